Context: an optimization exercise on an open-source flow, tuned for small area, a short achievable clock period and few clock cycles. The choices shown serve that exercise and are no tape-out recipe. RTL that was checked went through simulation tests only; none was proved equivalent to the original. Runs are listed by start time; runs that overlapped did not see each other's results, and the first one shown may already differ from the original design. Some runs may be left out. An edit can pass the tests and still lose a function that they never use. The RTL of run 1 was laid out without a check of its function.

$ cat flow/config.mk
export PLATFORM = sky130hd
export DESIGN_NAME = riscv_trainy_soc
export DESIGN_NICKNAME = riscv_trainy_soc
export VERILOG_FILES = /design/flow/design.v
export SDC_FILE = /design/flow/constraint.sdc
export NUM_CORES = 4
export LEC_CHECK = 0
export CAP_MARGIN = 20
export CORE_MARGIN = 2
export CORE_UTILIZATION = 40
export SLEW_MARGIN = 20
$ cat flow/constraint.sdc
create_clock -name core_clock -period 14.0 [get_ports {clock}]
set_input_delay 2.8000 -clock core_clock [delete_from_list [all_inputs] [get_ports {clock}]]
set_output_delay 2.8000 -clock core_clock [all_outputs]
set_load 0.01 [all_outputs]
$ cat flow/design.v
module riscv_trainy_soc
(
	input         clock,
	input         reset,
	output [31:0] mem_read_address,
	output        mem_read,
	input  [31:0] mem_read_data,
	input         mem_read_ready,
	output [31:0] mem_write_address,
	output        mem_write,
	output [31:0] mem_write_data
);
function [31:0] rev32(input [31:0] v);
	integer k;
	for (k = 0; k < 32; k = k + 1) rev32[k] = v[31 - k];
endfunction
reg [31:2] fpc;        
reg [31:2] ipc;        
reg        inflight;   
reg        xv;         
reg [31:0] ir;
reg [31:2] xpc;
reg        m_req;      
reg        m_resp;     
reg        m_load;     
reg [31:2] m_addr;
reg [1:0]  m_off;
reg [2:0]  m_f3;
reg [3:0]  m_rd;
reg        w_valid;
reg [31:0] w_data;
reg [31:0] rf [1:15];
reg        md_busy, md_done;
reg [1:0]  md_ph;      
reg [5:0]  md_cnt;
reg [32:0] hi;
reg [31:0] lo;
reg        md_swap, md_neg;
wire [6:0] op  = ir[6:0];
wire [2:0] f3  = ir[14:12];
wire [3:0] rd  = ir[10:7];
wire [3:0] rs1 = ir[18:15];
wire [3:0] rs2 = ir[23:20];
wire is_load  = op[6:2] == 5'b00000;
wire is_store = op[6:2] == 5'b01000;
wire is_op    = op[6:2] == 5'b01100;
wire is_opimm = op[6:2] == 5'b00100;
wire is_lui   = op[6:2] == 5'b01101;
wire is_auipc = op[6:2] == 5'b00101;
wire is_br    = op[6:2] == 5'b11000;
wire is_jal   = op[6:2] == 5'b11011;
wire is_jalr  = op[6:2] == 5'b11001;
wire is_md    = is_op & ir[25];
wire [31:0] imm_i = {{20{ir[31]}}, ir[31:20]};
wire [31:0] imm_s = {{20{ir[31]}}, ir[31:25], ir[11:7]};
wire [31:0] imm_b = {{20{ir[31]}}, ir[7], ir[30:25], ir[11:8], 1'b0};
wire [31:0] imm_u = {ir[31:12], 12'b0};
wire [31:0] imm_j = {{12{ir[31]}}, ir[19:12], ir[20], ir[30:21], 1'b0};
wire [31:0] rs1v = (rs1 == 4'd0) ? 32'd0 : rf[rs1];
wire [31:0] rs2v = (rs2 == 4'd0) ? 32'd0 : rf[rs2];
wire use_rs2 = is_op | is_br;
wire [31:0] opb = use_rs2 ? rs2v : (is_store ? imm_s : imm_i);
wire sub = is_br | ((is_op | is_opimm) & (f3 == 3'd2 || f3 == 3'd3)) | (is_op & f3 == 3'd0 & ir[30]);
wire [32:0] sum = {1'b0, rs1v} + {1'b0, opb ^ {32{sub}}} + {32'd0, sub};
wire ltu = !sum[32];
wire lt  = (rs1v[31] ^ opb[31]) ? rs1v[31] : sum[31];
wire sh_left = !f3[2];
wire [31:0] sh_in = sh_left ? rev32(rs1v) : rs1v;
wire sh_fill = ir[30] & rs1v[31] & !sh_left;
wire [32:0] sh_wide = $signed({sh_fill, sh_in}) >>> opb[4:0];
wire [31:0] sh_res = sh_left ? rev32(sh_wide[31:0]) : sh_wide[31:0];
reg [31:0] alu;
always @(*) begin
	case (f3)
	3'd0: alu = sum[31:0];
	3'd1: alu = sh_res;
	3'd2: alu = {31'd0, lt};
	3'd3: alu = {31'd0, ltu};
	3'd4: alu = rs1v ^ opb;
	3'd5: alu = sh_res;
	3'd6: alu = rs1v | opb;
	default: alu = rs1v & opb;
	endcase
end
wire eq = rs1v == rs2v;
wire br_taken = (f3[2] ? (f3[1] ? ltu : lt) : eq) ^ f3[0];
wire [31:0] pcimm = {xpc, 2'b00} + (is_br ? imm_b : is_jal ? imm_j : imm_u);
wire [31:2] pc4 = xpc + 30'd1;
wire jump = is_jal | is_jalr | (is_br & br_taken);
wire [31:2] target = is_jalr ? sum[31:2] : pcimm[31:2];
wire x_wr = (is_lui | is_auipc | is_jal | is_jalr | is_op | is_opimm) & (rd != 4'd0);
wire uses_rs1 = !(is_lui | is_auipc | is_jal);
wire uses_rs2 = is_op | is_br | is_store;
wire m_busy = m_req | m_resp;
wire load_pend = m_busy & m_load;
wire hazard = load_pend & ((uses_rs1 & rs1 == m_rd) | (uses_rs2 & rs2 == m_rd) |
                           ((x_wr | is_load) & rd == m_rd));
wire stall = hazard | ((is_load | is_store) & m_busy) | (m_resp & m_load) | (is_md & !md_done);
wire x_done = xv & !stall;
wire md_mul = !f3[2];
wire a_sgn = md_mul ? (f3 != 3'd3) : !f3[0];
wire b_sgn = md_mul ? (f3[1] == 1'b0) : !f3[0];
wire a_neg = a_sgn & rs1v[31];
wire b_neg = b_sgn & rs2v[31];
wire md_sel_hi = md_mul ? (f3[1:0] != 2'd0) : f3[1];
wire a_small = a_neg ? (&rs1v[31:16]) : ~|rs1v[31:16];
wire b_small = b_neg ? (&rs2v[31:16]) : ~|rs2v[31:16];
wire swap_now = !b_small & a_small;
wire [31:0] mx_now = swap_now ? rs1v : rs2v;
wire mx_neg_now = swap_now ? a_neg : b_neg;
wire [31:0] ysrc = md_swap ? rs2v : rs1v;
wire ysgn = md_swap ? b_sgn : a_sgn;
wire [33:0] y34 = {{2{ysgn & ysrc[31]}}, ysrc};
wire [33:0] nb34 = b_neg ? {{2{rs2v[31]}}, rs2v} : ~{2'b00, rs2v};
wire nb_cin = !b_neg;
wire md_start = xv & is_md & !md_busy & !md_done & !hazard;
reg [33:0] add_a, add_b;
reg        add_c;
always @(*) begin
	add_a = 34'd0; add_b = 34'd0; add_c = 1'b0;
	if (!md_busy) begin
		if (md_mul) begin
			add_a = {2'b00, mx_neg_now ? ~mx_now : mx_now}; add_c = mx_neg_now;
		end else begin
			add_a = {{2{a_neg}}, rs1v};
			add_b = (a_neg == b_neg) ? ~{{2{b_neg}}, rs2v} : {{2{b_neg}}, rs2v};
			add_c = (a_neg == b_neg);
		end
	end else if (md_ph == 2'd0) begin
		add_a = {2'b00, ~lo}; add_c = 1'b1;
	end else if (md_ph == 2'd1) begin
		if (md_mul) begin
			add_a = {hi[32], hi}; add_b = lo[0] ? y34 : 34'd0;
		end else begin
			add_a = {1'b0, hi[31:0], lo[31]}; add_b = nb34; add_c = nb_cin;
		end
	end else begin
		if (md_sel_hi) begin
			add_a = {1'b0, ~hi}; add_c = md_mul ? (lo == 32'd0) : 1'b1;
		end else begin
			add_a = {2'b00, ~lo}; add_c = 1'b1;
		end
	end
end
wire [33:0] md_sum = add_a + add_b + {33'd0, add_c};
wire [36:0] skip_t = {1'b0, hi[31:0], lo[31:28]} + {{3{nb34[33]}}, nb34} + {36'd0, nb_cin};
wire div_skip4 = skip_t[36] && md_cnt[5:2] != 4'd0;
wire quick_lt = a_neg ? (!md_sum[33] && md_sum != 34'd0) : md_sum[33];
wire a_zero = rs1v == 32'd0;
wire b_zero = rs2v == 32'd0;
wire mul_skip8 = lo[7:0] == 8'd0 && md_cnt[5:3] != 3'd0;
wire mul_skip4 = lo[3:0] == 4'd0 && md_cnt[5:2] != 4'd0;
wire [5:0] cnt_next = md_mul ? (mul_skip8 ? md_cnt - 6'd8 : mul_skip4 ? md_cnt - 6'd4 : md_cnt - 6'd1)
                             : (div_skip4 ? md_cnt - 6'd4 : md_cnt - 6'd1);
always @(posedge clock or posedge reset) begin
	if (reset) begin
		md_busy <= 1'b0;
		md_done <= 1'b0;
		md_ph <= 2'd0;
	end else if (md_start) begin
		if (md_mul ? (a_zero | b_zero) : (b_zero | quick_lt)) begin
			md_done <= 1'b1;
		end else begin
			md_busy <= 1'b1;
			md_ph <= (!md_mul & a_neg) ? 2'd0 : 2'd1;
		end
	end else if (md_busy) begin
		if (md_ph == 2'd0) md_ph <= 2'd1;
		else if (md_ph == 2'd1) begin
			if (cnt_next == 6'd0) begin
				if (md_neg) md_ph <= 2'd2;
				else begin md_busy <= 1'b0; md_done <= 1'b1; end
			end
		end else begin
			md_busy <= 1'b0; md_done <= 1'b1;
		end
	end else if (md_done & x_done) begin
		md_done <= 1'b0;
	end
end
always @(posedge clock) begin
	if (md_start) begin
		md_cnt <= 6'd32;
		md_swap <= swap_now;
		if (md_mul) begin
			hi <= 33'd0;
			lo <= (a_zero | b_zero) ? 32'd0 : md_sum[31:0];
			md_neg <= mx_neg_now;
		end else begin
			hi <= {1'b0, rs1v};
			lo <= b_zero ? 32'hffffffff : quick_lt ? 32'd0 : rs1v;
			if (!b_zero & !quick_lt) hi <= 33'd0;
			md_neg <= f3[1] ? a_neg : (a_neg ^ b_neg);
		end
	end else if (md_busy) begin
		if (md_ph == 2'd0) begin
			lo <= md_sum[31:0];
		end else if (md_ph == 2'd1) begin
			md_cnt <= cnt_next;
			if (md_mul) begin
				if (mul_skip8) begin
					hi <= {{8{hi[32]}}, hi[32:8]};
					lo <= {hi[7:0], lo[31:8]};
				end else if (mul_skip4) begin
					hi <= {{4{hi[32]}}, hi[32:4]};
					lo <= {hi[3:0], lo[31:4]};
				end else begin
					hi <= md_sum[33:1];
					lo <= {md_sum[0], lo[31:1]};
				end
			end else begin
				if (div_skip4) begin
					hi <= {1'b0, hi[27:0], lo[31:28]};
					lo <= {lo[27:0], 4'd0};
				end else if (!md_sum[33]) begin
					hi <= {1'b0, md_sum[31:0]};
					lo <= {lo[30:0], 1'b1};
				end else begin
					hi <= {hi[31:0], lo[31]};
					lo <= {lo[30:0], 1'b0};
				end
			end
		end else begin
			if (md_sel_hi) hi <= {1'b0, md_sum[31:0]};
			else lo <= md_sum[31:0];
		end
	end
end
wire [31:0] md_res = md_sel_hi ? hi[31:0] : lo;
wire redirect = x_done & jump;
wire ir_free = !xv | x_done;
wire accept = inflight & ir_free & !redirect;
wire rewind = inflight & !redirect & (!ir_free | !mem_read_ready);
wire issue = !m_req;
assign mem_read = 1'b1;
assign mem_read_address = {m_req ? m_addr : fpc, 2'b00};
always @(posedge clock or posedge reset) begin
	if (reset) begin
		fpc <= 30'd0;
		inflight <= 1'b0;
		xv <= 1'b0;
	end else begin
		if (redirect) begin
			fpc <= target;
			inflight <= 1'b0;
		end else if (rewind) begin
			fpc <= ipc;
			inflight <= 1'b0;
		end else if (issue) begin
			fpc <= fpc + 30'd1;
			inflight <= 1'b1;
		end else begin
			inflight <= 1'b0;
		end
		xv <= (xv & !x_done) | (accept & mem_read_ready);
	end
end
always @(posedge clock) begin
	if (issue) ipc <= fpc;
	if (accept) begin
		ir <= mem_read_data;
		xpc <= ipc;
	end
end
wire do_load = x_done & is_load & (rd != 4'd0);
wire do_sub  = x_done & is_store & !f3[1];
wire do_sw   = x_done & is_store & f3[1];
wire [31:0] st_data = f3[1] ? rs2v : f3[0] ? {2{rs2v[15:0]}} : {4{rs2v[7:0]}};
wire [3:0] st_mask = m_f3[0] ? (m_off[1] ? 4'b1100 : 4'b0011) : (4'b0001 << m_off);
wire [31:0] wmask = {{8{st_mask[3]}}, {8{st_mask[2]}}, {8{st_mask[1]}}, {8{st_mask[0]}}};
always @(posedge clock or posedge reset) begin
	if (reset) begin
		m_req <= 1'b0;
		m_resp <= 1'b0;
		w_valid <= 1'b0;
	end else begin
		m_req <= do_load | do_sub | (m_resp & !mem_read_ready);
		m_resp <= m_req;
		w_valid <= do_sw | (m_resp & !m_load & mem_read_ready);
	end
end
always @(posedge clock) begin
	if (do_load | do_sub | do_sw) begin
		m_addr <= sum[31:2];
		m_off <= sum[1:0];
		m_f3 <= f3;
		m_rd <= rd;
		m_load <= is_load;
	end
	if (do_sub | do_sw) w_data <= st_data;
	else if (m_resp & !m_load) w_data <= (mem_read_data & ~wmask) | (w_data & wmask);
end
assign mem_write = w_valid;
assign mem_write_address = {m_addr, 2'b00};
assign mem_write_data = w_data;
wire [31:0] ld_sh = mem_read_data >> {m_off, 3'b000};
wire [31:0] ld_val = m_f3[1] ? mem_read_data :
                     m_f3[0] ? {{16{!m_f3[2] & ld_sh[15]}}, ld_sh[15:0]} :
                               {{24{!m_f3[2] & ld_sh[7]}}, ld_sh[7:0]};
wire [31:0] xres = is_lui ? imm_u : is_auipc ? pcimm : (is_jal | is_jalr) ? {pc4, 2'b00} :
                   is_md ? md_res : alu;
wire wr_ld = m_resp & m_load;
wire [3:0] wr_idx = wr_ld ? m_rd : rd;
wire [31:0] wr_val = wr_ld ? ld_val : xres;
wire wr_en = wr_ld | (x_done & x_wr);
always @(posedge clock) begin
	if (wr_en) rf[wr_idx] <= wr_val;
end
endmodule
$ cat flow/run.sh
#!/bin/bash
# synth_recipe.tcl (not shown) runs the flow's synth.tcl, then flattens the netlist and writes it again
# the make line also repeats each setting of config.mk as NAME=value (left out here)
make -C /OpenROAD-flow-scripts/flow DESIGN_CONFIG=/design/flow/config.mk WORK_HOME=/design/flow/orfs CLKGATE_MAP_FILE= SYNTH_SCRIPT=/design/flow/synth_recipe.tcl finish
==> run notes, run 1 <==
- Vias in the first global route: slightly above 50000
- Number of port buffers: 127
- DR WL/cell: 36.9 um
- Pre-antenna DRT Iters: 7
- Hold endpoint: xpc[20]
- Count of cell types in the netlist: 101
- Worst skew pair latency: 0.76 ns
- Max Freq: 87.2 MHz
- Longest Clk Path Bufs: 3
- Cell count after synthesis: a little under 6000
- Fin. max-slew vios: 0
- Fin crit share: 81.9%
- Sink Count: roughly 760
- RSZ-0062 raised after global routing: false
- Asr flop ratio synth: 5.12%
- Max Cap Viol: 0
- Sequential share of the synthesized area: 39.2%
- Worst stage delay on the critical path: 0.93 ns
- Post-synth design cell area: ~57000 um^2
- Clock root buffer: clkbuf_16
- Synth top area share: a little under two fifths
- Cell at the slowest stage of the critical path: o21ai_2
- Fill cell count: around 14000
- Remaining global-route overflow: 0
- First-pass GRT wire length: roughly 400000 um
- Area grow syn2layout: 11.6%
- # hold bufs at CTS: 0
- Die H: about 380 um
- Worst setup path category: reg -> reg
- Routability congestion estimate: around 1.1
- Hold Violations, Final: 0
- R2R setup slack: 2.53 ns
- CTS tree: done
- # IOs: 133
- Most instantiated cells after synthesis: edfxtp_1 (709), nor2_1 (524), a21oi_1 (517)
- Total die area: 147000 um^2
- HP Class: reg -> reg
- Min-delay src: ipc[20]
- R2r endpoint: md_ph[0]
- Hpwl dp: 208000 um
- GRT Util Overall: 38.1%
- Routed Antenna Nets: 0
- Placement Cell Area: between 60000 and 70000 um^2
- Starting Density: 40.2%
- CP Buf/Inv Count: 5
- Rel. slew slack: under 10%
- Synthesized flop and latch total: 762
- Yosys top cell by area: edfxtp_1
- Post-CTS Setup Repair Bufs: 0
- Delay-heaviest family, CP: compound AO/OA/AOI/OAI gates
- Die width: 383 um
- Final WL: ~290000 um
- Number of synthesized flops with an enable pin: 709
- Most common cell in the netlist: edfxtp_1
- Startpoint Class: flip-flop
- Final setup fails: 0
- Num CTS Buffers: 85
- Most used DFF post-synth: edfxtp_1
- Reg2Reg Depth: 30
- Largest cells by area after synthesis: edfxtp_1 (37%), mux4_2 (7.1%), mux2i_1 (5.9%)
- Critical path arrival: 12.05 ns
- DRT iter0 DRCs: 8730
- Largest net degree at the start of global routing: 140
- Setup TNS: 0 ns
- Hold Slack: about 0.45 ns
- Crit path time final: 11.47 ns
- Vias per cell: 6.97
- Row cnt: 139
- Drt drc: 0
- Status: finished clean
- Post-cts gate resize count: 0
- Worst Tran Pin Value: approximately 1.4 ns
- CP Data Required Time: approximately 15 ns
- Clk_skew: approximately 0.066 ns
- Fin area: between 60000 and 70000 um^2
- Synth Area per Inst: 9.87 um^2
- NumNets Final: roughly 6100
- Initial antenna violation count: 19
- Core area: 143000 um^2
- CP max FO: 60
- Ratio of cells with drive above 1 in the final layout: around an eighth
- Clk slew on worst S/H paths: 0.06 ns
- Worst setup EP type: flip-flop
- Vias: 54400
- Ys Warns: 1
- Hold path depth: 0
- Max H-tree Level: 3
[cell usage in the layout (no fill, tap or decap), types with 84 or more instances in the layout]
cell	instances
a211oi_1	159
a21oi_1	512
a221oi_1	84
buf_4	220
clkbuf_16	85
clkdlybuf4s50_1	127
edfxtp_1	709
ha_1	193
inv_1	119
mux2i_1	339
mux4_2	180
nand2_1	472
nand3_1	119
nor2_1	502
nor3_1	103
o21ai_0	320
o22ai_1	91
xnor2_1	168
xor2_1	98
[metal layers]
metal / track usage (%) / share of wire, % / vias up
met5: 0 / 0.052 / -
met4: 24.1 / 7.9 / 8
met3: 10.6 / 12 / 981
met2: 55.6 / 42 / 4022
met1: 49.7 / 38 / 26900
li1: - / - / 22500
[metrics by stage]
stage,util [%],instances,setup slack (ns)
2_1_floorplan,-,5828,5.97
3_3_place_gp,42.8,7637,3.38
3_5_place_dp,42.8,7637,3.18
5_1_grt,44.8,7798,2.35
4_1_cts,44.8,7796,3.07
6_report,44.8,7804,2.53
[worst register-to-register path, delay by kind of cell (launching register included)]
| family | cells | cell delay (ns) |
|---|---|---|
| AOI/OAI and AO/OA | 13 | 4.13 |
| and+or+nand+nor | 9 | 3.87 |
| buffers and inverters | 5 | 1.50 |
| adders and majority gates | 2 | 0.74 |
| DFF | 1 | 0.72 |
| xor gates and xnor gates | 1 | 0.33 |
[worst max-delay path by stage]
stage / slack, ns / to / cells after the start / from
floorplan: 5.97 / lo[27] / 32 / flip-flop
global placement: 3.38 / lo[15] / 31 / flip-flop
detailed placement: 3.18 / md_ph[0] / 30 / flip-flop
CTS: 3.07 / md_ph[0] / 30 / flip-flop
global route: 2.35 / lo[7] / 31 / flip-flop
finish: 2.53 / md_ph[0] / 30 / flip-flop
[layout make-up]
class | count | area, um^2 | share of cell area (%)
antenna | 6 | 15.0 | 0.0234
clock buffer | 112 | 2260 | 3.52
clock inverter | 47 | 609 | 0.950
inverter | 132 | 498 | 0.776
multi-input combinational | 4488 | 32800 | 51.1
sequential | 762 | 22600 | 35.2
tap | 1903 | 2380 | 3.71
timing repair buffer | 354 | 3050 | 4.75
[state kept, by name (all words and copies together), names as in the netlist, 6 cells and up, named ones only]
signal,count
ipc,30
xpc,30
ir,30
lo,32
hi,33
fpc,30
m_addr,30
rf,480
md_cnt,6
[cell families (layout without fill, tap and decap cells)]
kind of cell	after synthesis	count (layout)	share of synthesized area, %
AO/OA/AOI/OAI	1833	1833	21.0
XOR/XNOR	267	267	4.08
adder cells (fa/ha/maj)	197	197	4.34
buffers and inverters	578	645	4.29
flip-flops	762	762	39.2
multiplexers	583	583	14.2
other	2	11	0.0131
AND/OR/NAND/NOR	1603	1603	12.9
Power of run 1 is not shown: default switching activity piles up to over one toggle a cycle in this logic, so the estimate is an artifact.
==> inputs of run 2 (changes only) <==
==> flow/design.v (replaced) <==
module riscv_trainy_soc
(
	input         clock,
	input         reset,
	output [31:0] mem_read_address,
	output        mem_read,
	input  [31:0] mem_read_data,
	input         mem_read_ready,
	output [31:0] mem_write_address,
	output        mem_write,
	output [31:0] mem_write_data
);
function [31:0] rev32(input [31:0] v);
	integer k;
	for (k = 0; k < 32; k = k + 1) rev32[k] = v[31 - k];
endfunction
reg [31:2] fpc;        
reg        inflight;   
reg        rv;         
reg [31:0] ir;
reg [31:2] rpc;
reg        xv;         
reg [31:0] xa, xb;     
reg [31:0] xc;         
reg [3:0]  x_rd;
reg [2:0]  x_f3;
reg        x_wr, x_load, x_store, x_br, x_jalr, x_md, x_link, x_sub, x_arith, x_pred;
reg        m_req;      
reg        m_resp;     
reg        m_load;     
reg [31:2] m_addr;
reg [1:0]  m_off;
reg [2:0]  m_f3;
reg [3:0]  m_rd;
reg        w_valid;
reg [31:0] w_data;
reg        md_busy, md_done;
reg [1:0]  md_ph;      
reg [5:0]  md_cnt;
reg [32:0] hi;
reg [31:0] lo;
reg        md_swap, md_neg;
reg        md_mulr, md_bneg, md_selhi, md_ysgn;   
reg [31:0] rf [1:15];
wire [32:0] sum = {1'b0, xa} + {1'b0, xb ^ {32{x_sub}}} + {32'd0, x_sub};
wire ltu = !sum[32];
wire lt  = (xa[31] ^ xb[31]) ? xa[31] : sum[31];
wire sh_left = !x_f3[2];
wire [31:0] sh_in = sh_left ? rev32(xa) : xa;
wire sh_fill = x_arith & xa[31] & !sh_left;
wire [32:0] sh_wide = $signed({sh_fill, sh_in}) >>> xb[4:0];
wire [31:0] sh_res = sh_left ? rev32(sh_wide[31:0]) : sh_wide[31:0];
reg [31:0] alu;
always @(*) begin
	case (x_f3)
	3'd0: alu = sum[31:0];
	3'd1: alu = sh_res;
	3'd2: alu = {31'd0, lt};
	3'd3: alu = {31'd0, ltu};
	3'd4: alu = xa ^ xb;
	3'd5: alu = sh_res;
	3'd6: alu = xa | xb;
	default: alu = xa & xb;
	endcase
end
wire eq = xa == xb;
wire taken = (x_f3[2] ? (x_f3[1] ? ltu : lt) : eq) ^ x_f3[0];
wire x_jump = x_jalr | (x_br & (taken ^ x_pred));
wire [31:2] x_target = x_jalr ? sum[31:2] : xc[31:2];
wire md_mul = !x_f3[2];
wire a_sgn = md_mul ? (x_f3 != 3'd3) : !x_f3[0];
wire b_sgn = md_mul ? (x_f3[1] == 1'b0) : !x_f3[0];
wire a_neg = a_sgn & xa[31];
wire b_neg = b_sgn & xb[31];
wire md_sel_hi = md_mul ? (x_f3[1:0] != 2'd0) : x_f3[1];
wire a_small = a_neg ? (&xa[31:16]) : ~|xa[31:16];
wire b_small = b_neg ? (&xb[31:16]) : ~|xb[31:16];
wire swap_now = !b_small & a_small;
wire [31:0] mx_now = swap_now ? xa : xb;
wire mx_neg_now = swap_now ? a_neg : b_neg;
wire [31:0] ysrc = md_swap ? xb : xa;
wire [33:0] y34 = {{2{md_ysgn & ysrc[31]}}, ysrc};
wire [33:0] nb34 = md_bneg ? {{2{xb[31]}}, xb} : ~{2'b00, xb};
wire nb_cin = !md_bneg;
wire md_start = xv & x_md & !md_busy & !md_done;
reg [33:0] add_a, add_b;
reg        add_c;
always @(*) begin
	add_a = 34'd0; add_b = 34'd0; add_c = 1'b0;
	if (md_ph == 2'd0) begin
		add_a = {2'b00, ~lo}; add_c = 1'b1;
	end else if (md_ph == 2'd1) begin
		if (md_mulr) begin
			add_a = {hi[32], hi}; add_b = lo[0] ? y34 : 34'd0;
		end else begin
			add_a = {1'b0, hi[31:0], lo[31]}; add_b = nb34; add_c = nb_cin;
		end
	end else begin
		if (md_selhi) begin
			add_a = {1'b0, ~hi}; add_c = md_mulr ? (lo == 32'd0) : 1'b1;
		end else begin
			add_a = {2'b00, ~lo}; add_c = 1'b1;
		end
	end
end
wire [33:0] md_sum = add_a + add_b + {33'd0, add_c};
wire [36:0] skip_t = {1'b0, hi[31:0], lo[31:28]} + {{3{nb34[33]}}, nb34} + {36'd0, nb_cin};
wire div_skip4 = skip_t[36] && md_cnt[5:2] != 4'd0;
wire [31:0] a1 = a_neg ? ~xa : xa;
wire [31:0] b1 = b_neg ? ~xb : xb;
wire lt1 = a1 < b1;
wire a_is_not_b = (xa ^ xb) == 32'hffffffff;
wire ab_sum0 = (xa ^ xb) == {xa[30:0] | xb[30:0], 1'b0};
wire quick_lt = (a_neg == b_neg) ? lt1 : a_neg ? (lt1 & !ab_sum0) : (lt1 | a_is_not_b);
wire a_zero = xa == 32'd0;
wire b_zero = xb == 32'd0;
wire mul_skip8 = lo[7:0] == 8'd0 && md_cnt[5:3] != 3'd0;
wire mul_skip4 = lo[3:0] == 4'd0 && md_cnt[5:2] != 4'd0;
wire [5:0] cnt_next = md_mulr ? (mul_skip8 ? md_cnt - 6'd8 : mul_skip4 ? md_cnt - 6'd4 : md_cnt - 6'd1)
                             : (div_skip4 ? md_cnt - 6'd4 : md_cnt - 6'd1);
wire [31:0] md_res = md_selhi ? hi[31:0] : lo;
wire [31:0] x_res = x_link ? xc : x_md ? md_res : alu;
wire m_busy = m_req | m_resp;
wire x_stall = ((x_load | x_store) & m_busy) | (m_resp & m_load) | (x_md & !md_done);
wire x_done = xv & !x_stall;
wire x_redirect = x_done & x_jump;
wire x_free = !xv | x_done;
always @(posedge clock or posedge reset) begin
	if (reset) begin
		md_busy <= 1'b0;
		md_done <= 1'b0;
		md_ph <= 2'd0;
	end else if (md_start) begin
		if (md_mul ? (a_zero | b_zero) : (b_zero | quick_lt)) begin
			md_done <= 1'b1;
		end else begin
			md_busy <= 1'b1;
			md_ph <= (md_mul ? mx_neg_now : a_neg) ? 2'd0 : 2'd1;
		end
	end else if (md_busy) begin
		if (md_ph == 2'd0) md_ph <= 2'd1;
		else if (md_ph == 2'd1) begin
			if (cnt_next == 6'd0) begin
				if (md_neg) md_ph <= 2'd2;
				else begin md_busy <= 1'b0; md_done <= 1'b1; end
			end
		end else begin
			md_busy <= 1'b0; md_done <= 1'b1;
		end
	end else if (md_done & x_done) begin
		md_done <= 1'b0;
	end
end
always @(posedge clock) begin
	if (md_start) begin
		md_cnt <= 6'd32;
		md_swap <= swap_now;
		md_mulr <= md_mul;
		md_bneg <= b_neg;
		md_selhi <= md_sel_hi;
		md_ysgn <= swap_now ? b_sgn : a_sgn;
		if (md_mul) begin
			hi <= 33'd0;
			lo <= (a_zero | b_zero) ? 32'd0 : mx_now;
			md_neg <= mx_neg_now;
		end else begin
			hi <= (b_zero | quick_lt) ? {1'b0, xa} : 33'd0;
			lo <= b_zero ? 32'hffffffff : quick_lt ? 32'd0 : xa;
			md_neg <= x_f3[1] ? a_neg : (a_neg ^ b_neg);
		end
	end else if (md_busy) begin
		if (md_ph == 2'd0) begin
			lo <= md_sum[31:0];
		end else if (md_ph == 2'd1) begin
			md_cnt <= cnt_next;
			if (md_mulr) begin
				if (mul_skip8) begin
					hi <= {{8{hi[32]}}, hi[32:8]};
					lo <= {hi[7:0], lo[31:8]};
				end else if (mul_skip4) begin
					hi <= {{4{hi[32]}}, hi[32:4]};
					lo <= {hi[3:0], lo[31:4]};
				end else begin
					hi <= md_sum[33:1];
					lo <= {md_sum[0], lo[31:1]};
				end
			end else begin
				if (div_skip4) begin
					hi <= {1'b0, hi[27:0], lo[31:28]};
					lo <= {lo[27:0], 4'd0};
				end else if (!md_sum[33]) begin
					hi <= {1'b0, md_sum[31:0]};
					lo <= {lo[30:0], 1'b1};
				end else begin
					hi <= {hi[31:0], lo[31]};
					lo <= {lo[30:0], 1'b0};
				end
			end
		end else begin
			if (md_selhi) hi <= {1'b0, md_sum[31:0]};
			else lo <= md_sum[31:0];
		end
	end
end
wire [6:0] op  = ir[6:0];
wire [2:0] f3  = ir[14:12];
wire [3:0] rd  = ir[10:7];
wire [3:0] rs1 = ir[18:15];
wire [3:0] rs2 = ir[23:20];
wire is_load  = op[6:2] == 5'b00000;
wire is_store = op[6:2] == 5'b01000;
wire is_op    = op[6:2] == 5'b01100;
wire is_opimm = op[6:2] == 5'b00100;
wire is_lui   = op[6:2] == 5'b01101;
wire is_auipc = op[6:2] == 5'b00101;
wire is_br    = op[6:2] == 5'b11000;
wire is_jal   = op[6:2] == 5'b11011;
wire is_jalr  = op[6:2] == 5'b11001;
wire [31:0] imm_i = {{20{ir[31]}}, ir[31:20]};
wire [31:0] imm_s = {{20{ir[31]}}, ir[31:25], ir[11:7]};
wire [31:0] imm_b = {{20{ir[31]}}, ir[7], ir[30:25], ir[11:8], 1'b0};
wire [31:0] imm_u = {ir[31:12], 12'b0};
wire [31:0] imm_j = {{12{ir[31]}}, ir[19:12], ir[20], ir[30:21], 1'b0};
wire rd_nz = rd != 4'd0;
wire r_wr = (is_lui | is_auipc | is_jal | is_jalr | is_op | is_opimm) & rd_nz;
wire r_ld = is_load & rd_nz;
wire r_uses_rs1 = !(is_lui | is_auipc | is_jal);
wire r_uses_rs2 = is_op | is_br | is_store;
wire [31:0] rf1 = (rs1 == 4'd0) ? 32'd0 : rf[rs1];
wire [31:0] rf2 = (rs2 == 4'd0) ? 32'd0 : rf[rs2];
wire r_pred = is_jal | (is_br & ir[31]);
wire [31:2] r_tgt = rpc + (is_jal ? imm_j[31:2] : imm_b[31:2]);
wire [31:2] r_pc4 = rpc + 30'd1;
wire x_fwd = xv & x_wr;
wire byp1 = x_fwd & (x_rd == rs1);
wire byp2 = x_fwd & (x_rd == rs2);
wire [31:0] a_pre = is_lui ? 32'd0 : is_auipc ? {rpc, 2'b00} : rf1;
wire [31:0] b_pre = (is_op | is_br) ? rf2 : is_store ? imm_s : (is_lui | is_auipc) ? imm_u : imm_i;
wire [31:0] c_pre = is_store ? rf2 : (is_br & !r_pred) ? {r_tgt, 2'b00} : {r_pc4, 2'b00};
wire sel_a = byp1 & r_uses_rs1 & !is_lui & !is_auipc;
wire sel_b = byp2 & (is_op | is_br);
wire sel_c = byp2 & is_store;
wire load_x = xv & x_load;
wire load_m = m_busy & m_load;
wire hz_x = load_x & ((r_uses_rs1 & rs1 == x_rd) | (r_uses_rs2 & rs2 == x_rd) | ((r_wr | r_ld) & rd == x_rd));
wire hz_m = load_m & ((r_uses_rs1 & rs1 == m_rd) | (r_uses_rs2 & rs2 == m_rd) | ((r_wr | r_ld) & rd == m_rd));
wire r_go = rv & !hz_x & !hz_m & x_free & !x_redirect;
wire r_redirect = r_go & r_pred;
wire r_free = !rv | r_go;
always @(posedge clock) begin
	if (r_go) begin
		xa <= sel_a ? x_res : a_pre;
		xb <= sel_b ? x_res : b_pre;
		xc <= sel_c ? x_res : c_pre;
		x_rd <= rd;
		x_f3 <= (is_lui | is_auipc) ? 3'd0 : f3;
		x_wr <= r_wr;
		x_load <= r_ld;
		x_store <= is_store;
		x_br <= is_br;
		x_jalr <= is_jalr;
		x_md <= is_op & ir[25];
		x_link <= is_jal | is_jalr;
		x_sub <= is_br | ((is_op | is_opimm) & (f3 == 3'd2 || f3 == 3'd3)) | (is_op & f3 == 3'd0 & ir[30]);
		x_arith <= ir[30];
		x_pred <= r_pred;
	end
end
wire squash = x_redirect | r_redirect;
wire accept = inflight & r_free;
wire rewind = inflight & !squash & (!r_free | !mem_read_ready);
wire issue = !m_req;
wire [31:2] fpc_m1 = fpc - 30'd1;
assign mem_read = 1'b1;
assign mem_read_address = {m_req ? m_addr : fpc, 2'b00};
always @(posedge clock or posedge reset) begin
	if (reset) begin
		fpc <= 30'd0;
		inflight <= 1'b0;
		rv <= 1'b0;
		xv <= 1'b0;
	end else begin
		if (x_redirect) begin
			fpc <= x_target;
			inflight <= 1'b0;
		end else if (r_redirect) begin
			fpc <= r_tgt;
			inflight <= 1'b0;
		end else if (rewind) begin
			fpc <= fpc_m1;
			inflight <= 1'b0;
		end else if (issue) begin
			fpc <= fpc + 30'd1;
			inflight <= 1'b1;
		end else begin
			inflight <= 1'b0;
		end
		rv <= (rv & !r_go & !x_redirect) | (accept & !squash & mem_read_ready);
		xv <= (xv & !x_done) | r_go;
	end
end
always @(posedge clock) begin
	if (accept) begin
		ir <= mem_read_data;
		rpc <= fpc_m1;
	end
end
wire do_load = x_done & x_load;
wire do_sub  = x_done & x_store & !x_f3[1];
wire do_sw   = x_done & x_store & x_f3[1];
wire [31:0] st_data = x_f3[1] ? xc : x_f3[0] ? {2{xc[15:0]}} : {4{xc[7:0]}};
wire [3:0] st_mask = m_f3[0] ? (m_off[1] ? 4'b1100 : 4'b0011) : (4'b0001 << m_off);
wire [31:0] wmask = {{8{st_mask[3]}}, {8{st_mask[2]}}, {8{st_mask[1]}}, {8{st_mask[0]}}};
always @(posedge clock or posedge reset) begin
	if (reset) begin
		m_req <= 1'b0;
		m_resp <= 1'b0;
		w_valid <= 1'b0;
	end else begin
		m_req <= do_load | do_sub | (m_resp & !mem_read_ready);
		m_resp <= m_req;
		w_valid <= do_sw | (m_resp & !m_load & mem_read_ready);
	end
end
always @(posedge clock) begin
	if (do_load | do_sub | do_sw) begin
		m_addr <= sum[31:2];
		m_off <= sum[1:0];
		m_f3 <= x_f3;
		m_rd <= x_rd;
		m_load <= x_load;
	end
	if (do_sub | do_sw) w_data <= st_data;
	else if (m_resp & !m_load) w_data <= (mem_read_data & ~wmask) | (w_data & wmask);
end
assign mem_write = w_valid;
assign mem_write_address = {m_addr, 2'b00};
assign mem_write_data = w_data;
wire [31:0] ld_sh = mem_read_data >> {m_off, 3'b000};
wire [31:0] ld_val = m_f3[1] ? mem_read_data :
                     m_f3[0] ? {{16{!m_f3[2] & ld_sh[15]}}, ld_sh[15:0]} :
                               {{24{!m_f3[2] & ld_sh[7]}}, ld_sh[7:0]};
wire wr_ld = m_resp & m_load;
wire [3:0] wr_idx = wr_ld ? m_rd : x_rd;
wire [31:0] wr_val = wr_ld ? ld_val : x_res;
wire wr_en = wr_ld | (x_done & x_wr);
always @(posedge clock) begin
	if (wr_en) rf[wr_idx] <= wr_val;
end
endmodule
--- a/flow/config.mk
+++ b/flow/config.mk
@@ -7,5 +7,6 @@
 export LEC_CHECK = 0
 export CAP_MARGIN = 20
 export CORE_MARGIN = 2
-export CORE_UTILIZATION = 40
+export CORE_UTILIZATION = 55
+export SETUP_SLACK_MARGIN = 5
 export SLEW_MARGIN = 20
==> run notes, run 2 <==
- Most common cell after layout, fill and taps aside: edfxtp_1 (unchanged)
- Count of cell types in the netlist: 110 (was 101)
- Reg2reg start: md_mulr
- Initial antenna violation count: 24 (was 19)
- Reg2Reg Depth: 20 (was 30)
- Clk_skew: 0.0526 ns (was 0.0659 ns)
- Worst skew pair latency: 0.75 ns (was 0.76 ns)
- R2r endpoint: hi[27] (was md_ph[0])
- Critical path arrival: 7.55 ns (was 12.05 ns)
- Min-delay src: md_cnt[0] (was ipc[20])
- Max Cap Viol: 0 (unchanged)
- Row cnt: 122 (was 139)
- Longest Clk Path Bufs: 3 (unchanged)
- Fill cell count: 9068 (was 13600)
- Area grow syn2layout: 10.1% (was 11.6%)
- Vias in the first global route: 49800 (was 50800)
- Most frequent cells in the layout: edfxtp_1 (796), nand2_1 (515), a21oi_1 (450) (was edfxtp_1 (709), a21oi_1 (512), nor2_1 (502))
- Number of synthesized flops with an enable pin: 796 (was 709)
- Remaining global-route overflow: 0 (unchanged)
- Yosys top cell by area: edfxtp_1 (unchanged)
- Drt drc: 0 (unchanged)
- DRT iter0 DRCs: 9972 (was 8730)
- Startpoint Class: flip-flop (unchanged)
- R2R setup slack: 7.06 ns (was 2.53 ns)
- Asr flop ratio synth: 4.71% (was 5.12%)
- Die width: 337 um (was 383 um)
- Fin. max-slew vios: 0 (unchanged)
- NumNets Final: 6067 (was 6055)
- Area occupied by multi-input gates: 33500 um^2 (was 32800 um^2)
- Cell count after synthesis: 5883 (was 5825)
- Starting Density: 55.4% (was 40.2%)
- RSZ-0062 raised after global routing: false (unchanged)
- Setup TNS: 0 ns (unchanged)
- Worst Tran Pin Value: 1.33 ns (was 1.35 ns)
- Worst setup EP type: flip-flop (unchanged)
- Fin crit share: 49.5% (was 81.9%)
- Max Freq: 144 MHz (was 87.2 MHz)
- Clock root buffer: clkbuf_16 (unchanged)
- Pre-antenna DRT Iters: 13 (was 7)
- Number of port buffers: 127 (unchanged)
- Rel. slew slack: 11.2% (was 9.26%)
- Die H: 337 um (was 383 um)
- Sink Count: 850 (was 762)
- Vias per cell: 7.46 (was 6.97)
- Final WL: 279000 um (was 288000 um)
- Hold endpoint: md_cnt[0] (was xpc[20])
- Ratio of cells with drive above 1 in the final layout: 14.5% (was 12.3%)
- Hold path depth: 1 (was 0)
- Crit path time final: 6.94 ns (was 11.47 ns)
- Routed Antenna Nets: 0 (unchanged)
- GRT Util Overall: 48.3% (was 38.1%)
- Most instantiated cells after synthesis: edfxtp_1 (796), nand2_1 (518), nor2_1 (462) (was edfxtp_1 (709), nor2_1 (524), a21oi_1 (517))
- Total die area: 114000 um^2 (was 147000 um^2)
- HP Class: reg -> reg (unchanged)
- Largest net degree at the start of global routing: 148 (was 140)
- Num CTS Buffers: 94 (was 85)
- Status: finished clean (unchanged)
- # hold bufs at CTS: 0 (unchanged)
- Synthesized flop and latch total: 850 (was 762)
- CP Data Required Time: 14.62 ns (was 14.58 ns)
- Post-synth design cell area: 61100 um^2 (was 57500 um^2)
- CTS tree: done (unchanged)
- Post-cts gate resize count: 0 (unchanged)
- First-pass GRT wire length: 385000 um (was 398000 um)
- # IOs: 133 (unchanged)
- Routability congestion estimate: 1.07 (was 1.09)
- Sequential share of the synthesized area: 41.2% (was 39.2%)
- Most common cell in the netlist: edfxtp_1 (unchanged)
- Hold Violations, Final: 0 (unchanged)
- Hpwl dp: 194000 um (was 208000 um)
- Sequential Area: 25200 um^2 (was 22600 um^2)
- Clk slew on worst S/H paths: 0.07 ns (was 0.06 ns)
- Core area: 110000 um^2 (was 143000 um^2)
- Post-CTS Setup Repair Bufs: 0 (unchanged)
- CP max FO: 147 (was 60)
- Most used DFF post-synth: edfxtp_1 (unchanged)
- Worst setup path category: reg -> reg (unchanged)
- Register bank with the most flops: rf (unchanged)
- Synth top area share: 39.1% (was 37.0%)
- Fin area: 67300 um^2 (was 64200 um^2)
- Ys Warns: 1 (unchanged)
- Max reg flops: 480 (unchanged)
- Vias: 55000 (was 54400)
- Final setup fails: 0 (unchanged)
- Placement Cell Area: 64000 um^2 (was 61300 um^2)
- Max H-tree Level: 3 (unchanged)
- Largest cells by area after synthesis: edfxtp_1 (39%), mux4_2 (9.9%), ha_1 (4.7%) (was edfxtp_1 (37%), mux4_2 (7.1%), mux2i_1 (5.9%))
- Largest regs: rf (480), hi (33) (was rf (480), hi (33), lo (32))
- Final core occ: 61.0% (was 44.8%)
- Synth Area per Inst: 10.4 um^2 (was 9.87 um^2)
- DR WL/cell: 37.9 um (was 36.9 um)
[run 2: how the worst max path moves through the flow]
stage	cells after the start	startpoint	endpoint	slack, ns
detailed placement	20	md_mulr	hi[27]	7.31
finish	20	md_mulr	hi[27]	7.06
CTS	20	md_mulr	hi[27]	7.32
global placement	20	md_mulr	hi[27]	7.38
floorplan	16	xb[3]	ir[10]	5.85
global route	20	md_mulr	hi[27]	6.88
[run 2: per-layer routing]
| layer | track usage (%) | wire length [um] |
|---|---|---|
| met5 | 0 | 199 |
| met4 | 26.9 | 20300 |
| met3 | 19.2 | 44400 |
| met2 | 67.6 | 113000 |
| met1 | 63.6 | 101000 |
[run 2: worst max-delay path, cell delays in order (launching register included)]
cell      delay [ns]
edfxtp_1        0.38
buf_12          0.56
inv_1           0.66
nor3b_2         0.31
buf_4           0.36
a221o_1         0.21
nand2_1         0.07
fa_1            0.52
nor2b_1         0.15
o21a_1          0.17
o21ai_0         0.13
a21o_1          0.22
o21ai_1         0.29
a31oi_1         0.33
a211oi_1        0.47
o22ai_2         0.21
xnor2_2         0.59
buf_4           0.39
nand2_1         0.26
a221oi_1        0.36
a221o_1         0.16
[run 2: area by class of cell]
class,instances,share of cell area (%)
multi-input cells,4365,49.8
flip-flops and latches,850,37.5
repair buffers,336,4.29
clock buffers,126,3.82
well taps,1488,2.77
clock inverters,45,0.930
inverters,151,0.844
diodes,10,0.0372
[run 2: stage by stage]
stage / hold slack (ns) / cells / worst slack (ns)
after global placement: 0.479 / 7174 / 7.38
after global routing: 0.524 / 7362 / 6.88
final: 0.499 / 7371 / 7.06
after detailed placement: 0.492 / 7179 / 7.31
after CTS: 0.500 / 7350 / 7.32
after floorplan: 0.394 / 5886 / 5.85
[run 2: kinds of logic (layout without fill, tap and decap cells)]
logic type | count (synthesis) | in the layout | share of synthesized area, %
other | 2 | 15 | 0.0123
flip-flops | 850 | 850 | 41.2
AND/OR/NAND/NOR | 1508 | 1508 | 11.1
multiplexers | 659 | 659 | 16.5
adder cells (fa/ha/maj) | 234 | 234 | 4.84
XOR/XNOR | 346 | 346 | 4.96
AO/OA/AOI/OAI | 1613 | 1613 | 16.9
buffers and inverters | 671 | 658 | 4.34
Testbench counts for the RTL of run 2, summed over its fixed seeds: cycles 213,654.
Power of run 2 is left out for the same reason.
==> inputs of run 3 (changes only) <==
--- a/flow/design.v
+++ b/flow/design.v
@@ -19,12 +19,15 @@
 reg        rv;         
 reg [31:0] ir;
 reg [31:2] rpc;
+reg [15:1] r_s1, r_s2;  
 reg        xv;         
 reg [31:0] xa, xb;     
 reg [31:0] xc;         
 reg [3:0]  x_rd;
 reg [2:0]  x_f3;
 reg        x_wr, x_load, x_store, x_br, x_jalr, x_md, x_link, x_sub, x_arith, x_pred;
+reg        x_mdmul, x_asgn, x_bsgn, x_mdhi;   
+reg        x_shl;      
 reg        m_req;      
 reg        m_resp;     
 reg        m_load;     
@@ -41,11 +44,12 @@
 reg [31:0] lo;
 reg        md_swap, md_neg;
 reg        md_mulr, md_bneg, md_selhi, md_ysgn;   
+reg        md_sp, md_spa, md_sp1;   
 reg [31:0] rf [1:15];
 wire [32:0] sum = {1'b0, xa} + {1'b0, xb ^ {32{x_sub}}} + {32'd0, x_sub};
 wire ltu = !sum[32];
 wire lt  = (xa[31] ^ xb[31]) ? xa[31] : sum[31];
-wire sh_left = !x_f3[2];
+wire sh_left = x_shl;
 wire [31:0] sh_in = sh_left ? rev32(xa) : xa;
 wire sh_fill = x_arith & xa[31] & !sh_left;
 wire [32:0] sh_wide = $signed({sh_fill, sh_in}) >>> xb[4:0];
@@ -67,12 +71,12 @@
 wire taken = (x_f3[2] ? (x_f3[1] ? ltu : lt) : eq) ^ x_f3[0];
 wire x_jump = x_jalr | (x_br & (taken ^ x_pred));
 wire [31:2] x_target = x_jalr ? sum[31:2] : xc[31:2];
-wire md_mul = !x_f3[2];
-wire a_sgn = md_mul ? (x_f3 != 3'd3) : !x_f3[0];
-wire b_sgn = md_mul ? (x_f3[1] == 1'b0) : !x_f3[0];
+wire md_mul = x_mdmul;
+wire a_sgn = x_asgn;
+wire b_sgn = x_bsgn;
 wire a_neg = a_sgn & xa[31];
 wire b_neg = b_sgn & xb[31];
-wire md_sel_hi = md_mul ? (x_f3[1:0] != 2'd0) : x_f3[1];
+wire md_sel_hi = x_mdhi;
 wire a_small = a_neg ? (&xa[31:16]) : ~|xa[31:16];
 wire b_small = b_neg ? (&xb[31:16]) : ~|xb[31:16];
 wire swap_now = !b_small & a_small;
@@ -83,29 +87,15 @@
 wire [33:0] nb34 = md_bneg ? {{2{xb[31]}}, xb} : ~{2'b00, xb};
 wire nb_cin = !md_bneg;
 wire md_start = xv & x_md & !md_busy & !md_done;
-reg [33:0] add_a, add_b;
-reg        add_c;
-always @(*) begin
-	add_a = 34'd0; add_b = 34'd0; add_c = 1'b0;
-	if (md_ph == 2'd0) begin
-		add_a = {2'b00, ~lo}; add_c = 1'b1;
-	end else if (md_ph == 2'd1) begin
-		if (md_mulr) begin
-			add_a = {hi[32], hi}; add_b = lo[0] ? y34 : 34'd0;
-		end else begin
-			add_a = {1'b0, hi[31:0], lo[31]}; add_b = nb34; add_c = nb_cin;
-		end
-	end else begin
-		if (md_selhi) begin
-			add_a = {1'b0, ~hi}; add_c = md_mulr ? (lo == 32'd0) : 1'b1;
-		end else begin
-			add_a = {2'b00, ~lo}; add_c = 1'b1;
-		end
-	end
-end
-wire [33:0] md_sum = add_a + add_b + {33'd0, add_c};
+wire [33:0] mul_sum = {hi[32], hi} + (lo[0] ? y34 : 34'd0);
+wire [33:0] div_t = {1'b0, hi[31:0], lo[31]} + nb34 + {33'd0, nb_cin};
+wire div_ge = !div_t[33];
 wire [36:0] skip_t = {1'b0, hi[31:0], lo[31:28]} + {{3{nb34[33]}}, nb34} + {36'd0, nb_cin};
 wire div_skip4 = skip_t[36] && md_cnt[5:2] != 4'd0;
+wire neg_hi = md_ph[1] & md_selhi;
+wire [31:0] neg_in = neg_hi ? hi[31:0] : lo;
+wire neg_c = !(neg_hi & md_mulr) | (lo == 32'd0);
+wire [31:0] neg_out = ~neg_in + {31'd0, neg_c};
 wire [31:0] a1 = a_neg ? ~xa : xa;
 wire [31:0] b1 = b_neg ? ~xb : xb;
 wire lt1 = a1 < b1;
@@ -117,8 +107,12 @@
 wire mul_skip8 = lo[7:0] == 8'd0 && md_cnt[5:3] != 3'd0;
 wire mul_skip4 = lo[3:0] == 4'd0 && md_cnt[5:2] != 4'd0;
 wire [5:0] cnt_next = md_mulr ? (mul_skip8 ? md_cnt - 6'd8 : mul_skip4 ? md_cnt - 6'd4 : md_cnt - 6'd1)
-                             : (div_skip4 ? md_cnt - 6'd4 : md_cnt - 6'd1);
-wire [31:0] md_res = md_selhi ? hi[31:0] : lo;
+                              : (div_skip4 ? md_cnt - 6'd4 : md_cnt - 6'd1);
+wire [32:0] hi_mul = mul_skip8 ? {{8{hi[32]}}, hi[32:8]} : mul_skip4 ? {{4{hi[32]}}, hi[32:4]} : mul_sum[33:1];
+wire [31:0] lo_mul = mul_skip8 ? {hi[7:0], lo[31:8]} : mul_skip4 ? {hi[3:0], lo[31:4]} : {mul_sum[0], lo[31:1]};
+wire [32:0] hi_div = div_skip4 ? {1'b0, hi[27:0], lo[31:28]} : div_ge ? {1'b0, div_t[31:0]} : {hi[31:0], lo[31]};
+wire [31:0] lo_div = div_skip4 ? {lo[27:0], 4'd0} : {lo[30:0], div_ge};
+wire [31:0] md_res = md_sp ? (md_spa ? xa : {32{md_sp1}}) : md_selhi ? hi[31:0] : lo;
 wire [31:0] x_res = x_link ? xc : x_md ? md_res : alu;
 wire m_busy = m_req | m_resp;
 wire x_stall = ((x_load | x_store) & m_busy) | (m_resp & m_load) | (x_md & !md_done);
@@ -159,46 +153,20 @@
 		md_bneg <= b_neg;
 		md_selhi <= md_sel_hi;
 		md_ysgn <= swap_now ? b_sgn : a_sgn;
-		if (md_mul) begin
-			hi <= 33'd0;
-			lo <= (a_zero | b_zero) ? 32'd0 : mx_now;
-			md_neg <= mx_neg_now;
-		end else begin
-			hi <= (b_zero | quick_lt) ? {1'b0, xa} : 33'd0;
-			lo <= b_zero ? 32'hffffffff : quick_lt ? 32'd0 : xa;
-			md_neg <= x_f3[1] ? a_neg : (a_neg ^ b_neg);
-		end
+		md_sp <= md_mul ? (a_zero | b_zero) : (b_zero | quick_lt);
+		md_spa <= !md_mul & md_sel_hi;
+		md_sp1 <= !md_mul & !md_sel_hi & b_zero;
+		hi <= 33'd0;
+		lo <= md_mul ? mx_now : xa;
+		md_neg <= md_mul ? mx_neg_now : md_sel_hi ? a_neg : (a_neg ^ b_neg);
 	end else if (md_busy) begin
-		if (md_ph == 2'd0) begin
-			lo <= md_sum[31:0];
-		end else if (md_ph == 2'd1) begin
+		if (md_ph == 2'd1) begin
 			md_cnt <= cnt_next;
-			if (md_mulr) begin
-				if (mul_skip8) begin
-					hi <= {{8{hi[32]}}, hi[32:8]};
-					lo <= {hi[7:0], lo[31:8]};
-				end else if (mul_skip4) begin
-					hi <= {{4{hi[32]}}, hi[32:4]};
-					lo <= {hi[3:0], lo[31:4]};
-				end else begin
-					hi <= md_sum[33:1];
-					lo <= {md_sum[0], lo[31:1]};
-				end
-			end else begin
-				if (div_skip4) begin
-					hi <= {1'b0, hi[27:0], lo[31:28]};
-					lo <= {lo[27:0], 4'd0};
-				end else if (!md_sum[33]) begin
-					hi <= {1'b0, md_sum[31:0]};
-					lo <= {lo[30:0], 1'b1};
-				end else begin
-					hi <= {hi[31:0], lo[31]};
-					lo <= {lo[30:0], 1'b0};
-				end
-			end
+			hi <= md_mulr ? hi_mul : hi_div;
+			lo <= md_mulr ? lo_mul : lo_div;
 		end else begin
-			if (md_selhi) hi <= {1'b0, md_sum[31:0]};
-			else lo <= md_sum[31:0];
+			if (neg_hi) hi <= {1'b0, neg_out};
+			else lo <= neg_out;
 		end
 	end
 end
@@ -226,8 +194,16 @@
 wire r_ld = is_load & rd_nz;
 wire r_uses_rs1 = !(is_lui | is_auipc | is_jal);
 wire r_uses_rs2 = is_op | is_br | is_store;
-wire [31:0] rf1 = (rs1 == 4'd0) ? 32'd0 : rf[rs1];
-wire [31:0] rf2 = (rs2 == 4'd0) ? 32'd0 : rf[rs2];
+reg [31:0] rf1, rf2;
+integer ri;
+always @(*) begin
+	rf1 = 32'd0;
+	rf2 = 32'd0;
+	for (ri = 1; ri < 16; ri = ri + 1) begin
+		rf1 = rf1 | (rf[ri] & {32{r_s1[ri]}});
+		rf2 = rf2 | (rf[ri] & {32{r_s2[ri]}});
+	end
+end
 wire r_pred = is_jal | (is_br & ir[31]);
 wire [31:2] r_tgt = rpc + (is_jal ? imm_j[31:2] : imm_b[31:2]);
 wire [31:2] r_pc4 = rpc + 30'd1;
@@ -244,11 +220,12 @@
 wire load_m = m_busy & m_load;
 wire hz_x = load_x & ((r_uses_rs1 & rs1 == x_rd) | (r_uses_rs2 & rs2 == x_rd) | ((r_wr | r_ld) & rd == x_rd));
 wire hz_m = load_m & ((r_uses_rs1 & rs1 == m_rd) | (r_uses_rs2 & rs2 == m_rd) | ((r_wr | r_ld) & rd == m_rd));
-wire r_go = rv & !hz_x & !hz_m & x_free & !x_redirect;
+wire r_adv = rv & !hz_x & !hz_m & x_free;
+wire r_go = r_adv & !x_redirect;
 wire r_redirect = r_go & r_pred;
-wire r_free = !rv | r_go;
+wire r_free = !rv | r_adv;    
 always @(posedge clock) begin
-	if (r_go) begin
+	if (r_adv) begin
 		xa <= sel_a ? x_res : a_pre;
 		xb <= sel_b ? x_res : b_pre;
 		xc <= sel_c ? x_res : c_pre;
@@ -264,13 +241,20 @@
 		x_sub <= is_br | ((is_op | is_opimm) & (f3 == 3'd2 || f3 == 3'd3)) | (is_op & f3 == 3'd0 & ir[30]);
 		x_arith <= ir[30];
 		x_pred <= r_pred;
+		x_mdmul <= !f3[2];
+		x_shl <= !f3[2];
+		x_asgn <= !f3[2] ? (f3 != 3'd3) : !f3[0];
+		x_bsgn <= !f3[2] ? !f3[1] : !f3[0];
+		x_mdhi <= !f3[2] ? (f3[1:0] != 2'd0) : f3[1];
 	end
 end
-wire squash = x_redirect | r_redirect;
-wire accept = inflight & r_free;
-wire rewind = inflight & !squash & (!r_free | !mem_read_ready);
 wire issue = !m_req;
 wire [31:2] fpc_m1 = fpc - 30'd1;
+wire accept = inflight & r_free;
+wire squash = x_redirect | r_redirect;
+wire rewind = inflight & !squash & (!r_free | !mem_read_ready);
+wire [15:0] i_s1 = 16'd1 << mem_read_data[18:15];
+wire [15:0] i_s2 = 16'd1 << mem_read_data[23:20];
 assign mem_read = 1'b1;
 assign mem_read_address = {m_req ? m_addr : fpc, 2'b00};
 always @(posedge clock or posedge reset) begin
@@ -295,7 +279,7 @@
 		end else begin
 			inflight <= 1'b0;
 		end
-		rv <= (rv & !r_go & !x_redirect) | (accept & !squash & mem_read_ready);
+		rv <= (rv & !r_adv & !x_redirect) | (accept & !squash & mem_read_ready);
 		xv <= (xv & !x_done) | r_go;
 	end
 end
@@ -303,6 +287,8 @@
 	if (accept) begin
 		ir <= mem_read_data;
 		rpc <= fpc_m1;
+		r_s1 <= i_s1[15:1];
+		r_s2 <= i_s2[15:1];
 	end
 end
 wire do_load = x_done & x_load;
==> run notes, run 3 <==
- Status: finished clean (unchanged)
- Clock root buffer: clkbuf_16 (unchanged)
- First-pass GRT wire length: 398000 um (was 385000 um)
- Synth top area share: 39.1% (about the same)
- Die width: 338 um (was 337 um)
- Clk slew on worst S/H paths: 0.07 ns (about the same)
- Asr flop ratio synth: 4.55% (was 4.71%)
- Die H: 338 um (was 337 um)
- # IOs: 133 (unchanged)
- Routability congestion estimate: 1.04 (was 1.07)
- Vias: 58800 (was 55000)
- Max Freq: 155 MHz (was 144 MHz)
- Hold path depth: 2 (was 1)
- Largest regs: rf (480), hi (33) (unchanged)
- Area occupied by multi-input gates: 33100 um^2 (was 33500 um^2)
- R2R setup slack: 7.54 ns (was 7.06 ns)
- Drt drc: 0 (unchanged)
- CP Data Required Time: 14.65 ns (was 14.62 ns)
- Finished Layout Cells: 7799 (was 7371)
- Register bank with the most flops: rf (unchanged)
- Longest Clk Path Bufs: 3 (unchanged)
- Worst Tran Pin Value: 1.41 ns (was 1.33 ns)
- Max Cap Viol: 0 (unchanged)
- Fill cell count: 9505 (was 9068)
- Hold Violations, Final: 0 (unchanged)
- Fin. max-slew vios: 0 (unchanged)
- GRT Util Overall: 48.0% (was 48.3%)
- DRT iter0 DRCs: 10900 (was 9972)
- Routed Antenna Nets: 0 (unchanged)
- Pre-antenna DRT Iters: 14 (was 13)
- Most common cell in the netlist: edfxtp_1 (unchanged)
- RSZ-0062 raised after global routing: false (unchanged)
- Critical path arrival: 7.11 ns (was 7.55 ns)
- Vias per cell: 7.54 (was 7.46)
- Placed Cells incl. Taps: 7608 (was 7179)
- Cell count after synthesis: 6359 (was 5883)
- Final setup fails: 0 (unchanged)
- Synthesized flop and latch total: 879 (was 850)
- # hold bufs at CTS: 0 (unchanged)
- HP Class: reg -> reg (unchanged)
- Max reg flops: 480 (unchanged)
- Most used DFF post-synth: edfxtp_1 (unchanged)
- CP max FO: 36 (was 147)
- Hpwl dp: 191000 um (was 194000 um)
- Fin crit share: 46.1% (was 49.5%)
- Sequential Area: 25800 um^2 (was 25200 um^2)
- Number of synthesized flops with an enable pin: 800 (was 796)
- NumNets Final: 6523 (was 6067)
- Synth Area per Inst: 9.66 um^2 (was 10.4 um^2)
- Most common cell after layout, fill and taps aside: edfxtp_1 (unchanged)
- Yosys top cell by area: edfxtp_1 (unchanged)
- Count of cell types in the netlist: 104 (was 110)
- Clk_skew: 0.0848 ns (was 0.0526 ns)
- Number of port buffers: 127 (unchanged)
- Post-CTS Setup Repair Bufs: 0 (unchanged)
- Reg2Reg Depth: 14 (was 20)
- Core area: 111000 um^2 (was 110000 um^2)
- Ratio of cells with drive above 1 in the final layout: 8.81% (was 14.5%)
- Post-cts gate resize count: 0 (unchanged)
- Max H-tree Level: 3 (unchanged)
- Worst setup EP type: flip-flop (unchanged)
- Rel. slew slack: 4.89% (was 11.2%)
- Sink Count: 879 (was 850)
- Final WL: 286000 um (was 279000 um)
- Most instantiated cells after synthesis: edfxtp_1 (800), nand2_1 (512), a21oi_1 (477) (was edfxtp_1 (796), nand2_1 (518), nor2_1 (462))
- Worst skew pair latency: 0.74 ns (was 0.75 ns)
- Total die area: 114000 um^2 (about the same)
- Sequential share of the synthesized area: 42.0% (was 41.2%)
- Num CTS Buffers: 95 (was 94)
- Hold Slack: 0.465 ns (was 0.499 ns)
- Post-synth design cell area: 61500 um^2 (was 61100 um^2)
- CTS tree: done (unchanged)
- Worst setup path category: reg -> reg (unchanged)
- Initial antenna violation count: 22 (was 24)
- DR WL/cell: 36.6 um (was 37.9 um)
- Remaining global-route overflow: 0 (unchanged)
- Ys Warns: 1 (unchanged)
- Most frequent cells in the layout: edfxtp_1 (800), nand2_1 (509), a21oi_1 (466) (was edfxtp_1 (796), nand2_1 (515), a21oi_1 (450))
- Setup TNS: 0 ns (unchanged)
- Vias in the first global route: 54300 (was 49800)
- Crit path time final: 6.46 ns (was 6.94 ns)
- Largest cells by area after synthesis: edfxtp_1 (39%), ha_1 (5.4%), a21oi_1 (3.9%) (was edfxtp_1 (39%), mux4_2 (9.9%), ha_1 (4.7%))
- Row cnt: 122 (unchanged)
- Largest net degree at the start of global routing: 80 (was 148)
- Startpoint Class: flip-flop (unchanged)
- Starting Density: 55.5% (was 55.4%)
- Area grow syn2layout: 9.75% (was 10.1%)
==> run 3: layer usage <==
| metal | share of wire [%] | GRT usage, % |
|---|---|---|
| met1 | 34 | 59.3 |
| met2 | 42 | 70.0 |
| met3 | 15 | 16.2 |
| met4 | 9.1 | 34.5 |
| met5 | 0.074 | 0 |
==> run 3: area by class of cell <==
type | instances | area share [%]
inverter | 167 | 0.933
timing repair buffer | 325 | 4.09
sequential | 879 | 38.3
multi-input combinational | 4752 | 49.1
clock buffer | 117 | 3.66
clock inverter | 59 | 1.11
antenna | 12 | 0.0445
tap | 1488 | 2.76
==> run 3: cell families after synthesis <==
group / synth area share [%]
compound gates: 22.6
simple gates: 13.6
flops: 42.0
buf+inv: 4.55
xor+xnor: 5.48
mux: 6.21
fa+ha+maj: 5.51
other cells: 0.0122
==> run 3: worst max-delay path, cell delays in order (launching register included) <==
cell	delay, ns
edfxtp_1	1.00
ha_1	0.47
inv_1	0.21
ha_1	0.33
a2111oi_0	0.40
o21bai_1	0.15
a21oi_1	0.25
nor3b_1	0.43
mux2i_4	0.69
buf_4	0.65
a221o_1	0.29
o211ai_1	0.11
nor4_1	0.92
o21ai_0	0.25
o2bb2ai_1	0.18
==> run 3: final timing paths <==
kind,from,endpoint
min in group asynchronous,reset,md_done
hold / removal,md_cnt[1],md_cnt[1]
setup reg to reg,md_bneg,md_done
hold reg to reg,md_cnt[1],md_cnt[1]
max in group asynchronous,reset,m_req
setup / recovery,md_bneg,md_done
==> run 3: stage by stage <==
| stage | area (um^2) | util, % | setup slack [ns] |
|---|---|---|---|
| 3_3_place_gp | 64100 | 57.8 | 7.82 |
| 5_1_grt | 67400 | 60.8 | 7.36 |
| 6_report | 67400 | 60.9 | 7.54 |
| 3_5_place_dp | 64100 | 57.9 | 7.81 |
| 4_1_cts | 67400 | 60.8 | 7.73 |
| 2_1_floorplan | 61500 | - | 8.68 |
Testbench counts for the RTL of run 3, summed over its fixed seeds: cycles 213,654.
Power of run 3 is not shown: the default activity estimate is doubtful for this run.
==> inputs of run 4 (changes only) <==
--- a/flow/design.v
+++ b/flow/design.v
@@ -40,9 +40,9 @@
 reg        md_busy, md_done;
 reg [1:0]  md_ph;      
 reg [5:0]  md_cnt;
-reg [32:0] hi;
+reg [33:0] hi;
 reg [31:0] lo;
-reg        md_swap, md_neg;
+reg        md_swap, md_neg, md_prev;
 reg        md_mulr, md_bneg, md_selhi, md_ysgn;   
 reg        md_sp, md_spa, md_sp1;   
 reg [31:0] rf [1:15];
@@ -77,17 +77,23 @@
 wire a_neg = a_sgn & xa[31];
 wire b_neg = b_sgn & xb[31];
 wire md_sel_hi = x_mdhi;
-wire a_small = a_neg ? (&xa[31:16]) : ~|xa[31:16];
-wire b_small = b_neg ? (&xb[31:16]) : ~|xb[31:16];
+wire a_small = a_sgn ? (&xa[31:15] | ~|xa[31:15]) : ~|xa[31:16];
+wire b_small = b_sgn ? (&xb[31:15] | ~|xb[31:15]) : ~|xb[31:16];
 wire swap_now = !b_small & a_small;
 wire [31:0] mx_now = swap_now ? xa : xb;
-wire mx_neg_now = swap_now ? a_neg : b_neg;
+wire mx_uns_top = !(swap_now ? a_sgn : b_sgn) & mx_now[31];
 wire [31:0] ysrc = md_swap ? xb : xa;
-wire [33:0] y34 = {{2{md_ysgn & ysrc[31]}}, ysrc};
+wire [35:0] y36 = {{4{md_ysgn & ysrc[31]}}, ysrc};
 wire [33:0] nb34 = md_bneg ? {{2{xb[31]}}, xb} : ~{2'b00, xb};
 wire nb_cin = !md_bneg;
 wire md_start = xv & x_md & !md_busy & !md_done;
-wire [33:0] mul_sum = {hi[32], hi} + (lo[0] ? y34 : 34'd0);
+wire bz = (lo[1:0] == {2{md_prev}}) & (lo[0] == md_prev);
+wire b2 = (lo[1] != lo[0]) & (lo[0] == md_prev);
+wire bn = lo[1] & !(lo[0] & md_prev);
+wire [35:0] bmul = b2 ? {y36[34:0], 1'b0} : y36;
+wire [35:0] m_add = md_ph[1] ? y36 : bz ? 36'd0 : bn ? ~bmul : bmul;
+wire m_cin = !md_ph[1] & !bz & bn;
+wire [35:0] mul_sum = {{2{hi[33]}}, hi} + m_add + {35'd0, m_cin};
 wire [33:0] div_t = {1'b0, hi[31:0], lo[31]} + nb34 + {33'd0, nb_cin};
 wire div_ge = !div_t[33];
 wire [36:0] skip_t = {1'b0, hi[31:0], lo[31:28]} + {{3{nb34[33]}}, nb34} + {36'd0, nb_cin};
@@ -104,18 +110,21 @@
 wire quick_lt = (a_neg == b_neg) ? lt1 : a_neg ? (lt1 & !ab_sum0) : (lt1 | a_is_not_b);
 wire a_zero = xa == 32'd0;
 wire b_zero = xb == 32'd0;
-wire mul_skip8 = lo[7:0] == 8'd0 && md_cnt[5:3] != 3'd0;
-wire mul_skip4 = lo[3:0] == 4'd0 && md_cnt[5:2] != 4'd0;
-wire [5:0] cnt_next = md_mulr ? (mul_skip8 ? md_cnt - 6'd8 : mul_skip4 ? md_cnt - 6'd4 : md_cnt - 6'd1)
+wire mul_skip8 = lo[7:0] == {8{md_prev}} && md_cnt[5:3] != 3'd0;
+wire mul_skip4 = lo[3:0] == {4{md_prev}} && md_cnt[5:2] != 4'd0;
+wire md_last = md_mulr ? (mul_skip8 ? md_cnt == 6'd8 : mul_skip4 ? md_cnt == 6'd4 : md_cnt == 6'd2)
+                       : (div_skip4 ? md_cnt == 6'd4 : md_cnt == 6'd1);
+wire [5:0] cnt_next = md_mulr ? (mul_skip8 ? md_cnt - 6'd8 : mul_skip4 ? md_cnt - 6'd4 : md_cnt - 6'd2)
                               : (div_skip4 ? md_cnt - 6'd4 : md_cnt - 6'd1);
-wire [32:0] hi_mul = mul_skip8 ? {{8{hi[32]}}, hi[32:8]} : mul_skip4 ? {{4{hi[32]}}, hi[32:4]} : mul_sum[33:1];
-wire [31:0] lo_mul = mul_skip8 ? {hi[7:0], lo[31:8]} : mul_skip4 ? {hi[3:0], lo[31:4]} : {mul_sum[0], lo[31:1]};
-wire [32:0] hi_div = div_skip4 ? {1'b0, hi[27:0], lo[31:28]} : div_ge ? {1'b0, div_t[31:0]} : {hi[31:0], lo[31]};
+wire [33:0] hi_mul = mul_skip8 ? {{8{hi[33]}}, hi[33:8]} : mul_skip4 ? {{4{hi[33]}}, hi[33:4]} : mul_sum[35:2];
+wire [31:0] lo_mul = mul_skip8 ? {hi[7:0], lo[31:8]} : mul_skip4 ? {hi[3:0], lo[31:4]} : {mul_sum[1:0], lo[31:2]};
+wire prev_mul = (mul_skip8 | mul_skip4) ? md_prev : lo[1];
+wire [33:0] hi_div = div_skip4 ? {2'b00, hi[27:0], lo[31:28]} : div_ge ? {2'b00, div_t[31:0]} : {1'b0, hi[31:0], lo[31]};
 wire [31:0] lo_div = div_skip4 ? {lo[27:0], 4'd0} : {lo[30:0], div_ge};
 wire [31:0] md_res = md_sp ? (md_spa ? xa : {32{md_sp1}}) : md_selhi ? hi[31:0] : lo;
 wire [31:0] x_res = x_link ? xc : x_md ? md_res : alu;
 wire m_busy = m_req | m_resp;
-wire x_stall = ((x_load | x_store) & m_busy) | (m_resp & m_load) | (x_md & !md_done);
+wire x_stall = ((x_load | x_store) & m_busy) | (m_resp & m_load & x_wr) | (x_md & !md_done);
 wire x_done = xv & !x_stall;
 wire x_redirect = x_done & x_jump;
 wire x_free = !xv | x_done;
@@ -129,12 +138,12 @@
 			md_done <= 1'b1;
 		end else begin
 			md_busy <= 1'b1;
-			md_ph <= (md_mul ? mx_neg_now : a_neg) ? 2'd0 : 2'd1;
+			md_ph <= (!md_mul & a_neg) ? 2'd0 : 2'd1;
 		end
 	end else if (md_busy) begin
 		if (md_ph == 2'd0) md_ph <= 2'd1;
 		else if (md_ph == 2'd1) begin
-			if (cnt_next == 6'd0) begin
+			if (md_last) begin
 				if (md_neg) md_ph <= 2'd2;
 				else begin md_busy <= 1'b0; md_done <= 1'b1; end
 			end
@@ -156,16 +165,20 @@
 		md_sp <= md_mul ? (a_zero | b_zero) : (b_zero | quick_lt);
 		md_spa <= !md_mul & md_sel_hi;
 		md_sp1 <= !md_mul & !md_sel_hi & b_zero;
-		hi <= 33'd0;
+		hi <= 34'd0;
 		lo <= md_mul ? mx_now : xa;
-		md_neg <= md_mul ? mx_neg_now : md_sel_hi ? a_neg : (a_neg ^ b_neg);
+		md_prev <= 1'b0;
+		md_neg <= md_mul ? mx_uns_top : md_sel_hi ? a_neg : (a_neg ^ b_neg);
 	end else if (md_busy) begin
 		if (md_ph == 2'd1) begin
 			md_cnt <= cnt_next;
 			hi <= md_mulr ? hi_mul : hi_div;
 			lo <= md_mulr ? lo_mul : lo_div;
+			md_prev <= prev_mul;
+		end else if (md_ph[1] & md_mulr) begin
+			hi <= mul_sum[33:0];
 		end else begin
-			if (neg_hi) hi <= {1'b0, neg_out};
+			if (neg_hi) hi <= {2'b00, neg_out};
 			else lo <= neg_out;
 		end
 	end
--- a/flow/config.mk
+++ b/flow/config.mk
@@ -7,6 +7,6 @@
 export LEC_CHECK = 0
 export CAP_MARGIN = 20
 export CORE_MARGIN = 2
-export CORE_UTILIZATION = 55
+export CORE_UTILIZATION = 50
 export SETUP_SLACK_MARGIN = 5
 export SLEW_MARGIN = 20
==> run notes, run 4 <==
- Status: finished clean (unchanged)
- Drt drc: 0 (unchanged)
- Setup TNS: 0 ns (unchanged)
- Critical path arrival: 6.77 ns (was 7.11 ns)
- Yosys top cell by area: edfxtp_1 (unchanged)
- RSZ-0062 raised after global routing: false (unchanged)
- # IOs: 133 (unchanged)
- Hpwl dp: 216000 um (was 191000 um)
- Most used DFF post-synth: edfxtp_1 (unchanged)
- Crit path time final: 6.38 ns (was 6.46 ns)
- R2R setup slack: 7.62 ns (was 7.54 ns)
- Number of port buffers: 127 (unchanged)
- Pre-antenna DRT Iters: 13 (was 14)
- Register bank with the most flops: rf (unchanged)
- Worst-case setup slack after placement: 7.68 ns (was 7.81 ns)
- Core area: 126000 um^2 (was 111000 um^2)
- Worst Tran Pin Value: 1.37 ns (was 1.41 ns)
- Cell Chain, Critical Path: buf_4 -> buf_4 -> mux2_2 -> fa_1 -> a211oi_1 -> o211ai_1 -> a21oi_1 -> o21ai_1 -> and4_1 -> o21ai_0 -> a41oi_1 -> o311ai_1 -> o21ai_2 -> o21ai_1 (was ha_1 -> inv_1 -> ha_1 -> a2111oi_0 -> o21bai_1 -> a21oi_1 -> nor3b_1 -> mux2i_4 -> buf_4 -> a221o_1 -> o211ai_1 -> nor4_1 -> o21ai_0 -> o2bb2ai_1)
- Max reg flops: 480 (unchanged)
- Vias per cell: 7.43 (was 7.54)
- Post-cts gate resize count: 0 (unchanged)
- Fin. max-slew vios: 0 (unchanged)
- DR WL/cell: 37.8 um (was 36.6 um)
- Clock root buffer: clkbuf_16 (unchanged)
- Routability congestion estimate: 1.05 (was 1.04)
- Reg2reg start: xb[0] (was md_bneg)
- Max Cap Viol: 0 (unchanged)
- R2r endpoint: rf[8][0] (was md_done)
- Clk_skew: 0.111 ns (was 0.0848 ns)
- Fin crit share: 45.6% (was 46.1%)
- Worst setup path category: reg -> reg (unchanged)
- Rel. slew slack: 8.90% (was 4.89%)
- Row cnt: 130 (was 122)
- Max Freq: 157 MHz (was 155 MHz)
- # hold bufs at CTS: 0 (unchanged)
- End of the critical path: rf[8][0] (was md_done)
- Vias: 62400 (was 58800)
- Clk slew on worst S/H paths: 0.07 ns (about the same)
- Routed Antenna Nets: 0 (unchanged)
- Largest net degree at the start of global routing: 81 (was 80)
- Worst stage delay on the critical path: 1.07 ns (was 1.00 ns)
- Die H: 361 um (was 338 um)
- Most common cell in the netlist: edfxtp_1 (unchanged)
- Cell count after synthesis: 6798 (was 6359)
- Asr flop ratio synth: 4.54% (was 4.55%)
- Remaining global-route overflow: 0 (unchanged)
- Crit. Startpoint: xb[0] (was md_bneg)
- Reg2Reg Depth: 14 (unchanged)
- Post-synth design cell area: 63700 um^2 (was 61500 um^2)
- Most common cell after layout, fill and taps aside: edfxtp_1 (unchanged)
- Final core occ: 55.5% (was 60.9%)
- Synthesized flop and latch total: 881 (was 879)
- First-pass GRT wire length: 440000 um (was 398000 um)
- Hold Violations, Final: 0 (unchanged)
- Largest cells by area after synthesis: edfxtp_1 (38%), ha_1 (5.4%), a21oi_1 (4.7%) (was edfxtp_1 (39%), ha_1 (5.4%), a21oi_1 (3.9%))
- Total die area: 130000 um^2 (was 114000 um^2)
- Die width: 361 um (was 338 um)
- Worst Slack Setup Final: 7.62 ns (was 7.54 ns)
- Final WL: 318000 um (was 286000 um)
- Sequential share of the synthesized area: 40.6% (was 42.0%)
- CP Data Required Time: 14.39 ns (was 14.65 ns)
- Area grow syn2layout: 9.84% (was 9.75%)
- Initial antenna violation count: 16 (was 22)
- Starting Density: 50.5% (was 55.5%)
- GRT Util Overall: 47.2% (was 48.0%)
- Number of synthesized flops with an enable pin: 800 (unchanged)
- Most instantiated cells after synthesis: edfxtp_1 (800), a21oi_1 (599), nand2_1 (594) (was edfxtp_1 (800), nand2_1 (512), a21oi_1 (477))
- Vias in the first global route: 57700 (was 54300)
- Worst setup EP type: flip-flop (unchanged)
- Sink Count: 881 (was 879)
- Largest regs: rf (480), hi (34) (was rf (480), hi (33))
- Longest Clk Path Bufs: 3 (unchanged)
- Ratio of cells with drive above 1 in the final layout: 8.69% (was 8.81%)
- Worst skew pair latency: 0.78 ns (was 0.74 ns)
- DRT iter0 DRCs: 12500 (was 10900)
- Synth Area per Inst: 9.37 um^2 (was 9.66 um^2)
- Ys Warns: 1 (unchanged)
- HP Class: reg -> reg (unchanged)
- CP max FO: 38 (was 36)
- Synth top area share: 37.7% (was 39.1%)
- Startpoint Class: flip-flop (unchanged)
- Cell at the slowest stage of the critical path: o311ai_1 (was edfxtp_1)
- Count of cell types in the netlist: 106 (was 104)
- Num CTS Buffers: 98 (was 95)
- Most frequent cells in the layout: edfxtp_1 (800), a21oi_1 (599), nand2_1 (589) (was edfxtp_1 (800), nand2_1 (509), a21oi_1 (466))
- Final setup fails: 0 (unchanged)
- Max H-tree Level: 3 (unchanged)
- Post-CTS Setup Repair Bufs: 0 (unchanged)
- NumNets Final: 6967 (was 6523)
- CTS tree: done (unchanged)
## run 4: cell count changes after synthesis, moves of 25 or more
cell | previous run | this run
buf_2 | 17 | 50
o211ai_1 | 104 | 70
nand2_1 | 512 | 594
nor2_1 | 362 | 452
a221oi_1 | 116 | 144
a21oi_1 | 477 | 599
o21ai_0 | 371 | 480
nor2b_1 | 97 | 59
mux2i_1 | 210 | 181
o22ai_1 | 19 | 44
## run 4: area by class of cell
class                      count  area [um^2]
clock buffer                 116         2560
inverter                     165          622
fill                       11200        56100
sequential                   881        25800
multi-input combinational   5159        35100
timing repair buffer         349         2940
tap                         1650         2060
antenna                        9         22.5
clock inverter                65          806
## run 4: cells by family (layout without fill, tap and decap cells)
kind of cell / count (synthesis) / after routing / share of synthesized area [%]
xor+xnor: 420 / 420 / 5.77
mux: 292 / 292 / 5.69
fa+ha+maj: 278 / 278 / 5.52
compound gates: 2329 / 2329 / 24.2
simple gates: 1835 / 1835 / 13.5
flops: 881 / 881 / 40.6
other cells: 2 / 14 / 0.0118
buf+inv: 761 / 695 / 4.76
## run 4: worst min path at each step
stage | startpoint | endpoint | slack, ns | depth (start not counted)
after floorplan | x_f3[0] | m_f3[0] | 0.42 | 0
after global placement | md_done | md_done | 0.48 | 1
after detailed placement | md_done | md_done | 0.49 | 1
after CTS | md_done | md_done | 0.50 | 1
after global routing | md_done | md_done | 0.53 | 1
final | md_done | md_done | 0.50 | 1
## run 4: through the flow
step                cell area [um^2]  cells  hold slack, ns
floorplan                      63700   6801           0.424
global placement               66600   8204           0.484
detailed placement             66600   8204           0.486
CTS                            70000   8385           0.502
global route                   70000   8386           0.526
finish                         70000   8394           0.502
## run 4: worst max-delay path, delay by kind of cell (launching register included)
kind | cells | cell delay (ns)
AO/OA/AOI/OAI | 9 | 3.70
buffers and inverters | 2 | 0.74
adder cells (fa/ha/maj) | 1 | 0.46
multiplexers | 1 | 0.45
flip-flops | 1 | 0.35
AND/OR/NAND/NOR | 1 | 0.28
## run 4: layer usage
layer	track usage (%)	vias to the layer above	routed length [um]
met5	0.148	-	117
met4	31.4	18	25900
met2	67.7	5524	131000
met3	15.5	1307	46900
met1	60.6	29900	114000
li1	-	25700	-
Testbench counts for the RTL of run 4, summed over its fixed seeds: cycles 206,279.
Power of run 4 is not shown: the default activity estimate is doubtful for this run.
==> inputs of run 5 (changes only) <==
--- a/flow/design.v
+++ b/flow/design.v
@@ -20,6 +20,7 @@
 reg [31:0] ir;
 reg [31:2] rpc;
 reg [15:1] r_s1, r_s2;  
+reg [8:0]  r_op;        
 reg        xv;         
 reg [31:0] xa, xb;     
 reg [31:0] xc;         
@@ -28,6 +29,7 @@
 reg        x_wr, x_load, x_store, x_br, x_jalr, x_md, x_link, x_sub, x_arith, x_pred;
 reg        x_mdmul, x_asgn, x_bsgn, x_mdhi;   
 reg        x_shl;      
+reg [4:0]  x_sha;      
 reg        m_req;      
 reg        m_resp;     
 reg        m_load;     
@@ -46,13 +48,16 @@
 reg        md_mulr, md_bneg, md_selhi, md_ysgn;   
 reg        md_sp, md_spa, md_sp1;   
 reg [31:0] rf [1:15];
+reg        w_en;       
+reg [3:0]  w_rd;
+reg [31:0] w_res;
 wire [32:0] sum = {1'b0, xa} + {1'b0, xb ^ {32{x_sub}}} + {32'd0, x_sub};
 wire ltu = !sum[32];
 wire lt  = (xa[31] ^ xb[31]) ? xa[31] : sum[31];
 wire sh_left = x_shl;
 wire [31:0] sh_in = sh_left ? rev32(xa) : xa;
 wire sh_fill = x_arith & xa[31] & !sh_left;
-wire [32:0] sh_wide = $signed({sh_fill, sh_in}) >>> xb[4:0];
+wire [32:0] sh_wide = $signed({sh_fill, sh_in}) >>> x_sha;
 wire [31:0] sh_res = sh_left ? rev32(sh_wide[31:0]) : sh_wide[31:0];
 reg [31:0] alu;
 always @(*) begin
@@ -183,20 +188,19 @@
 		end
 	end
 end
-wire [6:0] op  = ir[6:0];
 wire [2:0] f3  = ir[14:12];
 wire [3:0] rd  = ir[10:7];
 wire [3:0] rs1 = ir[18:15];
 wire [3:0] rs2 = ir[23:20];
-wire is_load  = op[6:2] == 5'b00000;
-wire is_store = op[6:2] == 5'b01000;
-wire is_op    = op[6:2] == 5'b01100;
-wire is_opimm = op[6:2] == 5'b00100;
-wire is_lui   = op[6:2] == 5'b01101;
-wire is_auipc = op[6:2] == 5'b00101;
-wire is_br    = op[6:2] == 5'b11000;
-wire is_jal   = op[6:2] == 5'b11011;
-wire is_jalr  = op[6:2] == 5'b11001;
+wire is_load  = r_op[0];
+wire is_store = r_op[1];
+wire is_op    = r_op[2];
+wire is_opimm = r_op[3];
+wire is_lui   = r_op[4];
+wire is_auipc = r_op[5];
+wire is_br    = r_op[6];
+wire is_jal   = r_op[7];
+wire is_jalr  = r_op[8];
 wire [31:0] imm_i = {{20{ir[31]}}, ir[31:20]};
 wire [31:0] imm_s = {{20{ir[31]}}, ir[31:25], ir[11:7]};
 wire [31:0] imm_b = {{20{ir[31]}}, ir[7], ir[30:25], ir[11:8], 1'b0};
@@ -218,15 +222,17 @@
 	end
 end
 wire r_pred = is_jal | (is_br & ir[31]);
-wire [31:2] r_tgt = rpc + (is_jal ? imm_j[31:2] : imm_b[31:2]);
+wire [31:2] r_tgt = rpc + (is_jal ? imm_j[31:2] : is_auipc ? imm_u[31:2] : imm_b[31:2]);
 wire [31:2] r_pc4 = rpc + 30'd1;
 wire x_fwd = xv & x_wr;
 wire byp1 = x_fwd & (x_rd == rs1);
 wire byp2 = x_fwd & (x_rd == rs2);
-wire [31:0] a_pre = is_lui ? 32'd0 : is_auipc ? {rpc, 2'b00} : rf1;
-wire [31:0] b_pre = (is_op | is_br) ? rf2 : is_store ? imm_s : (is_lui | is_auipc) ? imm_u : imm_i;
-wire [31:0] c_pre = is_store ? rf2 : (is_br & !r_pred) ? {r_tgt, 2'b00} : {r_pc4, 2'b00};
-wire sel_a = byp1 & r_uses_rs1 & !is_lui & !is_auipc;
+wire [31:0] rf1w = (w_en & r_uses_rs1 & (w_rd == rs1)) ? w_res : rf1;
+wire [31:0] rf2w = (w_en & (w_rd == rs2)) ? w_res : rf2;
+wire [31:0] a_pre = rf1w;    
+wire [31:0] b_pre = (is_op | is_br) ? rf2w : is_store ? imm_s : (is_lui | is_auipc) ? imm_u : imm_i;
+wire [31:0] c_pre = is_store ? rf2w : (is_auipc | (is_br & !r_pred)) ? {r_tgt, 2'b00} : {r_pc4, 2'b00};
+wire sel_a = byp1 & r_uses_rs1;
 wire sel_b = byp2 & (is_op | is_br);
 wire sel_c = byp2 & is_store;
 wire load_x = xv & x_load;
@@ -241,6 +247,7 @@
 	if (r_adv) begin
 		xa <= sel_a ? x_res : a_pre;
 		xb <= sel_b ? x_res : b_pre;
+		x_sha <= sel_b ? x_res[4:0] : b_pre[4:0];
 		xc <= sel_c ? x_res : c_pre;
 		x_rd <= rd;
 		x_f3 <= (is_lui | is_auipc) ? 3'd0 : f3;
@@ -250,7 +257,7 @@
 		x_br <= is_br;
 		x_jalr <= is_jalr;
 		x_md <= is_op & ir[25];
-		x_link <= is_jal | is_jalr;
+		x_link <= is_jal | is_jalr | is_auipc;
 		x_sub <= is_br | ((is_op | is_opimm) & (f3 == 3'd2 || f3 == 3'd3)) | (is_op & f3 == 3'd0 & ir[30]);
 		x_arith <= ir[30];
 		x_pred <= r_pred;
@@ -266,7 +273,11 @@
 wire accept = inflight & r_free;
 wire squash = x_redirect | r_redirect;
 wire rewind = inflight & !squash & (!r_free | !mem_read_ready);
-wire [15:0] i_s1 = 16'd1 << mem_read_data[18:15];
+wire [4:0] i_opc = mem_read_data[6:2];
+wire [8:0] i_op = {i_opc == 5'b11001, i_opc == 5'b11011, i_opc == 5'b11000, i_opc == 5'b00101,
+                   i_opc == 5'b01101, i_opc == 5'b00100, i_opc == 5'b01100, i_opc == 5'b01000,
+                   i_opc == 5'b00000};
+wire [15:0] i_s1 = (mem_read_data[6:2] == 5'b01101) ? 16'd0 : 16'd1 << mem_read_data[18:15];
 wire [15:0] i_s2 = 16'd1 << mem_read_data[23:20];
 assign mem_read = 1'b1;
 assign mem_read_address = {m_req ? m_addr : fpc, 2'b00};
@@ -299,6 +310,7 @@
 always @(posedge clock) begin
 	if (accept) begin
 		ir <= mem_read_data;
+		r_op <= i_op;
 		rpc <= fpc_m1;
 		r_s1 <= i_s1[15:1];
 		r_s2 <= i_s2[15:1];
@@ -343,7 +355,15 @@
 wire [3:0] wr_idx = wr_ld ? m_rd : x_rd;
 wire [31:0] wr_val = wr_ld ? ld_val : x_res;
 wire wr_en = wr_ld | (x_done & x_wr);
+always @(posedge clock or posedge reset) begin
+	if (reset) w_en <= 1'b0;
+	else w_en <= wr_en;
+end
 always @(posedge clock) begin
-	if (wr_en) rf[wr_idx] <= wr_val;
+	if (wr_en) begin
+		w_rd <= wr_idx;
+		w_res <= wr_val;
+	end
+	if (w_en) rf[w_rd] <= w_res;
 end
 endmodule
==> run notes, run 5 <==
- Worst Tran Pin Value: 1.29 ns (was 1.37 ns)
- Fin. max-slew vios: 0 (unchanged)
- Rel. slew slack: 13.9% (was 8.90%)
- Hold endpoint: m_f3[2] (was md_done)
- Worst stage delay on the critical path: 0.74 ns (was 1.07 ns)
- First-pass GRT wire length: 432000 um (was 440000 um)
- Core area: 129000 um^2 (was 126000 um^2)
- Longest Clk Path Bufs: 3 (unchanged)
- Crit path time final: 6.35 ns (was 6.38 ns)
- R2R setup slack: 7.65 ns (was 7.62 ns)
- DR WL/cell: 36.5 um (was 37.8 um)
- Min-delay src: x_f3[2] (was md_done)
- Routability congestion estimate: 1.06 (was 1.05)
- CTS tree: done (unchanged)
- Ratio of cells with drive above 1 in the final layout: 8.80% (was 8.69%)
- Final setup fails: 0 (unchanged)
- # hold bufs at CTS: 0 (unchanged)
- Remaining global-route overflow: 0 (unchanged)
- Post-synth design cell area: 64900 um^2 (was 63700 um^2)
- Post-cts gate resize count: 0 (unchanged)
- Die H: 364 um (was 361 um)
- Fin crit share: 45.4% (was 45.6%)
- Most instantiated cells after synthesis: edfxtp_1 (840), nand2_1 (582), nor2_1 (527) (was edfxtp_1 (800), a21oi_1 (599), nand2_1 (594))
- Worst skew pair latency: 0.81 ns (was 0.78 ns)
- HP Class: reg -> reg (unchanged)
- Worst setup path category: reg -> reg (unchanged)
- Most common cell in the netlist: edfxtp_1 (unchanged)
- Worst setup EP type: flip-flop (unchanged)
- Max H-tree Level: 3 (unchanged)
- Cell repeated most along the worst path: o21ai_0
- GRT Util Overall: 45.7% (was 47.2%)
- Cell Chain, Critical Path: inv_1 -> ha_1 -> nor2b_4 -> buf_4 -> nor2_1 -> xnor2_1 -> o22ai_1 -> fa_1 -> inv_1 -> fa_1 -> nor2b_1 -> o21ai_0 -> a21boi_0 -> o221ai_1 -> o21ai_0 -> a311oi_1 -> nor2_1 -> o221ai_1 -> o21ai_0 -> xnor2_1 -> o21ai_0 -> o221a_2 (was buf_4 -> buf_4 -> mux2_2 -> fa_1 -> a211oi_1 -> o211ai_1 -> a21oi_1 -> o21ai_1 -> and4_1 -> o21ai_0 -> a41oi_1 -> o311ai_1 -> o21ai_2 -> o21ai_1)
- Setup TNS: 0 ns (unchanged)
- Starting Density: 50.3% (was 50.5%)
- Total die area: 133000 um^2 (was 130000 um^2)
- Max Cap Viol: 0 (unchanged)
- # IOs: 133 (unchanged)
- Fill cell count: 11600 (was 11200)
- Clock root buffer: clkbuf_16 (unchanged)
- Most frequent cells in the layout: edfxtp_1 (840), nand2_1 (575), a21oi_1 (524) (was edfxtp_1 (800), a21oi_1 (599), nand2_1 (589))
- Routed Antenna Nets: 0 (unchanged)
- Area grow syn2layout: 10.2% (was 9.84%)
- Register bank with the most flops: rf (unchanged)
- DRT iter0 DRCs: 11300 (was 12500)
- Clk_skew: 0.100 ns (was 0.111 ns)
- R2r endpoint: hi[32] (was rf[8][0])
- Clk slew on worst S/H paths: 0.06 ns (was 0.07 ns)
- Reg2reg start: lo[1] (was xb[0])
- Status: finished clean (unchanged)
- Largest regs: rf (480), hi (34) (unchanged)
- Startpoint Class: flip-flop (unchanged)
- Drt drc: 0 (unchanged)
- CP max FO: 37 (was 38)
- Final WL: 312000 um (was 318000 um)
- Most common cell after layout, fill and taps aside: edfxtp_1 (unchanged)
- Post-CTS Setup Repair Bufs: 0 (unchanged)
- NumNets Final: 7028 (was 6967)
- Largest net degree at the start of global routing: 70 (was 81)
- Hold path depth: 0 (was 1)
- Hold Slack: 0.516 ns (was 0.502 ns)
- Vias: 62000 (was 62400)
- Number of port buffers: 127 (unchanged)
- Sequential share of the synthesized area: 41.7% (was 40.6%)
- RSZ-0062 raised after global routing: false (unchanged)
- Sink Count: 922 (was 881)
- Die width: 364 um (was 361 um)
- Hpwl dp: 214000 um (was 216000 um)
- Cell at the slowest stage of the critical path: o21ai_0 (was o311ai_1)
- Most used DFF post-synth: edfxtp_1 (unchanged)
- Critical path arrival: 6.99 ns (was 6.77 ns)
- Synth top area share: 38.9% (was 37.7%)
- Number of synthesized flops with an enable pin: 840 (was 800)
- Synth Area per Inst: 9.48 um^2 (was 9.37 um^2)
- Max reg flops: 480 (unchanged)
- Row cnt: 132 (was 130)
- Cell count after synthesis: 6849 (was 6798)
- Count of cell types in the netlist: 101 (was 106)
- Asr flop ratio synth: 4.45% (was 4.54%)
- Synthesized flop and latch total: 922 (was 881)
- Pre-antenna DRT Iters: 9 (was 13)
- Initial antenna violation count: 15 (was 16)
- CP Buf/Inv Count: 3 (was 2)
- Delay-heaviest family, CP: compound AO/OA/AOI/OAI gates (unchanged)
- Largest cells by area after synthesis: edfxtp_1 (39%), ha_1 (5.3%), a21oi_1 (4.1%) (was edfxtp_1 (38%), ha_1 (5.4%), a21oi_1 (4.7%))
- Max Freq: 157 MHz (about the same)
- CP Data Required Time: 14.64 ns (was 14.39 ns)
- Vias in the first global route: 57200 (was 57700)
- Num CTS Buffers: 101 (was 98)
- Yosys top cell by area: edfxtp_1 (unchanged)
- Reg2Reg Depth: 22 (was 14)
- Vias per cell: 7.25 (was 7.43)
- Ys Warns: 1 (unchanged)
- Hold Violations, Final: 0 (unchanged)
==> run 5: changes by cell type in the layout (fill, tap and decap cells not counted), sizes merged, moves of 21 or more <==
cell,previous run,this run
nand3,203,288
nor2,453,528
a21oi,601,529
a22oi,234,287
edfxtp,800,840
nor3,138,103
a211oi,115,86
a21o,86,115
o22ai,44,19
o31ai,49,27
nand4,95,74
==> run 5: cell families after synthesis <==
kind of cell | share of synthesized area [%]
other | 0.0116
adder cells (fa/ha/maj) | 5.42
buffers and inverters | 4.56
AND/OR/NAND/NOR | 13.3
AO/OA/AOI/OAI | 23.2
XOR/XNOR | 5.82
multiplexers | 5.98
flip-flops | 41.7
==> run 5: cell type report <==
cell class / instances / area [um^2] / area share (%)
inverter: 159 / 599 / 0.838
clock inverter: 66 / 843 / 1.18
sequential: 922 / 27100 / 37.8
tap: 1742 / 2180 / 3.05
multi-input combinational: 5172 / 35200 / 49.2
antenna: 9 / 22.5 / 0.0315
clock buffer: 121 / 2630 / 3.68
timing repair buffer: 359 / 3010 / 4.21
==> run 5: layer usage <==
layer / part of all wire, % / wire length (um) / track usage (%) / vias to the layer above
met5: 0.030 / 93 / 0 / -
met1: 37 / 115000 / 59.8 / 29800
met4: 7.3 / 22700 / 27.1 / 14
met2: 41 / 129000 / 65.5 / 5261
li1: - / - / - / 25800
met3: 15 / 45300 / 15.4 / 1086
==> run 5: worst max path at each step <==
stage / slack (ns) / depth (start not counted) / end / startpoint
after floorplan: 7.46 / 8 / ir[10] / r_op[5]
after global placement: 7.84 / 22 / hi[32] / lo[1]
after detailed placement: 7.76 / 22 / hi[32] / lo[1]
after CTS: 7.75 / 22 / hi[32] / lo[1]
after global routing: 7.21 / 22 / hi[32] / lo[1]
final: 7.65 / 22 / hi[32] / lo[1]
==> run 5: per-stage QoR <==
step                cells  cell area [um^2]  utilization, %  setup slack, ns
floorplan            6852             64900               -             7.46
global placement     8353             68000            52.7             7.84
detailed placement   8353             68000            52.7             7.76
CTS                  8540             71500            55.4             7.75
global route         8541             71500            55.4             7.21
finish               8550             71600            55.4             7.65
Testbench counts for the RTL of run 5, summed over its fixed seeds: cycles 206,279.
Power of run 5 is not shown: the default activity estimate is doubtful for this run.
==> inputs of run 6 (changes only) <==
--- a/flow/design.v
+++ b/flow/design.v
@@ -15,6 +15,7 @@
 	for (k = 0; k < 32; k = k + 1) rev32[k] = v[31 - k];
 endfunction
 reg [31:2] fpc;        
+reg [31:2] ra;         
 reg        inflight;   
 reg        rv;         
 reg [31:0] ir;
@@ -45,8 +46,8 @@
 reg [33:0] hi;
 reg [31:0] lo;
 reg        md_swap, md_neg, md_prev;
+reg        md_bz, md_b2, md_bn;   
 reg        md_mulr, md_bneg, md_selhi, md_ysgn;   
-reg        md_sp, md_spa, md_sp1;   
 reg [31:0] rf [1:15];
 reg        w_en;       
 reg [3:0]  w_rd;
@@ -92,9 +93,9 @@
 wire [33:0] nb34 = md_bneg ? {{2{xb[31]}}, xb} : ~{2'b00, xb};
 wire nb_cin = !md_bneg;
 wire md_start = xv & x_md & !md_busy & !md_done;
-wire bz = (lo[1:0] == {2{md_prev}}) & (lo[0] == md_prev);
-wire b2 = (lo[1] != lo[0]) & (lo[0] == md_prev);
-wire bn = lo[1] & !(lo[0] & md_prev);
+wire bz = md_bz;
+wire b2 = md_b2;
+wire bn = md_bn;
 wire [35:0] bmul = b2 ? {y36[34:0], 1'b0} : y36;
 wire [35:0] m_add = md_ph[1] ? y36 : bz ? 36'd0 : bn ? ~bmul : bmul;
 wire m_cin = !md_ph[1] & !bz & bn;
@@ -124,12 +125,16 @@
 wire [33:0] hi_mul = mul_skip8 ? {{8{hi[33]}}, hi[33:8]} : mul_skip4 ? {{4{hi[33]}}, hi[33:4]} : mul_sum[35:2];
 wire [31:0] lo_mul = mul_skip8 ? {hi[7:0], lo[31:8]} : mul_skip4 ? {hi[3:0], lo[31:4]} : {mul_sum[1:0], lo[31:2]};
 wire prev_mul = (mul_skip8 | mul_skip4) ? md_prev : lo[1];
+wire [1:0] nd = mul_skip8 ? lo[9:8] : mul_skip4 ? lo[5:4] : lo[3:2];
 wire [33:0] hi_div = div_skip4 ? {2'b00, hi[27:0], lo[31:28]} : div_ge ? {2'b00, div_t[31:0]} : {1'b0, hi[31:0], lo[31]};
 wire [31:0] lo_div = div_skip4 ? {lo[27:0], 4'd0} : {lo[30:0], div_ge};
-wire [31:0] md_res = md_sp ? (md_spa ? xa : {32{md_sp1}}) : md_selhi ? hi[31:0] : lo;
+wire md_special = md_mul ? (a_zero | b_zero) : (b_zero | quick_lt);
+wire md_now = md_start & md_special;
+wire [31:0] md_sp_val = (!md_mul & md_sel_hi) ? xa : {32{!md_mul & b_zero}};
+wire [31:0] md_res = md_now ? md_sp_val : md_selhi ? hi[31:0] : lo;
 wire [31:0] x_res = x_link ? xc : x_md ? md_res : alu;
 wire m_busy = m_req | m_resp;
-wire x_stall = ((x_load | x_store) & m_busy) | (m_resp & m_load & x_wr) | (x_md & !md_done);
+wire x_stall = ((x_load | x_store) & m_busy) | (m_resp & m_load & x_wr) | (x_md & !md_done & !md_now);
 wire x_done = xv & !x_stall;
 wire x_redirect = x_done & x_jump;
 wire x_free = !xv | x_done;
@@ -139,9 +144,7 @@
 		md_done <= 1'b0;
 		md_ph <= 2'd0;
 	end else if (md_start) begin
-		if (md_mul ? (a_zero | b_zero) : (b_zero | quick_lt)) begin
-			md_done <= 1'b1;
-		end else begin
+		if (!md_special) begin
 			md_busy <= 1'b1;
 			md_ph <= (!md_mul & a_neg) ? 2'd0 : 2'd1;
 		end
@@ -167,12 +170,12 @@
 		md_bneg <= b_neg;
 		md_selhi <= md_sel_hi;
 		md_ysgn <= swap_now ? b_sgn : a_sgn;
-		md_sp <= md_mul ? (a_zero | b_zero) : (b_zero | quick_lt);
-		md_spa <= !md_mul & md_sel_hi;
-		md_sp1 <= !md_mul & !md_sel_hi & b_zero;
 		hi <= 34'd0;
 		lo <= md_mul ? mx_now : xa;
 		md_prev <= 1'b0;
+		md_bz <= mx_now[1:0] == 2'b00;
+		md_b2 <= mx_now[1:0] == 2'b10;
+		md_bn <= mx_now[1];
 		md_neg <= md_mul ? mx_uns_top : md_sel_hi ? a_neg : (a_neg ^ b_neg);
 	end else if (md_busy) begin
 		if (md_ph == 2'd1) begin
@@ -180,6 +183,9 @@
 			hi <= md_mulr ? hi_mul : hi_div;
 			lo <= md_mulr ? lo_mul : lo_div;
 			md_prev <= prev_mul;
+			md_bz <= (nd[1] == nd[0]) & (nd[0] == prev_mul);
+			md_b2 <= (nd[1] != nd[0]) & (nd[0] == prev_mul);
+			md_bn <= nd[1] & !(nd[0] & prev_mul);
 		end else if (md_ph[1] & md_mulr) begin
 			hi <= mul_sum[33:0];
 		end else begin
@@ -279,8 +285,9 @@
                    i_opc == 5'b00000};
 wire [15:0] i_s1 = (mem_read_data[6:2] == 5'b01101) ? 16'd0 : 16'd1 << mem_read_data[18:15];
 wire [15:0] i_s2 = 16'd1 << mem_read_data[23:20];
+wire [31:2] fpc_next = x_redirect ? x_target : r_redirect ? r_tgt : rewind ? fpc_m1 : issue ? fpc + 30'd1 : fpc;
 assign mem_read = 1'b1;
-assign mem_read_address = {m_req ? m_addr : fpc, 2'b00};
+assign mem_read_address = {ra, 2'b00};
 always @(posedge clock or posedge reset) begin
 	if (reset) begin
 		fpc <= 30'd0;
@@ -288,21 +295,8 @@
 		rv <= 1'b0;
 		xv <= 1'b0;
 	end else begin
-		if (x_redirect) begin
-			fpc <= x_target;
-			inflight <= 1'b0;
-		end else if (r_redirect) begin
-			fpc <= r_tgt;
-			inflight <= 1'b0;
-		end else if (rewind) begin
-			fpc <= fpc_m1;
-			inflight <= 1'b0;
-		end else if (issue) begin
-			fpc <= fpc + 30'd1;
-			inflight <= 1'b1;
-		end else begin
-			inflight <= 1'b0;
-		end
+		fpc <= fpc_next;
+		inflight <= !x_redirect & !r_redirect & !rewind & issue;
 		rv <= (rv & !r_adv & !x_redirect) | (accept & !squash & mem_read_ready);
 		xv <= (xv & !x_done) | r_go;
 	end
@@ -322,13 +316,18 @@
 wire [31:0] st_data = x_f3[1] ? xc : x_f3[0] ? {2{xc[15:0]}} : {4{xc[7:0]}};
 wire [3:0] st_mask = m_f3[0] ? (m_off[1] ? 4'b1100 : 4'b0011) : (4'b0001 << m_off);
 wire [31:0] wmask = {{8{st_mask[3]}}, {8{st_mask[2]}}, {8{st_mask[1]}}, {8{st_mask[0]}}};
+wire m_req_next = do_load | do_sub | (m_resp & !mem_read_ready);
+always @(posedge clock or posedge reset) begin
+	if (reset) ra <= 30'd0;
+	else ra <= m_req_next ? ((do_load | do_sub) ? sum[31:2] : m_addr) : fpc_next;
+end
 always @(posedge clock or posedge reset) begin
 	if (reset) begin
 		m_req <= 1'b0;
 		m_resp <= 1'b0;
 		w_valid <= 1'b0;
 	end else begin
-		m_req <= do_load | do_sub | (m_resp & !mem_read_ready);
+		m_req <= m_req_next;
 		m_resp <= m_req;
 		w_valid <= do_sw | (m_resp & !m_load & mem_read_ready);
 	end
==> flow/flow/run.sh (new file) <==
#!/bin/bash
set -euo pipefail
bash standard.sh SETUP_SLACK_MARGIN=9 finish > standard_make.log 2>&1
==> flow/standard.sh (new file) <==
#!/bin/bash
# synth_recipe.tcl (not shown) runs the flow's synth.tcl, then flattens the netlist and writes it again
# the make line also repeats each setting of config.mk as NAME=value (left out here)
make -C /OpenROAD-flow-scripts/flow DESIGN_CONFIG=/design/flow/config.mk WORK_HOME=/design/flow/orfs CLKGATE_MAP_FILE= SYNTH_SCRIPT=/design/flow/synth_recipe.tcl "${@:-finish}"
removed: flow/run.sh
==> run notes, run 6 <==
- Sequential share of the synthesized area: 42.1% (was 41.7%)
- Sink Count: 952 (was 922)
- Area grow syn2layout: 12.7% (was 10.2%)
- Post-synth design cell area: 66100 um^2 (was 64900 um^2)
- Synthesized flop and latch total: 952 (was 922)
- Fin crit share: 36.2% (was 45.4%)
- Critical path arrival: 5.58 ns (was 6.99 ns)
- Worst skew pair latency: 0.77 ns (was 0.81 ns)
- Max H-tree Level: 3 (unchanged)
- Final WL: 324000 um (was 312000 um)
- Max Freq: 197 MHz (was 157 MHz)
- Vias in the first global route: 58800 (was 57200)
- Most frequent cells in the layout: edfxtp_1 (840), nand2_1 (606), nor2_1 (507) (was edfxtp_1 (840), nand2_1 (575), a21oi_1 (524))
- Routed Antenna Nets: 0 (unchanged)
- Largest cells by area after synthesis: edfxtp_1 (38%), ha_1 (5.2%), a21oi_1 (3.5%) (was edfxtp_1 (39%), ha_1 (5.3%), a21oi_1 (4.1%))
- Reg2Reg Depth: 12 (was 22)
- Die width: 367 um (was 364 um)
- Clk_skew: 0.0714 ns (was 0.100 ns)
- DR WL/cell: 37.2 um (was 36.5 um)
- DRT iter0 DRCs: 11900 (was 11300)
- Cell count after synthesis: 6880 (was 6849)
- Initial antenna violation count: 21 (was 15)
- Clock root buffer: clkbuf_16 (unchanged)
- Max reg flops: 480 (unchanged)
- Pre-antenna DRT Iters: 10 (was 9)
- Vias: 64300 (was 62000)
- Clk slew on worst S/H paths: 0.06 ns (about the same)
- Row cnt: 133 (was 132)
- Register bank with the most flops: rf (unchanged)
- Largest net degree at the start of global routing: 77 (was 70)
- Drt drc: 0 (unchanged)
- Synth top area share: 38.2% (was 38.9%)
- Starting Density: 50.3% (about the same)
- CTS tree: done (unchanged)
- Hold path depth: 0 (unchanged)
- Number of port buffers: 127 (unchanged)
- # hold bufs at CTS: 0 (unchanged)
- Final setup fails: 0 (unchanged)
- Status: finished clean (unchanged)
- Crit path time final: 5.07 ns (was 6.35 ns)
- Max Cap Viol: 0 (unchanged)
- CP max FO: 14 (was 37)
- RSZ-0062 raised after global routing: false (unchanged)
- Synth Area per Inst: 9.60 um^2 (was 9.48 um^2)
- Worst Tran Pin Value: 1.24 ns (was 1.29 ns)
- Most common cell in the netlist: edfxtp_1 (unchanged)
- Ratio of cells with drive above 1 in the final layout: 11.2% (was 8.80%)
- Remaining global-route overflow: 0 (unchanged)
- Asr flop ratio synth: 7.46% (was 4.45%)
- First-pass GRT wire length: 447000 um (was 432000 um)
- NumNets Final: 7153 (was 7028)
- Fin. max-slew vios: 0 (unchanged)
- Routability congestion estimate: 1.06 (about the same)
- Most used DFF post-synth: edfxtp_1 (unchanged)
- Most instantiated cells after synthesis: edfxtp_1 (840), nand2_1 (611), nor2_1 (529) (was edfxtp_1 (840), nand2_1 (582), nor2_1 (527))
- Vias per cell: 7.40 (was 7.25)
- Worst setup path category: reg -> reg (unchanged)
- Longest Clk Path Bufs: 3 (unchanged)
- CP Data Required Time: 14.51 ns (was 14.64 ns)
- Yosys top cell by area: edfxtp_1 (unchanged)
- # IOs: 133 (unchanged)
- Hpwl dp: 217000 um (was 214000 um)
- Setup TNS: 0 ns (unchanged)
- Ys Warns: 1 (unchanged)
- Startpoint Class: flip-flop (unchanged)
- Total die area: 135000 um^2 (was 133000 um^2)
- Core area: 131000 um^2 (was 129000 um^2)
- Number of synthesized flops with an enable pin: 840 (unchanged)
- Rel. slew slack: 16.8% (was 13.9%)
- Hold Violations, Final: 0 (unchanged)
- Largest regs: rf (480), hi (34) (unchanged)
- Most common cell after layout, fill and taps aside: edfxtp_1 (unchanged)
- GRT Util Overall: 46.1% (was 45.7%)
- HP Class: reg -> reg (unchanged)
- Num CTS Buffers: 105 (was 101)
- Die H: 367 um (was 364 um)
- Worst setup EP type: flip-flop (unchanged)
- Count of cell types in the netlist: 110 (was 101)
[run 6: critical path, cell delays in order (launching register included)]
cell,delay (ns)
edfxtp_1,0.41
buf_12,0.20
mux2i_4,0.30
fa_1,0.24
and2b_1,0.20
o31a_2,0.31
o21ai_1,0.31
o21ai_0,0.16
xor2_1,0.72
a22oi_1,0.25
a21oi_1,0.95
o22ai_1,0.44
o21ai_0,0.33
[run 6: what timing repair did]
| item | 4_1_cts | 5_1_grt |
|---|---|---|
| pin swaps | 7 | 17 |
| endpoints found under the setup margin | 576 | 229 |
| setup buffers | 46 | 36 |
| hold endpoints to repair | 0 | 0 |
| cloned | 2 | 4 |
| resized for setup | 75 | 114 |
[run 6: path summary, 6_finish.rpt]
kind	from	to	slack [ns]
max in group asynchronous	reset	m_resp	10.66
min in group asynchronous	reset	md_busy	2.32
worst max-delay path	xb[0]	xc[10]	8.93
worst min-delay path	x_f3[1]	m_f3[1]	0.46
worst min register to register	x_f3[1]	m_f3[1]	0.46
worst max register to register	xb[0]	xc[10]	8.93
[run 6: kinds of logic (layout without fill, tap and decap cells)]
kind of cell             after synthesis  after routing  synth area share [%]
AO/OA/AOI/OAI                       2252           2252                  23.5
XOR/XNOR                             411            411                  5.45
adder cells (fa/ha/maj)              277            277                  5.30
AND/OR/NAND/NOR                     1885           1888                  13.2
buffers and inverters                779            825                  4.62
flip-flops                           952            952                  42.1
multiplexers                         322            322                  5.79
other                                  2             15                0.0114
[run 6: final cells by class]
cell class | instances | area, um^2
clock buffers | 150 | 2930
repair buffers | 448 | 4090
diodes | 10 | 25.0
multi-input cells | 5155 | 36100
inverters | 179 | 681
well taps | 1755 | 2200
fillers | 11500 | 56900
flip-flops and latches | 952 | 27800
clock inverters | 48 | 572
[run 6: stage by stage]
stage / instances / utilization [%] / cell area (um^2) / hold WS (ns) / setup slack (ns)
finish: 8697 / 56.7 / 74400 / 0.464 / 8.93
global route: 8687 / 56.7 / 74400 / 0.471 / 8.97
CTS: 8647 / 56.0 / 73500 / 0.458 / 8.98
detailed placement: 8401 / 52.7 / 69200 / 0.438 / 7.87
global placement: 8400 / 52.7 / 69200 / 0.441 / 7.92
floorplan: 6883 / - / 66100 / 0.424 / 9.00
[run 6: layer usage]
layer  up-vias  GRT usage (%)  part of all wire, %
li1      26300              -                    -
met1     31000           59.2                   36
met2      5620           65.1                   41
met3      1378           15.8                   15
met4        26           31.3                  8.7
met5         -           1.25                 0.11
Testbench counts for the RTL of run 6, summed over its fixed seeds: cycles 201,322.
Power of run 6 is not shown: the default activity estimate is doubtful for this run.
==> inputs of run 7 (changes only) <==
--- a/flow/design.v
+++ b/flow/design.v
@@ -49,9 +49,6 @@
 reg        md_bz, md_b2, md_bn;   
 reg        md_mulr, md_bneg, md_selhi, md_ysgn;   
 reg [31:0] rf [1:15];
-reg        w_en;       
-reg [3:0]  w_rd;
-reg [31:0] w_res;
 wire [32:0] sum = {1'b0, xa} + {1'b0, xb ^ {32{x_sub}}} + {32'd0, x_sub};
 wire ltu = !sum[32];
 wire lt  = (xa[31] ^ xb[31]) ? xa[31] : sum[31];
@@ -233,8 +230,8 @@
 wire x_fwd = xv & x_wr;
 wire byp1 = x_fwd & (x_rd == rs1);
 wire byp2 = x_fwd & (x_rd == rs2);
-wire [31:0] rf1w = (w_en & r_uses_rs1 & (w_rd == rs1)) ? w_res : rf1;
-wire [31:0] rf2w = (w_en & (w_rd == rs2)) ? w_res : rf2;
+wire [31:0] rf1w = rf1;
+wire [31:0] rf2w = rf2;
 wire [31:0] a_pre = rf1w;    
 wire [31:0] b_pre = (is_op | is_br) ? rf2w : is_store ? imm_s : (is_lui | is_auipc) ? imm_u : imm_i;
 wire [31:0] c_pre = is_store ? rf2w : (is_auipc | (is_br & !r_pred)) ? {r_tgt, 2'b00} : {r_pc4, 2'b00};
@@ -354,15 +351,7 @@
 wire [3:0] wr_idx = wr_ld ? m_rd : x_rd;
 wire [31:0] wr_val = wr_ld ? ld_val : x_res;
 wire wr_en = wr_ld | (x_done & x_wr);
-always @(posedge clock or posedge reset) begin
-	if (reset) w_en <= 1'b0;
-	else w_en <= wr_en;
-end
 always @(posedge clock) begin
-	if (wr_en) begin
-		w_rd <= wr_idx;
-		w_res <= wr_val;
-	end
-	if (w_en) rf[w_rd] <= w_res;
+	if (wr_en) rf[wr_idx] <= wr_val;
 end
 endmodule
--- a/flow/config.mk
+++ b/flow/config.mk
@@ -5,8 +5,8 @@
 export SDC_FILE = /design/flow/constraint.sdc
 export NUM_CORES = 4
 export LEC_CHECK = 0
-export CAP_MARGIN = 20
+export CAP_MARGIN = 40
 export CORE_MARGIN = 2
 export CORE_UTILIZATION = 50
 export SETUP_SLACK_MARGIN = 5
-export SLEW_MARGIN = 20
+export SLEW_MARGIN = 40
==> run notes, run 7 <==
- Rel. slew slack: 33.8% (was 16.8%)
- Most instantiated cells after synthesis: edfxtp_1 (804), a21oi_1 (478), nand2_1 (460) (was edfxtp_1 (840), nand2_1 (611), nor2_1 (529))
- Worst setup path category: reg -> reg (unchanged)
- DR WL/cell: 38.6 um (was 37.2 um)
- Clock root buffer: clkbuf_16 (unchanged)
- Max H-tree Level: 3 (unchanged)
- # hold bufs at CTS: 0 (unchanged)
- Cell at the slowest stage of the critical path: o21ai_0 (was a21oi_1)
- Most common cell after layout, fill and taps aside: edfxtp_1 (unchanged)
- Status: finished clean (unchanged)
- Register bank with the most flops: rf (unchanged)
- Reg2Reg Depth: 13 (was 12)
- Final WL: 325000 um (was 324000 um)
- Synth Area per Inst: 9.65 um^2 (was 9.60 um^2)
- Synthesized flop and latch total: 915 (was 952)
- Max Cap Viol: 0 (unchanged)
- Initial antenna violation count: 15 (was 21)
- Most used DFF post-synth: edfxtp_1 (unchanged)
- Starting Density: 50.5% (was 50.3%)
- Yosys top cell by area: edfxtp_1 (unchanged)
- Reg2reg start: xa[17] (was xb[0])
- Drt drc: 0 (unchanged)
- Remaining global-route overflow: 0 (unchanged)
- DRT iter0 DRCs: 12100 (was 11900)
- Max reg flops: 480 (unchanged)
- RSZ-0062 raised after global routing: true (was false)
- Min-delay src: md_prev (was x_f3[1])
- Sequential share of the synthesized area: 41.4% (was 42.1%)
- Most frequent cells in the layout: edfxtp_1 (804), a21oi_1 (464), nand2_1 (458) (was edfxtp_1 (840), nand2_1 (606), nor2_1 (507))
- Final setup fails: 0 (unchanged)
- Worst setup EP type: flip-flop (unchanged)
- Total die area: 132000 um^2 (was 135000 um^2)
- Clk slew on worst S/H paths: 0.06 ns (about the same)
- Num CTS Buffers: 102 (was 105)
- R2r endpoint: md_done (was xc[10])
- Critical path depth: 13 (was 12)
- Startpoint Class: flip-flop (unchanged)
- Number of port buffers: 127 (unchanged)
- Ratio of cells with drive above 1 in the final layout: 12.9% (was 11.2%)
- Pre-antenna DRT Iters: 9 (was 10)
- R2R setup slack: 8.91 ns (was 8.93 ns)
- HP Class: reg -> reg (unchanged)
- Asr flop ratio synth: 7.65% (was 7.46%)
- Post-synth design cell area: 64500 um^2 (was 66100 um^2)
- Core area: 128000 um^2 (was 131000 um^2)
- Crit path time final: 5.09 ns (was 5.07 ns)
- Fin. max-slew vios: 0 (unchanged)
- Vias in the first global route: 57700 (was 58800)
- Hpwl dp: 218000 um (was 217000 um)
- Largest regs: rf (480), hi (34) (unchanged)
- Hold path depth: 2 (was 0)
- Die width: 363 um (was 367 um)
- CP Buf/Inv Count: 3 (was 1)
- Hold endpoint: md_prev (was m_f3[1])
- Area grow syn2layout: 13.4% (was 12.7%)
- Largest net degree at the start of global routing: 73 (was 77)
- Synth top area share: 37.4% (was 38.2%)
- Number of synthesized flops with an enable pin: 804 (was 840)
- Cell Chain, Critical Path: buf_4 -> inv_1 -> ha_1 -> nand4_1 -> nor4_1 -> nand2_1 -> o311a_1 -> a21boi_4 -> o41ai_4 -> buf_4 -> nand2_1 -> o21ai_0 -> o21ai_0 (was buf_12 -> mux2i_4 -> fa_1 -> and2b_1 -> o31a_2 -> o21ai_1 -> o21ai_0 -> xor2_1 -> a22oi_1 -> a21oi_1 -> o22ai_1 -> o21ai_0)
- CTS tree: done (unchanged)
- Count of cell types in the netlist: 113 (was 110)
- Worst stage delay on the critical path: 0.79 ns (was 0.95 ns)
- Most common cell in the netlist: edfxtp_1 (unchanged)
- Routability congestion estimate: 1.09 (was 1.06)
- Worst skew pair latency: 0.78 ns (was 0.77 ns)
- Sink Count: 915 (was 952)
- Hold Violations, Final: 0 (unchanged)
- Max Freq: 196 MHz (was 197 MHz)
- Setup TNS: 0 ns (unchanged)
- First-pass GRT wire length: 446000 um (was 447000 um)
- Largest cells by area after synthesis: edfxtp_1 (37%), ha_1 (5.3%), a22oi_1 (4.2%) (was edfxtp_1 (38%), ha_1 (5.2%), a21oi_1 (3.5%))
- GRT Util Overall: 47.6% (was 46.1%)
- Vias: 63000 (was 64300)
- Routed Antenna Nets: 0 (unchanged)
- CP max FO: 12 (was 14)
- Clk_skew: 0.0905 ns (was 0.0714 ns)
- Critical path arrival: 5.49 ns (was 5.58 ns)
- Worst Tran Pin Value: 0.985 ns (was 1.24 ns)
- Fin crit share: 36.4% (was 36.2%)
- Delay-heaviest family, CP: compound AO/OA/AOI/OAI gates (unchanged)
- Cell count after synthesis: 6686 (was 6880)
- NumNets Final: 6964 (was 7153)
- Die H: 363 um (was 367 um)
- CP Data Required Time: 14.39 ns (was 14.51 ns)
- Ys Warns: 1 (unchanged)
- # IOs: 133 (unchanged)
- Longest Clk Path Bufs: 3 (unchanged)
- Row cnt: 131 (was 133)
- Vias per cell: 7.49 (was 7.40)
run 7: metrics by stage:
| step | util [%] | cell area, um^2 | worst slack [ns] | hold WS, ns | instances |
|---|---|---|---|---|---|
| detailed placement | 53.1 | 67900 | 8.26 | 0.500 | 8140 |
| finish | 57.2 | 73100 | 8.91 | 0.510 | 8415 |
| floorplan | - | 64600 | 8.59 | 0.424 | 6689 |
| CTS | 56.3 | 72000 | 8.81 | 0.511 | 8360 |
| global placement | 52.9 | 67600 | 8.12 | 0.495 | 8125 |
| global route | 57.2 | 73100 | 8.93 | 0.534 | 8403 |
run 7: cell families (layout without fill, tap and decap cells):
kind of cell / Yosys count / in the layout / share of synthesized area [%]
compound gates: 2239 / 2239 / 23.7
xor+xnor: 391 / 391 / 5.31
fa+ha+maj: 277 / 277 / 5.43
buf+inv: 769 / 817 / 4.73
flops: 915 / 915 / 41.4
mux: 374 / 374 / 6.68
other cells: 2 / 18 / 0.0116
simple gates: 1719 / 1722 / 12.8
run 7: worst max path at each step:
stage	startpoint	endpoint	slack, ns
floorplan	xb[31]	rf[1][0]	8.59
global placement	xa[31]	rf[12][19]	8.12
detailed placement	xa[31]	rf[6][19]	8.26
CTS	xb[6]	hi[18]	8.81
global route	md_bneg	hi[18]	8.93
finish	xa[17]	md_done	8.91
run 7: timing repair:
action	in CTS	in global routing
resized for setup	81	139
endpoints found under the hold margin	0	0
pin swaps	7	12
endpoints found under the setup margin	1033	940
buffers inserted	26	36
gates cloned	2	5
run 7: cell type report:
cell class / instances / area, um^2
sequential: 915 / 26700
multi-input combinational: 5008 / 36100
fill: 11100 / 54700
clock inverter: 66 / 783
tap: 1662 / 2080
antenna: 13 / 32.5
inverter: 174 / 661
timing repair buffer: 451 / 4110
clock buffer: 126 / 2670
run 7: worst reg2reg max path: stages, from the launching register on:
cell      delay [ns]
edfxtp_1        0.33
buf_4           0.33
inv_1           0.25
ha_1            0.42
nand4_1         0.12
nor4_1          0.42
nand2_1         0.20
o311a_1         0.36
a21boi_4        0.20
o41ai_4         0.22
buf_4           0.26
nand2_1         0.23
o21ai_0         0.79
o21ai_0         0.63
run 7: routing by layer:
layer	wire length, um	global-route usage (%)
met2	132000	67.4
met4	31300	36.0
met3	49100	18.2
met5	272	1.42
met1	112000	58.5
Testbench counts for the RTL of run 7, summed over its fixed seeds: cycles 201,322.
Power of run 7 is not shown: the default activity estimate is doubtful for this run.
==> inputs of run 8 (changes only) <==
--- a/flow/config.mk
+++ b/flow/config.mk
@@ -7,6 +7,6 @@
 export LEC_CHECK = 0
 export CAP_MARGIN = 40
 export CORE_MARGIN = 2
-export CORE_UTILIZATION = 50
+export CORE_UTILIZATION = 60
 export SETUP_SLACK_MARGIN = 5
 export SLEW_MARGIN = 40
==> run notes, run 8 <==
- Largest net degree at the start of global routing: 75 (was 73)
- Final setup fails: 0 (unchanged)
- HP Class: reg -> reg (unchanged)
- Cell Chain, Critical Path: buf_4 -> inv_1 -> ha_1 -> nand4_1 -> nor4_2 -> nand2_1 -> o311a_1 -> a21boi_4 -> o21ai_1 -> a41oi_2 -> a21o_1 -> nor2_4 -> buf_4 (was buf_4 -> inv_1 -> ha_1 -> nand4_1 -> nor4_1 -> nand2_1 -> o311a_1 -> a21boi_4 -> o41ai_4 -> buf_4 -> nand2_1 -> o21ai_0 -> o21ai_0)
- Sink Count: 915 (unchanged)
- Worst skew pair latency: 0.73 ns (was 0.78 ns)
- CP Data Required Time: 14.34 ns (was 14.39 ns)
- Final WL: 304000 um (was 325000 um)
- Largest regs: rf (480), hi (34) (unchanged)
- # hold bufs at CTS: 0 (unchanged)
- Routed Antenna Nets: 0 (unchanged)
- GRT Util Overall: 53.2% (was 47.6%)
- Pre-antenna DRT Iters: 14 (was 9)
- Crit path time final: 5.13 ns (was 5.09 ns)
- Count of cell types in the netlist: 113 (unchanged)
- Initial antenna violation count: 15 (unchanged)
- DRT iter0 DRCs: 14100 (was 12100)
- Yosys top cell by area: edfxtp_1 (unchanged)
- Most frequent cells in the layout: edfxtp_1 (804), a21oi_1 (463), nand2_1 (458) (was edfxtp_1 (804), a21oi_1 (464), nand2_1 (458))
- Cell at the slowest stage of the critical path: buf_4 (was o21ai_0)
- Clk slew on worst S/H paths: 0.06 ns (about the same)
- Remaining global-route overflow: 0 (unchanged)
- Num CTS Buffers: 97 (was 102)
- Register bank with the most flops: rf (unchanged)
- Vias in the first global route: 57900 (was 57700)
- CTS tree: done (unchanged)
- Worst setup path category: reg -> reg (unchanged)
- Most common cell after layout, fill and taps aside: edfxtp_1 (unchanged)
- Synth Area per Inst: 9.65 um^2 (unchanged)
- Rel. slew slack: 32.2% (was 33.8%)
- CP max FO: 31 (was 12)
- Max H-tree Level: 3 (unchanged)
- Hpwl dp: 201000 um (was 218000 um)
- Worst stage delay on the critical path: 0.61 ns (was 0.79 ns)
- Longest Clk Path Bufs: 3 (unchanged)
- Total die area: 110000 um^2 (was 132000 um^2)
- Number of synthesized flops with an enable pin: 804 (unchanged)
- CP Buf/Inv Count: 3 (unchanged)
- Startpoint Class: flip-flop (unchanged)
- # IOs: 133 (unchanged)
- RSZ-0062 raised after global routing: true (unchanged)
- Sequential share of the synthesized area: 41.4% (unchanged)
- Die width: 332 um (was 363 um)
- Fin. max-slew vios: 0 (unchanged)
- Die H: 332 um (was 363 um)
- NumNets Final: 6941 (was 6964)
- Core area: 107000 um^2 (was 128000 um^2)
- Vias per cell: 7.86 (was 7.49)
- Vias: 63900 (was 63000)
- Setup TNS: 0 ns (unchanged)
- Hold Violations, Final: 0 (unchanged)
- Routability congestion estimate: 1.09 (about the same)
- Max reg flops: 480 (unchanged)
- Post-synth design cell area: 64500 um^2 (unchanged)
- Most common cell in the netlist: edfxtp_1 (unchanged)
- Row cnt: 120 (was 131)
- Largest cells by area after synthesis: edfxtp_1 (37%), ha_1 (5.3%), a22oi_1 (4.2%) (unchanged)
- Cell repeated most along the worst path: buf_4
- Ys Warns: 1 (unchanged)
- Most used DFF post-synth: edfxtp_1 (unchanged)
- Asr flop ratio synth: 7.65% (unchanged)
- Ratio of cells with drive above 1 in the final layout: 12.7% (was 12.9%)
- Max Freq: 195 MHz (was 196 MHz)
- Status: finished clean (unchanged)
- Fin crit share: 36.6% (was 36.4%)
- Synth top area share: 37.4% (unchanged)
- Max Cap Viol: 0 (unchanged)
- DR WL/cell: 37.4 um (was 38.6 um)
- Area grow syn2layout: 12.4% (was 13.4%)
- Clock root buffer: clkbuf_16 (unchanged)
- Number of port buffers: 127 (unchanged)
- Delay-heaviest family, CP: compound AO/OA/AOI/OAI gates (unchanged)
- Most instantiated cells after synthesis: edfxtp_1 (804), a21oi_1 (478), nand2_1 (460) (unchanged)
- Critical path arrival: 5.47 ns (was 5.49 ns)
- Cell count after synthesis: 6686 (unchanged)
- Starting Density: 60.3% (was 50.5%)
- First-pass GRT wire length: 426000 um (was 446000 um)
- Synthesized flop and latch total: 915 (unchanged)
- Clk_skew: 0.0585 ns (was 0.0905 ns)
- Worst setup EP type: flip-flop (unchanged)
- Worst Tran Pin Value: 1.01 ns (was 0.985 ns)
- Drt drc: 0 (unchanged)
[run 8: cell counts after synthesis]
No cell type changed its count.
[run 8: kinds of logic (layout without fill, tap and decap cells)]
group	count (synthesis)	after routing	synth area share, %
AND/OR/NAND/NOR	1719	1723	12.8
multiplexers	374	374	6.68
other	2	20	0.0116
adder cells (fa/ha/maj)	277	277	5.43
buffers and inverters	769	784	4.73
AO/OA/AOI/OAI	2239	2239	23.7
flip-flops	915	915	41.4
XOR/XNOR	391	391	5.31
[run 8: path summary, 6_finish.rpt]
check,endpoint,cells past startpoint,slack (ns),start
worst min-delay path,md_prev,2,0.51,md_prev
worst max-delay path,rf[11][16],13,8.87,xb[19]
min in group asynchronous,ra[17],2,2.41,reset
worst min register to register,md_prev,2,0.51,md_prev
max in group asynchronous,fpc[7],3,10.66,reset
worst max register to register,rf[11][16],13,8.87,xb[19]
[run 8: repair_timing]
action / CTS / global route
gates resized for setup: 75 / 160
cloned: 0 / 7
setup buffers: 24 / 51
pin swaps: 14 / 21
setup endpoints to repair: 1205 / 1199
[run 8: layer usage]
layer | track usage, % | wire length, um | up-vias
met5 | 0.521 | 290 | -
met4 | 40.1 | 32100 | 16
met3 | 24.9 | 53600 | 1932
met2 | 73.1 | 119000 | 6630
met1 | 64.6 | 98800 | 29700
li1 | - | - | 25600
[run 8: tightest hold or removal path, delay by kind of cell (launching register included)]
family,cells,cell delay (ns)
DFF,1,0.35
and+or+nand+nor,2,0.13
[run 8: cell type report]
cell class,count,area (um^2)
tap,1403,1760
multi-input combinational,5009,36100
antenna,15,37.5
clock inverter,65,756
timing repair buffer,431,3960
inverter,174,672
fill,8445,34400
sequential,915,26700
timing repair inverter,1,5.00
clock buffer,113,2540
[run 8: metrics by stage]
stage / util, % / area, um^2 / hold WS [ns] / cells / worst slack, ns
finish: 67.8 / 72500 / 0.513 / 8126 / 8.87
global placement: 62.7 / 67100 / 0.482 / 7838 / 8.02
floorplan: - / 64600 / 0.424 / 6689 / 8.59
global route: 67.8 / 72500 / 0.515 / 8114 / 8.89
detailed placement: 62.9 / 67300 / 0.473 / 7847 / 8.12
CTS: 66.5 / 71100 / 0.498 / 8049 / 9.00
Power of run 8 is not shown: the default activity estimate is doubtful for this run.
==> inputs of run 9 (changes only) <==
--- a/flow/config.mk
+++ b/flow/config.mk
@@ -7,6 +7,6 @@
 export LEC_CHECK = 0
 export CAP_MARGIN = 40
 export CORE_MARGIN = 2
-export CORE_UTILIZATION = 60
+export CORE_UTILIZATION = 55
 export SETUP_SLACK_MARGIN = 5
 export SLEW_MARGIN = 40
==> run notes, run 9 <==
- Status: finished clean (unchanged)
- Synth top area share: 37.4% (unchanged)
- Count of cell types in the netlist: 113 (unchanged)
- Layer with the highest usage: met2 (unchanged)
- Hold Slack: 0.523 ns (was 0.513 ns)
- Placement Cell Area: 67700 um^2 (was 67300 um^2)
- Clk slew on worst S/H paths: 0.07 ns (was 0.06 ns)
- Rel. slew slack: 33.0% (was 32.2%)
- Asr flop ratio synth: 7.65% (unchanged)
- Final WL: 310000 um (was 304000 um)
- Fin. max-slew vios: 0 (unchanged)
- Worst setup EP type: flip-flop (unchanged)
- # IOs: 133 (unchanged)
- GRT Util Overall: 50.0% (was 53.2%)
- CP Buf/Inv Count: 2 (was 3)
- Max Freq: 195 MHz (about the same)
- Pre-antenna DRT Iters: 10 (was 14)
- Area grow syn2layout: 12.8% (was 12.4%)
- Delay-heaviest family, CP: compound AO/OA/AOI/OAI gates (unchanged)
- Max reg flops: 480 (unchanged)
- Register bank with the most flops: rf (unchanged)
- M2 GR Usage: 70.6% (was 73.1%)
- Starting Density: 55.5% (was 60.3%)
- Longest Clk Path Bufs: 3 (unchanged)
- Hold Violations, Final: 0 (unchanged)
- Most frequent cells in the layout: edfxtp_1 (804), a21oi_1 (459), nand2_1 (459) (was edfxtp_1 (804), a21oi_1 (463), nand2_1 (458))
- First-pass GRT wire length: 432000 um (was 426000 um)
- Vias per cell: 7.65 (was 7.86)
- Sequential share of the synthesized area: 41.4% (unchanged)
- Most instantiated cells after synthesis: edfxtp_1 (804), a21oi_1 (478), nand2_1 (460) (unchanged)
- Placed Cells incl. Taps: 8001 (was 7847)
- Die H: 346 um (was 332 um)
- NumNets Final: 6958 (was 6941)
- Startpoint Class: flip-flop (unchanged)
- CP Data Required Time: 14.46 ns (was 14.34 ns)
- Drt drc: 0 (unchanged)
- Max Cap Viol: 0 (unchanged)
- Clk_skew: 0.0922 ns (was 0.0585 ns)
- Largest net degree at the start of global routing: 68 (was 75)
- Routed Antenna Nets: 0 (unchanged)
- Fin crit share: 36.6% (about the same)
- Cell Chain, Critical Path: clkinvlp_4 -> ha_2 -> xor2_1 -> nand4_1 -> nor3_1 -> nand3_1 -> and3_1 -> a21boi_4 -> nor2_4 -> buf_12 -> mux2_2 -> a21oi_1 -> a22oi_1 -> a21oi_1 -> o21a_1 (was buf_4 -> inv_1 -> ha_1 -> nand4_1 -> nor4_2 -> nand2_1 -> o311a_1 -> a21boi_4 -> o21ai_1 -> a41oi_2 -> a21o_1 -> nor2_4 -> buf_4)
- Critical path arrival: 5.59 ns (was 5.47 ns)
- Vias in the first global route: 58500 (was 57900)
- Cell repeated most along the worst path: a21oi_1 (was buf_4)
- DRT iter0 DRCs: 12700 (was 14100)
- Most common cell in the netlist: edfxtp_1 (unchanged)
- Setup TNS: 0 ns (unchanged)
- Total die area: 120000 um^2 (was 110000 um^2)
- HP Class: reg -> reg (unchanged)
- Num CTS Buffers: 99 (was 97)
- Routability congestion estimate: 1.07 (was 1.09)
- Grt met3 use: 18.3% (was 24.9%)
- Worst skew pair latency: 0.76 ns (was 0.73 ns)
- Hpwl dp: 207000 um (was 201000 um)
- Final setup fails: 0 (unchanged)
- Finished Layout Cells: 8255 (was 8126)
- Fin area: 72800 um^2 (was 72500 um^2)
- Ys Warns: 1 (unchanged)
- # hold bufs at CTS: 0 (unchanged)
- DR WL/cell: 37.6 um (was 37.4 um)
- Yosys top cell by area: edfxtp_1 (unchanged)
- Number of port buffers: 127 (unchanged)
- Synth Area per Inst: 9.65 um^2 (unchanged)
- Die width: 346 um (was 332 um)
- Ratio of cells with drive above 1 in the final layout: 12.9% (was 12.7%)
- Worst stage delay on the critical path: 0.62 ns (was 0.61 ns)
- Crit path time final: 5.12 ns (was 5.13 ns)
- Largest regs: rf (480), hi (34) (unchanged)
- Core area: 116000 um^2 (was 107000 um^2)
- Largest cells by area after synthesis: edfxtp_1 (37%), ha_1 (5.3%), a22oi_1 (4.2%) (unchanged)
- CP max FO: 48 (was 31)
- Max H-tree Level: 3 (unchanged)
- Remaining global-route overflow: 0 (unchanged)
- Worst setup path category: reg -> reg (unchanged)
- Row cnt: 125 (was 120)
- Vias: 63100 (was 63900)
- Worst Tran Pin Value: 0.995 ns (was 1.01 ns)
- Grt met1 use: 62.3% (was 64.6%)
- Most common cell after layout, fill and taps aside: edfxtp_1 (unchanged)
- Synthesized flop and latch total: 915 (unchanged)
- CTS tree: done (unchanged)
- RSZ-0062 raised after global routing: true (unchanged)
- Cell at the slowest stage of the critical path: a22oi_1 (was buf_4)
- Cell count after synthesis: 6686 (unchanged)
- Most used DFF post-synth: edfxtp_1 (unchanged)
- Sink Count: 915 (unchanged)
- Number of synthesized flops with an enable pin: 804 (unchanged)
- Fill cell count: 9591 (was 8445)
- Post-synth design cell area: 64500 um^2 (unchanged)
- Initial antenna violation count: 19 (was 15)
- Clock root buffer: clkbuf_16 (unchanged)
-- run 9: changes by cell type in the layout (fill, tap and decap cells not counted), sizes merged, moves of 2 or more --
cell and change:
and3 -2, buf +16, clkbuf +11, clkinv -3, clkinvlp -4, diode -7
-- run 9: routing by layer --
| metal | vias up | wire [um] |
|---|---|---|
| met3 | 1601 | 49800 |
| met4 | 24 | 29500 |
| li1 | 25600 | - |
| met5 | - | 374 |
| met1 | 30000 | 105000 |
| met2 | 5961 | 126000 |
-- run 9: worst min-delay path: cells and delay by family (launching register included) --
family | cells | cell delay, ns
flip-flops | 1 | 0.34
AND/OR/NAND/NOR | 2 | 0.13
-- run 9: final cells by class --
class                   instances  area, um^2  share of cell area (%)
well taps                    1524        1910                    2.62
clock inverters                57         721                   0.990
clock buffers                 121        2610                    3.59
flip-flops and latches        915       26700                    36.7
diodes                          8        20.0                  0.0275
inverters                     174         666                   0.914
multi-input cells            5006       36100                    49.5
repair buffers                450        4090                    5.62
-- run 9: path summary, 6_finish.rpt --
| kind | from | slack (ns) | depth (start not counted) | to |
|---|---|---|---|---|
| max | xb[31] | 8.88 | 15 | xb[1] |
| min | md_prev | 0.52 | 2 | md_prev |
| max reg2reg | xb[31] | 8.88 | 15 | xb[1] |
| min reg2reg | md_prev | 0.52 | 2 | md_prev |
| max in group asynchronous | reset | 10.61 | 3 | ra[21] |
| min in group asynchronous | reset | 2.36 | 2 | md_busy |
-- run 9: timing repair --
| action | 4_1_cts | 5_1_grt |
|---|---|---|
| setup buffers | 41 | 23 |
| setup endpoints to repair | 1129 | 1158 |
| pin swaps | 10 | 9 |
| resized for setup | 102 | 155 |
| gates cloned | 1 | 2 |
-- run 9: logic make-up after synthesis --
group | synth area share, %
simple gates | 12.8
flops | 41.4
fa+ha+maj | 5.43
buf+inv | 4.73
xor+xnor | 5.31
other cells | 0.0116
compound gates | 23.7
mux | 6.68
-- run 9: through the flow --
stage	worst slack (ns)	util [%]
finish	8.88	62.6
global route	8.97	62.6
CTS	9.00	61.8
detailed placement	8.17	58.3
global placement	7.96	58.0
floorplan	8.59	-
Power of run 9 is not shown: the default activity estimate is doubtful for this run.

-- what the ideal ports hide --
In the flow no input, the clock included, has a driving cell. The finished layouts below were timed again as built, in two steps.
Step 1 sets driving cells, clkbuf_16 on the clock port and buf_2 on the other inputs (assumed; they add their load-dependent delay and slew).
Step 2 moves the port delays by t, midway between the first and last clock arrival at a register: inputs arrive t later, outputs are due t later. That takes back most of the time a late clock gives input paths.
Three values: no drivers, after step 1, after step 2; two values: the first two.
| run | t, ns | setup slack, ns | latest minus earliest clock arrival (ns) |
|---|---|---|---|
| run 1 | 0.806 | 2.530 / 2.530 / 2.530 | 0.066 / 0.066 |
| run 2 | 0.804 | 7.064 / 7.064 / 7.064 | 0.055 / 0.055 |
| run 3 | 0.776 | 7.539 / 7.539 / 7.539 | 0.090 / 0.090 |
| run 4 | 0.806 | 7.620 / 7.620 / 7.539 | 0.111 / 0.111 |
| run 5 | 0.845 | 7.647 / 7.647 / 7.647 | 0.100 / 0.101 |
| run 6 | 0.822 | 8.933 / 8.933 / 8.349 | 0.073 / 0.072 |
| run 7 | 0.824 | 8.909 / 8.909 / 8.405 | 0.092 / 0.091 |
| run 8 | 0.782 | 8.874 / 8.874 / 8.340 | 0.061 / 0.061 |
| run 9 | 0.799 | 8.879 / 8.879 / 8.199 | 0.095 / 0.095 |
After both steps every run listed still meets setup and hold. The setup slack of run 9, which loses most, moves by 0.000 ns with the drivers and by -0.680 ns with both steps.
